This design comes from an exercise in tuning for small area and a short achievable clock period on the open sky130 flow, not from production work. RTL that was checked went through simulation tests only; none was proved equivalent to the original. The runs stand in the order in which they began. Some may have run side by side, so a run need not build on the results above it, and the first need not be the original design. Some runs may be left out. An edit can pass the tests and still lose a function that they never use. For run 3, only the layout was checked, not whether the RTL still works. In runs 4 to 8 the design's own scripts or RTL, not TritonCTS, make the clock network. The flow treats the clock pin as an ideal source. Dropping or thinning the clock tree relies on that and would not hold on a real chip. No activity file was given, so power comes from the tool's default toggle rates.

--- design/flow/config.mk ---
export PLATFORM = sky130hd
export DESIGN_NAME = axis_dwidth_downsizer
export DESIGN_NICKNAME = axis_dwidth_downsizer
export VERILOG_FILES = /design/flow/design.v
export SDC_FILE = /design/flow/constraint.sdc
export NUM_CORES = 4
export LEC_CHECK = 0
export CAP_MARGIN = 20
export CORE_MARGIN = 2
export CORE_UTILIZATION = 40
export SLEW_MARGIN = 20
--- design/flow/run.sh ---
#!/bin/bash
# synth_recipe.tcl (not shown) runs the flow's synth.tcl, then flattens the netlist and writes it again
# the make line also repeats each setting of config.mk as NAME=value (left out here)
make -C /OpenROAD-flow-scripts/flow DESIGN_CONFIG=/design/flow/config.mk WORK_HOME=/design/flow/orfs CLKGATE_MAP_FILE= SYNTH_SCRIPT=/design/flow/synth_recipe.tcl finish
--- design/flow/design.v ---
module axis_dwidth_downsizer #(
  parameter WIDTH      = 32,  
  parameter NUM_REG    =  4  
)(
    input  logic aclk,                     
    input  logic aresetn,               
    input  logic s_axis_tvalid,   
    output logic s_axis_tready,   
    input  logic [WIDTH*NUM_REG-1:0] s_axis_tdata,     
    input  logic s_axis_tlast,   
    output logic m_axis_tvalid,   
    input  logic m_axis_tready,   
    output [WIDTH-1:0] m_axis_tdata,     
    output m_axis_tlast
);
    localparam READY = 0;
    localparam SHIFT = 1;
    localparam LAST = 2;
  logic [NUM_REG*WIDTH - 1:0] s_reg;
  logic [32:0] cnt;
  logic [1:0] state_reg;
  logic m_axis_tlast_local;
  assign m_axis_tdata = s_reg[NUM_REG*WIDTH - 1:(NUM_REG-1)*WIDTH];
  assign m_axis_tlast = (cnt == NUM_REG - 1) & m_axis_tlast_local;
  always @(posedge aclk) begin
    if (aresetn == 0) begin
      state_reg       <= READY;
      cnt             <=  0;
      s_axis_tready   <=  1;
      m_axis_tvalid   <=  0;
      m_axis_tlast_local <= 0;
      s_reg           <= '0;
    end else begin
      if (s_axis_tlast == 1) m_axis_tlast_local <= 1;
      case (state_reg)
        READY:
          begin
            cnt <=  0;
            if (s_axis_tvalid == 1) begin
              s_reg       <= s_axis_tdata;
              state_reg   <= SHIFT;
              s_axis_tready <= 0;
              m_axis_tvalid <= 1;
            end
          end
        SHIFT:
          begin
            if (cnt < NUM_REG - 1  & m_axis_tready == 1) begin
                cnt   <= cnt + 1;
                s_reg <= s_reg << WIDTH;
            end else if (cnt < NUM_REG - 1 & m_axis_tready == 0) 
                state_reg <= SHIFT;
            else begin
                state_reg <= LAST;
	              m_axis_tvalid <= 0;
                m_axis_tlast_local <= 0;
	          end
          end
        LAST:
          begin
            if (m_axis_tready == 1) begin
                state_reg     <= READY;
                s_axis_tready <= 1;	
	        end
          end
      endcase
    end
  end
endmodule
--- design/flow/constraint.sdc ---
create_clock -name core_clock -period 4.0 [get_ports {aclk}]
set_input_delay 0.8000 -clock core_clock [delete_from_list [all_inputs] [get_ports {aclk}]]
set_output_delay 0.8000 -clock core_clock [all_outputs]
set_load 0.01 [all_outputs]
==> results.txt, run 1 <==
top-count cell post-synth=dfxtp_1; Critical R2R Launch=cnt[10]; largest net degree at the start of global routing=97; Avg Vias per Cell=5.425; # IOs=168; Syn Inst Count=698; All-Layer GR Usage=18.78%; DIE WIDTH=138.7 microns; Arr. time, crit path=2.67 ns; post-CTS setup buffers=0; RePlAce Congestion=0.7836; hold_buf cts=0; detailed-route via count=5615; minimum clock period=3.472 ns; drt drc=0; Routed WL=18720 microns; clock sink count=166; vias in the first global route=5384; dpl ws=0.9505 ns; number of max-cap violations=0; largest family of logic cells by synthesized area=compound AO/OA/AOI/OAI gates; critical path fanouts, max=4; number of synthesized flops with an enable pin=0; Die Height=138.7 microns; Worst setup EP type=primary output; WL/cell=18.08 microns; Max Slew Vio Count=0; Synth Area in Simple Gates=10.85%; final setup violation count=0; DP Wirelength=12900 microns; Setup Skew=0.008214 ns; nets=930; Hold Crit Depth=2; post-synth top area cell=dfxtp_1; YS warnings=1; worst min path class=register to register; # resized after CTS=0; Seq/Total Area, Yosys=45.80%; initial antenna violation count=1; maximum vdd drop=0.2960 mV; clk root buf=clkbuf_16; port buffer count=167; Post-synth top flop=dfxtp_1; FF-to-FF End=s_reg[33]; Clk pin slew, worst setup/hold paths=0.06 ns; setup ws final=0.5277 ns; Synth Register Bits=166; DRT Pass-1 Iters=6; Die ar.=0.01923 sq mm; Leakage Power=0.003834 uW; CTS buffer count=17; max FFs per register=128; total core area=0.01790 sq mm; R2R depth=6; Synth Net Count=836; Compound-Gate Fraction of Synth Area=21.42%; worst skew pair latency=0.42 ns; share of layout cells above drive strength 1=12.80%; crit path kind=register to primary output; RSZ-0062 raised after global routing=false; status=finished clean; Post-Syn Area=0.007256 sq mm; H-tree depth=4; power density over cell area=492.6 mW/mm^2; Fmax=0.2880 GHz; required time worst endpoint=3.20 ns; FFs w/ async S/R, synth=0%; crit share post-route=86.81%; top cells by count, synth=dfxtp_1, nand2_1, mux2i_1; Avg Inst Size Synth=10.39 sq um; drt initial violations=486; Hold Vio Cnt, Final=0; Worst slew margin=31.38%; R2R Setup Slk=1.12 ns; CTS tree=yes; area share of the largest cell type after synthesis=45.80%; nature of the critical path startpoint=register; grt ovf=0; Layout area overhead=29.33%; HP Start=cnt[18]; deepest clock path buffer count=2; Core Rows=49; mux share of post-synthesis cell area=13.24%; Starting Density=40.53%; first-pass GRT wire length=29060 microns; TNS Setup=0 ns; Synth area leaders=dfxtp_1, mux2i_1, o221a_2; XOR/XNOR Fraction of Synth Area=0%; Worst-Margin Slew=1.029 ns; Worst Hold End=cnt[18]; antenna-violating nets left=0; synth unique cells=37; adder-cell share of the synthesized area=0.8622%
kinds of logic after synthesis:
| logic type | Yosys count |
|---|---|
| fa+ha+maj | 5 |
| buf+inv | 110 |
| flops | 166 |
| compound gates | 151 |
| mux | 96 |
| simple gates | 170 |
worst max path at each step:
stage / startpoint / end / slack (ns) / cells after the start
5_1_grt: cnt[10] / m_axis_tlast / 0.37 / 5
2_1_floorplan: cnt[10] / s_reg[35] / 1.63 / 8
6_report: cnt[10] / m_axis_tlast / 0.53 / 5
3_5_place_dp: m_axis_tready / s_reg[121] / 0.95 / 7
3_3_place_gp: cnt[10] / m_axis_tlast / 0.96 / 5
4_1_cts: cnt[10] / m_axis_tlast / 0.52 / 5
metrics by stage:
stage / power [uW] / utilization, % / std cells / area [sq um] / hold slack, ns
3_3_place_gp: 3049 / 49.17 / 1002 / 8802 / 0.4399
2_1_floorplan: 2733 / - / 698 / 7256 / 0.4254
5_1_grt: 4846 / 52.42 / 1035 / 9384 / 0.4905
3_5_place_dp: 3072 / 49.17 / 1002 / 8802 / 0.4566
6_report: 4622 / 52.42 / 1035 / 9384 / 0.4651
4_1_cts: 4667 / 52.40 / 1034 / 9382 / 0.4660
layout make-up:
cell class                      count  area, sq um
Fill cell                        1575         8518
Multi-Input combinational cell    422         3406
Sequential cell                   166         3323
Timing Repair Buffer              177         1757
Clock buffer                       24        481.7
Tap cell                          229        286.5
Clock inverter                      8        97.59
Inverter                            8        30.03
Antenna cell                        1        2.502
worst max-delay path, cell delays in order (launching register included):
cell and delay (ns):
dfxtp_1 0.32, or4_1 0.53, nor4_1 0.56, nand2_1 0.16, nor2_1 0.13, clkdlybuf4s50_1 0.54
where the power goes:
part / total (uW) / switching [uW] / internal (uW)
sequential: 1970 / 121 / 1850
combinational: 1060 / 517 / 544
clock: 1590 / 622 / 966
total: 4620 / 1260 / 3360
cell usage in the layout, fill, tap and decap left out, drive strengths merged, types with 3 or more instances in the layout:
| cell | synthesis | routed |
|---|---|---|
| dfxtp | 166 | 166 |
| clkbuf | 47 | 24 |
| ha | 5 | 5 |
| clkinvlp | 0 | 3 |
| or4 | 5 | 5 |
| nor3 | 3 | 3 |
| nor2b | 3 | 3 |
| and3 | 29 | 29 |
| nand3 | 5 | 5 |
| a32o | 32 | 32 |
| nand4 | 3 | 3 |
| nor4 | 4 | 4 |
| a21oi | 10 | 10 |
| o221a | 96 | 96 |
| mux2i | 96 | 96 |
| o21ai | 3 | 3 |
| inv | 8 | 8 |
| clkinv | 0 | 3 |
| buf | 55 | 11 |
| clkdlybuf4s50 | 0 | 166 |
| nand2 | 106 | 106 |
| nor2 | 7 | 7 |
layer usage:
metal  track usage, %  up-vias  part of all wire [%]
met3            4.178       18                   5.0
met5                0        -                     0
li1                 -     2812                     -
met1            26.71     2632                    49
met2            28.30      153                    44
met4            6.380        0                   1.7
==> run 2: changes to the inputs <==
==> design/flow/design.v (replaced) <==
module axis_dwidth_downsizer #(
  parameter WIDTH      = 32,  
  parameter NUM_REG    =  4  
)(
    input  logic aclk,
    input  logic aresetn,
    input  logic s_axis_tvalid,
    output logic s_axis_tready,
    input  logic [WIDTH*NUM_REG-1:0] s_axis_tdata,
    input  logic s_axis_tlast,
    output logic m_axis_tvalid,
    input  logic m_axis_tready,
    output [WIDTH-1:0] m_axis_tdata,
    output m_axis_tlast
);
  logic [WIDTH-1:0] out_reg;
  logic [(NUM_REG-1)*WIDTH-1:0] hold_reg;
  logic [NUM_REG-1:0] sel;
  logic last_seen;    
  logic last_reg;     
  assign m_axis_tdata = out_reg;
  assign m_axis_tlast = last_reg;
  logic [WIDTH-1:0] next_word;
  logic [WIDTH-1:0] pick [NUM_REG];
  assign pick[0] = {WIDTH{s_axis_tready}} & s_axis_tdata[NUM_REG*WIDTH-1 -: WIDTH];
  for (genvar k = 0; k < NUM_REG-1; k++) begin : g_pick
    assign pick[k+1] = pick[k] |
      ({WIDTH{sel[k]}} & hold_reg[(NUM_REG-1-k)*WIDTH-1 -: WIDTH]);
  end
  assign next_word = pick[NUM_REG-1];
  always @(posedge aclk) begin
    if (s_axis_tready) hold_reg <= s_axis_tdata[(NUM_REG-1)*WIDTH-1:0];
    if (s_axis_tready | m_axis_tready) out_reg <= next_word;
    last_reg <= sel[NUM_REG-2] & m_axis_tready & (last_seen | s_axis_tlast);
  end
  always @(posedge aclk) begin
    if (aresetn == 0) begin
      s_axis_tready <= 1;
      m_axis_tvalid <= 0;
      sel           <= '0;
      last_seen     <= 0;
    end else begin
      last_seen <= ~sel[NUM_REG-1] & (last_seen | s_axis_tlast);
      if (s_axis_tready) begin
        sel <= {{(NUM_REG-1){1'b0}}, s_axis_tvalid};
        if (s_axis_tvalid) begin
          s_axis_tready <= 0;
          m_axis_tvalid <= 1;
        end
      end else begin
        sel <= m_axis_tready ? sel << 1 : {1'b0, sel[NUM_REG-2:0]};
        if (sel[NUM_REG-1]) m_axis_tvalid <= 0;
        if (!m_axis_tvalid & m_axis_tready) s_axis_tready <= 1;
      end
    end
  end
endmodule
==> results.txt, run 2 <==
status=finished clean (unchanged); Worst-Margin Slew=0.9807 ns (was 1.029 ns); DP Wirelength=7275 microns (was 12900 microns); R2R depth=3 (was 6); Core Rows=40 (was 49); slowest CP cell=clkdlybuf4s50_1 (was nor4_1); share of layout cells above drive strength 1=12.53% (was 12.80%); Syn Inst Count=268 (was 698); All-Layer GR Usage=16.97% (was 18.78%); Leakage Power=0.002567 uW (was 0.003834 uW); Worst slew margin=34.53% (was 31.38%); Layout area overhead=44.39% (was 29.33%); hold_buf cts=0 (unchanged); hold_ws=0.4061 ns (was 0.4651 ns); Non-Filler Instances=623 (was 1035); # resized after CTS=0 (unchanged); crit path cell chain=clkdlybuf4s50_1 (was or4_1, nor4_1, nand2_1, nor2_1, clkdlybuf4s50_1); Starting Density=41.39% (was 40.53%); post-CTS setup buffers=0 (unchanged); top cells by count, synth=edfxtp_1, a22oi_1, nand2_1 (was dfxtp_1, nand2_1, mux2i_1); final setup violation count=0 (unchanged); deepest clock path buffer count=2 (unchanged); antenna-violating nets left=0 (unchanged); max FFs per register=96 (was 128); clk root buf=clkbuf_16 (unchanged); required time worst endpoint=3.20 ns (about the same); YS warnings=2 (was 1); drt drc=0 (unchanged); port buffer count=167 (unchanged); RSZ-0062 raised after global routing=false (unchanged); minimum clock period=2.466 ns (was 3.472 ns); most frequent cells in the layout=clkdlybuf4s50_1, edfxtp_1, a22oi_1, nand2_1, a22oi_2 (was dfxtp_1, clkdlybuf4s50_1, nand2_1); Clk pin slew, worst setup/hold paths=0.05 ns (was 0.06 ns); critical path fanouts, max=33 (was 4); Avg Vias per Cell=4.750 (was 5.425); commonest non-fill, non-tap cell in the layout=clkdlybuf4s50_1; Fmax=0.4054 GHz (was 0.2880 GHz); Synth area leaders=edfxtp_1, a22oi_2, a22oi_1 (was dfxtp_1, mux2i_1, o221a_2); crit share post-route=61.66% (was 86.81%); Hold Crit Depth=1 (was 2); synth unique cells=17 (was 37); first-pass GRT wire length=16370 microns (was 29060 microns); worst skew pair latency=0.41 ns (was 0.42 ns); crit path kind=register to primary output (unchanged); Hold Vio Cnt, Final=0 (unchanged); setup ws final=1.534 ns (was 0.5277 ns); Avg Inst Size Synth=18.78 sq um (was 10.39 sq um); fin util=59.76% (was 52.42%); Max Slew Vio Count=0 (unchanged); drt initial violations=153 (was 486); Synth Net Count=401 (was 836); n_diodes=0 (was 1); max incr delay on CP=0.63 ns (was 0.56 ns); CTS buffer count=17 (unchanged); RePlAce Congestion=0.7264 (was 0.7836); FFs w/ async S/R, synth=0% (unchanged); Post-synth top flop=edfxtp_1 (was dfxtp_1); largest net degree at the start of global routing=72 (was 97); dpl ws=1.412 ns (was 0.9505 ns); DIE WIDTH=116.2 microns (was 138.7 microns); # IOs=168 (unchanged); Setup Skew=0.007937 ns (was 0.008214 ns); H-tree depth=4 (unchanged); total core area=0.01216 sq mm (was 0.01790 sq mm); DRT Pass-1 Iters=4 (was 6); WL/cell=17.31 microns (was 18.08 microns); clock sink count=136 (was 166); Synth Register Bits=136 (was 166); top-count cell post-synth=edfxtp_1 (was dfxtp_1); power density over cell area=466.2 mW/mm^2 (was 492.6 mW/mm^2); TNS Setup=0 ns (unchanged); Top delay family on crit path=buffers and inverters (was simple AND/OR/NAND/NOR gates); worst min path class=register to register (unchanged); Arr. time, crit path=1.67 ns (was 2.67 ns); maximum vdd drop=0.2582 mV (was 0.2960 mV); nets=575 (was 930); grt ovf=0 (unchanged); Post-Syn Area=0.005034 sq mm (was 0.007256 sq mm); post-synth top area cell=edfxtp_1 (was dfxtp_1); Seq/Total Area, Yosys=79.54% (was 45.80%); dpl cells=591 (was 1002); Levels on crit path=1 (was 5); Routed WL=10780 microns (was 18720 microns); initial antenna violation count=0 (was 1); Die Height=116.2 microns (was 138.7 microns); area share of the largest cell type after synthesis=76.36% (was 45.80%); Worst Path Buf+Inv=1 (unchanged); CTS tree=yes (unchanged); detailed-route via count=2959 (was 5615); vias in the first global route=3153 (was 5384); number of max-cap violations=0 (unchanged); Die ar.=0.01350 sq mm (was 0.01923 sq mm); number of synthesized flops with an enable pin=128 (was 0); nature of the critical path startpoint=register (unchanged); Worst setup EP type=primary output (unchanged)
run 2: changes by cell type in the layout (fill, tap and decap cells not counted), moves of 32 or more:
cell,change
a22oi_1,+35
a32o_1,-32
dfxtp_1,-160
edfxtp_1,+128
mux2i_1,-94
nand2_1,-71
o221a_1,-40
o221a_2,-56
run 2: power breakdown:
group          leakage [uW]  total [uW]  switching, uW  internal, uW
combinational      0.000954         342            123           219
clock              0.000235        1280            504           777
sequential          0.00138        1770           57.2          1710
total               0.00257        3390            685          2700
run 2: worst paths after layout:
path	start	to	slack (ns)
hold / removal	sel[3]	last_seen	0.41
setup / recovery	s_axis_tready	s_axis_tready	1.53
hold reg to reg	sel[3]	last_seen	0.41
setup reg to reg	s_axis_tready	out_reg[9]	2.12
run 2: cell type report:
class	count	area (sq um)
Fill cell	992	4893
Sequential cell	136	4011
Timing Repair Buffer	171	1702
Multi-Input combinational cell	115	857.1
Clock buffer	25	455.4
Tap cell	168	210.2
Clock inverter	7	28.78
Inverter	1	3.754
run 2: metrics by stage:
| stage | area [sq um] | total power, uW |
|---|---|---|
| after floorplan | 5034 | 1905 |
| after global routing | 7268 | 3528 |
| final | 7268 | 3388 |
| after global placement | 6782 | 2132 |
| after CTS | 7266 | 3436 |
| after detailed placement | 6782 | 2143 |
run 2: kinds of logic (layout without fill, tap and decap cells):
group,after synthesis,after routing,synth area share (%)
buffers and inverters,17,204,3.430
muxes,2,2,0.3977
DFF,136,136,79.54
and+or+nand+nor,46,46,3.828
AOI/OAI and AO/OA,67,67,12.80
run 2: routing by layer:
metal / up-vias / global-route usage, % / wire [microns]
li1: 1420 / - / -
met1: 1396 / 20.18 / 4403
met2: 126 / 26.43 / 5105
met3: 17 / 8.147 / 1066
met4: 0 / 7.460 / 208
met5: - / 0 / 0
==> run 3: changes to the inputs <==
--- a/design/flow/design.v
+++ b/design/flow/design.v
@@ -18,39 +18,45 @@
   logic [NUM_REG-1:0] sel;
   logic last_seen;    
   logic last_reg;     
+  logic idle;         
   assign m_axis_tdata = out_reg;
   assign m_axis_tlast = last_reg;
   logic [WIDTH-1:0] next_word;
   logic [WIDTH-1:0] pick [NUM_REG];
-  assign pick[0] = {WIDTH{s_axis_tready}} & s_axis_tdata[NUM_REG*WIDTH-1 -: WIDTH];
+  assign pick[0] = {WIDTH{idle}} & s_axis_tdata[NUM_REG*WIDTH-1 -: WIDTH];
   for (genvar k = 0; k < NUM_REG-1; k++) begin : g_pick
     assign pick[k+1] = pick[k] |
       ({WIDTH{sel[k]}} & hold_reg[(NUM_REG-1-k)*WIDTH-1 -: WIDTH]);
   end
   assign next_word = pick[NUM_REG-1];
   always @(posedge aclk) begin
-    if (s_axis_tready) hold_reg <= s_axis_tdata[(NUM_REG-1)*WIDTH-1:0];
-    if (s_axis_tready | m_axis_tready) out_reg <= next_word;
+    if (idle) hold_reg <= s_axis_tdata[(NUM_REG-1)*WIDTH-1:0];
+    if (idle | m_axis_tready) out_reg <= next_word;
     last_reg <= sel[NUM_REG-2] & m_axis_tready & (last_seen | s_axis_tlast);
   end
   always @(posedge aclk) begin
     if (aresetn == 0) begin
       s_axis_tready <= 1;
+      idle          <= 1;
       m_axis_tvalid <= 0;
       sel           <= '0;
       last_seen     <= 0;
     end else begin
       last_seen <= ~sel[NUM_REG-1] & (last_seen | s_axis_tlast);
-      if (s_axis_tready) begin
+      if (idle) begin
         sel <= {{(NUM_REG-1){1'b0}}, s_axis_tvalid};
         if (s_axis_tvalid) begin
           s_axis_tready <= 0;
+          idle          <= 0;
           m_axis_tvalid <= 1;
         end
       end else begin
         sel <= m_axis_tready ? sel << 1 : {1'b0, sel[NUM_REG-2:0]};
         if (sel[NUM_REG-1]) m_axis_tvalid <= 0;
-        if (!m_axis_tvalid & m_axis_tready) s_axis_tready <= 1;
+        if (!m_axis_tvalid & m_axis_tready) begin
+          s_axis_tready <= 1;
+          idle          <= 1;
+        end
       end
     end
   end
==> design/flow/flow/run.sh (new file) <==
#!/bin/bash
# Standard ORFS layout, with the port buffers made from the smallest plain buffer
# instead of the cell buffer_ports would pick on its own.
set -euo pipefail
export BUFFER_PORTS_ARGS="-buffer_cell sky130_fd_sc_hd__buf_1"
bash standard.sh finish > standard.log 2>&1
==> design/flow/standard.sh (new file) <==
#!/bin/bash
# synth_recipe.tcl (not shown) runs the flow's synth.tcl, then flattens the netlist and writes it again
# the make line also repeats each setting of config.mk as NAME=value (left out here)
make -C /OpenROAD-flow-scripts/flow DESIGN_CONFIG=/design/flow/config.mk WORK_HOME=/design/flow/orfs CLKGATE_MAP_FILE= SYNTH_SCRIPT=/design/flow/synth_recipe.tcl "${@:-finish}"
--- a/design/flow/config.mk
+++ b/design/flow/config.mk
@@ -7,5 +7,5 @@
 export LEC_CHECK = 0
 export CAP_MARGIN = 20
 export CORE_MARGIN = 2
-export CORE_UTILIZATION = 40
+export CORE_UTILIZATION = 60
 export SLEW_MARGIN = 20
removed: design/flow/run.sh
==> results.txt, run 3 <==
status=finished clean (unchanged); DRT Pass-1 Iters=4 (unchanged); post-synth top area cell=edfxtp_1 (unchanged); Post-synth top flop=edfxtp_1 (unchanged); initial antenna violation count=0 (unchanged); vias in the first global route=2989 (was 3153); H-tree depth=4 (unchanged); nature of the critical path startpoint=register (unchanged); Avg Vias per Cell=5.300 (was 4.750); fin util=76.53% (was 59.76%); YS warnings=2 (unchanged); WL/cell=17.52 microns (was 17.31 microns); Worst slew margin=32.01% (was 34.53%); crit path kind=register to register (was register to primary output); Avg Inst Size Synth=18.70 sq um (was 18.78 sq um); antenna-violating nets left=0 (unchanged); drt drc=0 (unchanged); commonest non-fill, non-tap cell in the layout=buf_1 (was clkdlybuf4s50_1); nets=578 (was 575); clock sink count=137 (was 136); Fmax=0.4492 GHz (was 0.4054 GHz); Layout area overhead=23.61% (was 44.39%); top-count cell post-synth=edfxtp_1 (unchanged); # resized after CTS=0 (unchanged); synth unique cells=19 (was 17); n_diodes=0 (unchanged); detailed-route via count=2984 (was 2959); Synth Net Count=405 (was 401); Post-Syn Area=0.005087 sq mm (was 0.005034 sq mm); Post-Place Cell Area=0.005697 sq mm (was 0.006782 sq mm); DIE WIDTH=96.08 microns (was 116.2 microns); Synth Register Bits=137 (was 136); Synth area leaders=edfxtp_1, a22oi_2, a22oi_1 (unchanged); CTS buffer count=17 (unchanged); Setup Skew=0.009432 ns (was 0.007937 ns); Starting Density=61.92% (was 41.39%); port buffer count=167 (unchanged); CTS tree=yes (unchanged); Max Slew Vio Count=0 (unchanged); max FFs per register=96 (unchanged); clk root buf=clkbuf_8 (was clkbuf_16); area share of the largest cell type after synthesis=75.55% (was 76.36%); DP Wirelength=6376 microns (was 7275 microns); power density over cell area=559.2 mW/mm^2 (was 466.2 mW/mm^2); drt initial violations=106 (was 153); Routed WL=9862 microns (was 10780 microns); critical path fanouts, max=76 (was 33); most frequent cells in the layout=buf_1, edfxtp_1, a22oi_1 (was clkdlybuf4s50_1, edfxtp_1, a22oi_1, nand2_1, a22oi_2); first-pass GRT wire length=14650 microns (was 16370 microns); crit share post-route=55.66% (was 61.66%); Seq/Total Area, Yosys=79.09% (was 79.54%); deepest clock path buffer count=2 (unchanged); R2R Setup Slk=1.77 ns (was 2.12 ns); grt ovf=0 (unchanged); final setup violation count=0 (unchanged); Non-Filler Instances=563 (was 623); share of layout cells above drive strength 1=15.07% (was 12.53%); Arr. time, crit path=2.67 ns (was 1.67 ns); hold_buf cts=0 (unchanged); number of max-cap violations=0 (unchanged); Die ar.=0.009231 sq mm (was 0.01350 sq mm); maximum vdd drop=0.4038 mV (was 0.2582 mV); minimum clock period=2.226 ns (was 2.466 ns); Syn Inst Count=272 (was 268); Leakage Power=0.002180 uW (was 0.002567 uW); FFs w/ async S/R, synth=0% (unchanged); RePlAce Congestion=0.7643 (was 0.7264); worst min path class=register to register (unchanged); largest net degree at the start of global routing=77 (was 72); TNS Setup=0 ns (unchanged); All-Layer GR Usage=22.53% (was 16.97%); Worst-Margin Slew=1.020 ns (was 0.9807 ns); Die Height=96.08 microns (was 116.2 microns); design area=0.006289 sq mm (was 0.007268 sq mm); dpl cells=531 (was 591); number of synthesized flops with an enable pin=128 (unchanged); Hold Vio Cnt, Final=0 (unchanged); Worst setup EP type=register (was primary output); total core area=0.008217 sq mm (was 0.01216 sq mm); RSZ-0062 raised after global routing=false (unchanged); # IOs=168 (unchanged); Core Rows=33 (was 40); hold_ws=0.4178 ns (was 0.4061 ns); worst skew pair latency=0.52 ns (was 0.41 ns); Clk pin slew, worst setup/hold paths=0.06 ns (was 0.05 ns); top cells by count, synth=edfxtp_1, a22oi_1, nand2_1 (unchanged); post-CTS setup buffers=0 (unchanged); required time worst endpoint=4.45 ns (was 3.20 ns)
-- run 3: metal layers --
| metal | track usage [%] | up-vias | routed length (microns) |
|---|---|---|---|
| li1 | - | 1437 | - |
| met1 | 25.79 | 1411 | 3727 |
| met2 | 36.86 | 127 | 5024 |
| met3 | 11.90 | 9 | 1020 |
| met4 | 6.667 | 0 | 91 |
| met5 | 0 | - | 0 |
-- run 3: cell type report --
cell class	count	area [sq um]
well taps	105	131.4
multi-input cells	119	887.1
repair buffers	170	649.4
clock inverters	15	177.7
flip-flops and latches	137	4029
fillers	527	1928
clock buffers	17	414.1
-- run 3: power breakdown --
group	leakage, uW	internal, uW	switching (uW)
Clock	0.000282	910	621
Combinational	0.000510	85.9	115
Sequential	0.00139	1720	66.7
-- run 3: cell families (layout without fill, tap and decap cells) --
| kind of cell | count (synthesis) | after routing | share of synthesized area (%) |
|---|---|---|---|
| DFF | 137 | 137 | 79.09 |
| AOI/OAI and AO/OA | 68 | 68 | 12.86 |
| and+or+nand+nor | 49 | 49 | 4.181 |
| buffers and inverters | 16 | 202 | 3.468 |
| muxes | 2 | 2 | 0.3935 |
-- run 3: path summary, 6_finish.rpt --
check	endpoint	start	cells past startpoint
min	last_seen	sel[3]	1
max	m_axis_tvalid	idle	3
min reg2reg	last_seen	sel[3]	1
max reg2reg	m_axis_tvalid	idle	3
-- run 3: worst max-delay path, cell delays in order (launching register included) --
cell     delay, ns
dfxtp_4       0.85
buf_4         0.85
and2b_1       0.28
o21ai_2       0.12
-- run 3: metrics by stage --
stage	worst slack [ns]	power [uW]
final	1.774	3517
after global routing	1.609	3652
after CTS	1.765	3547
after detailed placement	1.772	2018
after global placement	1.823	2006
after floorplan	0.2069	1921
==> run 4: changes to the inputs <==
--- a/design/flow/design.v
+++ b/design/flow/design.v
@@ -21,17 +21,20 @@
   logic idle;         
   assign m_axis_tdata = out_reg;
   assign m_axis_tlast = last_reg;
-  logic [WIDTH-1:0] next_word;
+  logic hold;
+  assign hold = ~idle & ~m_axis_tready;
+  logic [WIDTH-1:0] out_next;
   logic [WIDTH-1:0] pick [NUM_REG];
-  assign pick[0] = {WIDTH{idle}} & s_axis_tdata[NUM_REG*WIDTH-1 -: WIDTH];
+  assign pick[0] = ({WIDTH{idle}} & s_axis_tdata[NUM_REG*WIDTH-1 -: WIDTH]) |
+                   ({WIDTH{hold}} & out_reg);
   for (genvar k = 0; k < NUM_REG-1; k++) begin : g_pick
     assign pick[k+1] = pick[k] |
-      ({WIDTH{sel[k]}} & hold_reg[(NUM_REG-1-k)*WIDTH-1 -: WIDTH]);
+      ({WIDTH{sel[k] & m_axis_tready}} & hold_reg[(NUM_REG-1-k)*WIDTH-1 -: WIDTH]);
   end
-  assign next_word = pick[NUM_REG-1];
+  assign out_next = pick[NUM_REG-1];
   always @(posedge aclk) begin
     if (idle) hold_reg <= s_axis_tdata[(NUM_REG-1)*WIDTH-1:0];
-    if (idle | m_axis_tready) out_reg <= next_word;
+    out_reg <= out_next;
     last_reg <= sel[NUM_REG-2] & m_axis_tready & (last_seen | s_axis_tlast);
   end
   always @(posedge aclk) begin
==> design/flow/flow/run.sh (replaced) <==
#!/bin/bash
# The standard ORFS layout (standard.sh) with two changes:
#  - the port buffers are the smallest plain buffer, not the cell buffer_ports picks itself;
#  - the clock tree is one level of CTS_LEAVES buffers driven by the clock port, built by
#    flow/cts_tree.tcl in place of TritonCTS (the rest of ORFS's CTS step runs as usual).
set -euo pipefail
here=$(cd "$(dirname "$0")" && pwd)
export BUFFER_PORTS_ARGS="-buffer_cell sky130_fd_sc_hd__buf_1"
export PRE_CTS_TCL="$here/cts_tree.tcl"
export CTS_LEAVES=4
export CTS_LEAF_BUF=sky130_fd_sc_hd__clkbuf_16
bash standard.sh finish > standard.log 2>&1
==> design/flow/flow/cts_tree.tcl (new file) <==
# Sourced by ORFS's cts.tcl through PRE_CTS_TCL. Replaces TritonCTS with a one-level clock
# tree: the clock port drives CTS_LEAVES buffers of type CTS_LEAF_BUF, each placed at the centre
# of an equal share of the flip-flops (found by splitting them in halves along x and y in turn).
rename clock_tree_synthesis _tritoncts_unused
proc clock_tree_synthesis {args} {
  set nleaf $::env(CTS_LEAVES)
  set block [ord::get_db_block]
  set master [[ord::get_db] findMaster $::env(CTS_LEAF_BUF)]
  set clk [get_clocks *]
  set port_name [get_full_name [lindex [get_property $clk sources] 0]]
  set bterm [$block findBTerm $port_name]
  set net [$bterm getNet]
  set sinks {}
  foreach it [$net getITerms] {
    set bb [[$it getInst] getBBox]
    lappend sinks [list [expr {([$bb xMin] + [$bb xMax]) / 2}] [expr {([$bb yMin] + [$bb yMax]) / 2}] $it]
  }
  set groups [split_sinks $sinks $nleaf 0]
  set k 0
  foreach g $groups {
    set sx 0; set sy 0
    foreach s $g { set sx [expr {$sx + [lindex $s 0]}]; set sy [expr {$sy + [lindex $s 1]}] }
    set n [llength $g]
    set inst [odb::dbInst_create $block $master "clkbuf_leaf_$k"]
    set lnet [odb::dbNet_create $block "clknet_leaf_$k"]
    $lnet setSigType CLOCK
    $inst setLocation [expr {$sx / $n}] [expr {$sy / $n}]
    $inst setPlacementStatus PLACED
    foreach s $g {
      set it [lindex $s 2]
      $it disconnect
      $it connect $lnet
    }
    foreach it [$inst getITerms] {
      set m [$it getMTerm]
      if {[$m getSigType] ne "SIGNAL"} continue
      if {[$m getIoType] eq "INPUT"} { $it connect $net } else { $it connect $lnet }
    }
    puts "clock leaf $k: [$master getName] drives $n sinks"
    incr k
  }
  set_propagated_clock [all_clocks]
}
# Split sinks (lists x y iterm) into n groups of near-equal size, cutting across the longer side.
proc split_sinks {sinks n depth} {
  if {$n <= 1} { return [list $sinks] }
  set xs [lmap s $sinks {lindex $s 0}]
  set ys [lmap s $sinks {lindex $s 1}]
  set dx [expr {[tcl::mathfunc::max {*}$xs] - [tcl::mathfunc::min {*}$xs]}]
  set dy [expr {[tcl::mathfunc::max {*}$ys] - [tcl::mathfunc::min {*}$ys]}]
  set axis [expr {$dx >= $dy ? 0 : 1}]
  set sorted [lsort -integer -index $axis $sinks]
  set n1 [expr {$n / 2}]
  set cut [expr {round(double([llength $sorted]) * $n1 / $n)}]
  return [concat [split_sinks [lrange $sorted 0 [expr {$cut - 1}]] $n1 [expr {$depth + 1}]] \
                 [split_sinks [lrange $sorted $cut end] [expr {$n - $n1}] [expr {$depth + 1}]]]
}
--- a/design/flow/config.mk
+++ b/design/flow/config.mk
@@ -8,4 +8,5 @@
 export CAP_MARGIN = 20
 export CORE_MARGIN = 2
 export CORE_UTILIZATION = 60
+export SETUP_SLACK_MARGIN = 2.4
 export SLEW_MARGIN = 20
==> results.txt, run 4 <==
vias in the first global route=2967 (was 2989); All-Layer GR Usage=23.29% (was 22.53%); status=finished clean (unchanged); Layout area overhead=20.86% (was 23.61%); crit share post-route=39.47% (was 55.66%); initial antenna violation count=0 (unchanged); Fmax=0.6334 GHz (was 0.4492 GHz); R2R Setup Slk=2.45 ns (was 1.77 ns); TNS Setup=0 ns (unchanged); power density over cell area=433.1 mW/mm^2 (was 559.2 mW/mm^2); Hold Vio Cnt, Final=0 (unchanged); slowest CP cell=a222oi_1 (was dfxtp_4); Critical R2R Launch=idle (unchanged); commonest non-fill, non-tap cell in the layout=buf_1 (unchanged); Worst slew margin=65.33% (was 32.01%); Clk pin slew, worst setup/hold paths=0.12 ns (was 0.06 ns); detailed-route via count=3207 (was 2984); critical path fanouts, max=7 (was 76); Worst-Margin Slew=0.5188 ns (was 1.020 ns); most frequent cells in the layout=buf_1, edfxtp_1, dfxtp_1 (was buf_1, edfxtp_1, a22oi_1); top-count cell post-synth=edfxtp_1 (unchanged); Setup Skew=0.01143 ns (was 0.009432 ns); area share of the largest cell type after synthesis=61.39% (was 75.55%); most frequent CP cell=buf_12; n_diodes=0 (unchanged); worst min path class=register to register (unchanged); required time worst endpoint=4.05 ns (was 4.45 ns); number of synthesized flops with an enable pin=96 (was 128); max incr delay on CP=0.35 ns (was 0.85 ns); max FFs per register=96 (unchanged); grt ovf=0 (unchanged); top cells by count, synth=edfxtp_1, dfxtp_1, a22oi_1 (was edfxtp_1, a22oi_1, nand2_1); register area=0.003707 sq mm (was 0.004029 sq mm); Core Rows=32 (was 33); post-synth top area cell=edfxtp_1 (unchanged); crit path kind=input port to register (was register to register); Synth area leaders=edfxtp_1, dfxtp_1, a222oi_1 (was edfxtp_1, a22oi_2, a22oi_1); Seq/Total Area, Yosys=78.87% (was 79.09%); Worst Hold End=last_seen (unchanged); DIE WIDTH=92.47 microns (was 96.08 microns); multi-input logic area=893.4 sq um (was 887.1 sq um); XOR/XNOR Fraction of Synth Area=0% (unchanged); Post-synth top flop=edfxtp_1 (unchanged); first-pass GRT wire length=15390 microns (was 14650 microns); Synth Net Count=416 (was 405); Post-Syn Area=0.004696 sq mm (was 0.005087 sq mm); crit path cell chain=buf_12, nor2_4, buf_12, a222oi_1, o21ai_1 (was buf_4, and2b_1, o21ai_2); hold_buf cts=0 (unchanged); drt drc=0 (unchanged); nets=585 (was 578); Top delay family on crit path=compound AO/OA/AOI/OAI gates (was flip-flops); Arr. time, crit path=1.63 ns (was 2.67 ns); Die Height=92.47 microns (was 96.08 microns); # IOs=168 (unchanged); Compound-Gate Fraction of Synth Area=16.07% (was 12.86%); RePlAce Congestion=0.7367 (was 0.7643); Starting Density=61.40% (was 61.92%); total core area=0.007647 sq mm (was 0.008217 sq mm); FFs w/ async S/R, synth=0% (unchanged); RSZ-0062 raised after global routing=false (unchanged); antenna-violating nets left=0 (unchanged); final setup violation count=0 (unchanged); Worst Path Buf+Inv=2 (was 1); DRT Pass-1 Iters=6 (was 4); Worst setup EP type=register (unchanged); Synth Register Bits=137 (unchanged); synth unique cells=23 (was 19); FF-to-FF End=out_reg[0] (was m_axis_tvalid); Leakage Power=0.001868 uW (was 0.002180 uW); YS warnings=2 (unchanged); Syn Inst Count=283 (was 272); Tot Pwr=2458 uW (was 3517 uW); maximum vdd drop=0.3263 mV (was 0.4038 mV); HP Start=sel[3] (unchanged); adder-cell share of the synthesized area=0% (unchanged); share of layout cells above drive strength 1=5.778% (was 15.07%); Avg Inst Size Synth=16.59 sq um (was 18.70 sq um); Routed WL=10620 microns (was 9862 microns); Fillers=520 (was 527); DP Wirelength=6306 microns (was 6376 microns); WL/cell=19.24 microns (was 17.52 microns); worst skew pair latency=0.18 ns (was 0.52 ns); largest net degree at the start of global routing=50 (was 77); mux share of post-synthesis cell area=0.2132% (was 0.3935%); largest family of logic cells by synthesized area=compound AO/OA/AOI/OAI gates (unchanged); drt initial violations=238 (was 106); port buffer count=167 (unchanged); number of max-cap violations=0 (unchanged); nature of the critical path startpoint=input port (was register); Die ar.=0.008550 sq mm (was 0.009231 sq mm); Synth Area in Simple Gates=2.212% (was 4.181%); R2R depth=4 (was 3); Hold Crit Depth=1 (unchanged); minimum clock period=1.579 ns (was 2.226 ns); Max Slew Vio Count=0 (unchanged); Avg Vias per Cell=5.810 (was 5.300)
-- run 4: kinds of logic (layout without fill, tap and decap cells) --
logic type / after synthesis / after routing
AO/OA/AOI/OAI: 102 / 102
buffers and inverters: 23 / 188
flip-flops: 137 / 137
multiplexers: 1 / 1
AND/OR/NAND/NOR: 20 / 22
-- run 4: metrics by stage --
stage / setup slack (ns) / cell area [sq um] / util, % / hold slack [ns] / instances
after floorplan: 2.270 / 4732 / - / 0.3979 / 283
after global placement: 1.729 / 5373 / 70.26 / 0.4205 / 535
after detailed placement: 1.741 / 5373 / 70.26 / 0.4288 / 535
after CTS: 2.450 / 5605 / 73.30 / 0.4457 / 549
after global routing: 2.403 / 5675 / 74.21 / 0.4546 / 552
final: 2.421 / 5675 / 74.21 / 0.4465 / 552
-- run 4: power by group --
part / total, uW / leakage (uW) / internal [uW] / switching (uW)
Clock: 512 / 0.0000493 / 187 / 325
Combinational: 241 / 0.000495 / 108 / 133
Sequential: 1700 / 0.00132 / 1650 / 53.2
Total: 2460 / 0.00187 / 1950 / 511
-- run 4: worst reg2reg max path, cell delays in order, from the launching register on --
cell,delay [ns]
dfxtp_4,0.63
nor2_4,0.14
buf_12,0.16
a222oi_1,0.35
o21ai_1,0.15
-- run 4: final cells by class --
type | count | share of cell area, %
tap | 102 | 2.249
inverter | 2 | 0.1984
buffer | 4 | 1.764
timing repair buffer | 181 | 14.59
sequential | 137 | 65.32
timing repair inverter | 1 | 0.1323
multi-input combinational | 125 | 15.74
-- run 4: how the worst max path moves through the flow --
| stage | from | endpoint | slack (ns) | cells past startpoint |
|---|---|---|---|---|
| 5_1_grt | idle | out_reg[0] | 2.40 | 4 |
| 3_5_place_dp | m_axis_tready | out_reg[30] | 1.74 | 3 |
| 4_1_cts | m_axis_tready | out_reg[2] | 2.45 | 5 |
| 2_1_floorplan | idle | out_reg[25] | 2.27 | 4 |
| 6_report | m_axis_tready | out_reg[0] | 2.42 | 5 |
| 3_3_place_gp | m_axis_tready | out_reg[30] | 1.73 | 3 |
-- run 4: repair_timing --
action,CTS,global route
cloned,3,2
buffers inserted,7,1
pin swaps,1,2
setup endpoints to repair,102,10
resized for setup,8,4
-- run 4: layer usage --
layer	wire length, microns	GRT usage (%)	vias to the layer above
li1	-	-	1497
met1	4128	31.02	1549
met2	5377	41.42	150
met3	928	3.906	11
met4	185	3.607	0
met5	0	0	-
==> run 5: changes to the inputs <==
==> design/flow/design.v (replaced) <==
module axis_dwidth_downsizer #(
  parameter WIDTH      = 32,  
  parameter NUM_REG    =  4  
)(
    input  logic aclk,
    input  logic aresetn,
    input  logic s_axis_tvalid,
    output logic s_axis_tready,
    input  logic [WIDTH*NUM_REG-1:0] s_axis_tdata,
    input  logic s_axis_tlast,
    output logic m_axis_tvalid,
    input  logic m_axis_tready,
    output [WIDTH-1:0] m_axis_tdata,
    output m_axis_tlast
);
  localparam NH = NUM_REG - 1;
  logic [WIDTH-1:0] out_reg;
  logic [NH*WIDTH-1:0] hold_reg;
  logic [NUM_REG-1:0] sel;
  logic last_seen;    
  logic last_reg;     
  logic busy;         
  logic [NH-1:0] free;
  assign m_axis_tdata = out_reg;
  assign m_axis_tlast = last_reg;
  logic hold;
  assign hold = busy & ~m_axis_tready;
  logic [WIDTH-1:0] pick [NUM_REG];
  assign pick[0] = ({WIDTH{~busy}} & s_axis_tdata[NUM_REG*WIDTH-1 -: WIDTH]) |
                   ({WIDTH{hold}} & out_reg);
  for (genvar k = 0; k < NH; k++) begin : g_pick
    assign pick[k+1] = pick[k] |
      ({WIDTH{sel[k] & m_axis_tready}} & hold_reg[(NH-k)*WIDTH-1 -: WIDTH]);
  end
  always @(posedge aclk) begin
    for (int k = 0; k < NH; k++)
      if (free[k]) hold_reg[(NH-k)*WIDTH-1 -: WIDTH] <= s_axis_tdata[(NH-k)*WIDTH-1 -: WIDTH];
    out_reg <= pick[NH];
    last_reg <= sel[NUM_REG-2] & m_axis_tready & (last_seen | s_axis_tlast);
  end
  always @(posedge aclk) begin
    if (aresetn == 0) begin
      s_axis_tready <= 1;
      busy          <= 0;
      free          <= '1;
      m_axis_tvalid <= 0;
      sel           <= '0;
      last_seen     <= 0;
    end else begin
      last_seen <= ~sel[NUM_REG-1] & (last_seen | s_axis_tlast);
      if (s_axis_tready) begin
        sel <= {{(NUM_REG-1){1'b0}}, s_axis_tvalid};
        if (s_axis_tvalid) begin
          s_axis_tready <= 0;
          busy          <= 1;
          free          <= '0;
          m_axis_tvalid <= 1;
        end
      end else begin
        sel <= m_axis_tready ? sel << 1 : {1'b0, sel[NUM_REG-2:0]};
        if (m_axis_tready) free <= free | sel[NH-1:0];
        if (sel[NUM_REG-1]) m_axis_tvalid <= 0;
        if (!m_axis_tvalid & m_axis_tready) begin
          s_axis_tready <= 1;
          busy          <= 0;
        end
      end
    end
  end
endmodule
==> results.txt, run 5 <==
Max Slew Vio Count=0 (unchanged); initial antenna violation count=0 (unchanged); hold_buf cts=0 (unchanged); number of max-cap violations=0 (unchanged); most frequent cells in the layout=buf_1, edfxtp_1, dfxtp_1 (unchanged); slowest CP cell=dfxtp_1 (was a222oi_1); status=finished clean (unchanged); Setup Skew=0.008266 ns (was 0.01143 ns); critical path fanouts, max=4 (was 7); Synth area leaders=edfxtp_1, dfxtp_1, a222oi_1 (unchanged); nature of the critical path startpoint=register (was input port); drt drc=0 (unchanged); Leakage Power=0.001858 uW (was 0.001868 uW); vias in the first global route=3209 (was 2967); nets=590 (was 585); Worst Path Buf+Inv=1 (was 2); crit path cell chain=buf_1 (was buf_12, nor2_4, buf_12, a222oi_1, o21ai_1); drt initial violations=362 (was 238); detailed-route via count=3281 (was 3207); hold_ws=0.4352 ns (was 0.4465 ns); Avg Vias per Cell=5.890 (was 5.810); synth unique cells=26 (was 23); Die ar.=0.008739 sq mm (was 0.008550 sq mm); port buffer count=167 (unchanged); final setup violation count=0 (unchanged); Die Height=93.49 microns (was 92.47 microns); Post-synth top flop=edfxtp_1 (unchanged); maximum vdd drop=0.2816 mV (was 0.3263 mV); Starting Density=62.18% (was 61.40%); FFs w/ async S/R, synth=0% (unchanged); minimum clock period=1.543 ns (was 1.579 ns); # IOs=168 (unchanged); total core area=0.007727 sq mm (was 0.007647 sq mm); All-Layer GR Usage=24.42% (was 23.29%); antenna-violating nets left=0 (unchanged); top-count cell post-synth=edfxtp_1 (unchanged); Worst-Margin Slew=0.8875 ns (was 0.5188 ns); share of layout cells above drive strength 1=5.495% (was 5.778%); WL/cell=20.31 microns (was 19.24 microns); Routed WL=11310 microns (was 10620 microns); Synth Register Bits=140 (was 137); Avg Inst Size Synth=16.34 sq um (was 16.59 sq um); multi-input logic area=922.1 sq um (was 893.4 sq um); Seq/Total Area, Yosys=78.33% (was 78.87%); Top delay family on crit path=flip-flops (was compound AO/OA/AOI/OAI gates); DP Wirelength=6680 microns (was 6306 microns); RSZ-0062 raised after global routing=true (was false); worst min path class=register to register (unchanged); Tot Pwr=2507 uW (was 2458 uW); crit share post-route=38.57% (was 39.47%); n_diodes=0 (unchanged); Layout area overhead=18.07% (was 20.86%); Hold Vio Cnt, Final=0 (unchanged); TNS Setup=0 ns (unchanged); top cells by count, synth=edfxtp_1, dfxtp_1, a22oi_1 (unchanged); crit path kind=register to primary output (was input port to register); Syn Inst Count=294 (was 283); power density over cell area=441.9 mW/mm^2 (was 433.1 mW/mm^2); post-synth top area cell=edfxtp_1 (unchanged); commonest non-fill, non-tap cell in the layout=buf_1 (unchanged); worst skew pair latency=0.18 ns (about the same); Post-Syn Area=0.004805 sq mm (was 0.004696 sq mm); max FFs per register=96 (unchanged); DIE WIDTH=93.49 microns (was 92.47 microns); Clk pin slew, worst setup/hold paths=0.12 ns (about the same); DRT Pass-1 Iters=7 (was 6); register area=0.003767 sq mm (was 0.003707 sq mm); max incr delay on CP=0.40 ns (was 0.35 ns); grt ovf=0 (unchanged); Fillers=528 (was 520); largest net degree at the start of global routing=36 (was 50); Synth Net Count=427 (was 416); Arr. time, crit path=0.74 ns (was 1.63 ns); Worst setup EP type=primary output (was register); area share of the largest cell type after synthesis=60.00% (was 61.39%); first-pass GRT wire length=16360 microns (was 15390 microns); required time worst endpoint=3.20 ns (was 4.05 ns); Fmax=0.6482 GHz (was 0.6334 GHz); RePlAce Congestion=0.7812 (was 0.7367); number of synthesized flops with an enable pin=96 (unchanged); Worst slew margin=40.83% (was 65.33%); YS warnings=2 (unchanged); Core Rows=32 (unchanged)
## run 5: changes by cell type after synthesis, moves of 2 or more
cell      change
o21ai_0       -7
a222oi_1      +2
nand2_1       -3
a21oi_1       +4
clkbuf_1      +3
a221oi_1      -2
o21ai_1       +9
buf_2         -2
dfxtp_1       +3
inv_1         +2
## run 5: cells by family after synthesis
group | share of synthesized area, %
AO/OA/AOI/OAI | 16.48
flip-flops | 78.33
multiplexers | 0.2083
buffers and inverters | 2.995
AND/OR/NAND/NOR | 1.980
## run 5: layout make-up
| cell class | count | area share [%] |
|---|---|---|
| Timing Repair Buffer | 176 | 12.66 |
| Buffer | 4 | 1.764 |
| Inverter | 4 | 0.3970 |
| Tap cell | 102 | 2.250 |
| Sequential cell | 140 | 66.41 |
| Multi-Input combinational cell | 129 | 16.25 |
| Timing Repair inverter | 2 | 0.2647 |
## run 5: timing repair
action | in CTS | in global routing
resized for setup | 8 | 3
setup endpoints to repair | 36 | 32
buffers inserted | 3 | 3
cloned | 3 | 1
pin swaps | 1 | 1
## run 5: metal layers
layer | vias to the layer above | GRT usage [%] | share of wire (%)
met2 | 164 | 42.87 | 51
met5 | - | 0 | 0
met1 | 1581 | 32.35 | 38
li1 | 1525 | - | -
met4 | 0 | 4.534 | 1.6
met3 | 11 | 4.512 | 9.2
## run 5: path summary, 6_finish.rpt
path	startpoint	to	slack, ns	depth (start not counted)
max	m_axis_tvalid	m_axis_tvalid	2.46	1
min	sel[3]	last_seen	0.44	1
max reg2reg	busy	out_reg[20]	2.54	4
min reg2reg	sel[3]	last_seen	0.44	1
## run 5: power breakdown
group	internal, uW	total, uW	switching [uW]	leakage, uW
Sequential	1690	1770	82.9	0.00134
Clock	187	514	326	0.0000493
Combinational	101	220	119	0.000467
Total	1980	2510	528	0.00186
## run 5: per-stage QoR
stage,worst slack [ns],area (sq um),instances,utilization (%)
2_1_floorplan,2.265,4815,294,-
3_3_place_gp,1.602,5459,543,70.64
3_5_place_dp,1.556,5459,543,70.64
4_1_cts,2.374,5623,553,72.77
5_1_grt,2.390,5673,557,73.41
6_report,2.457,5673,557,73.41
==> run 6: changes to the inputs <==
--- a/design/flow/config.mk
+++ b/design/flow/config.mk
@@ -8,5 +8,5 @@
 export CAP_MARGIN = 20
 export CORE_MARGIN = 2
 export CORE_UTILIZATION = 60
-export SETUP_SLACK_MARGIN = 2.4
+export SETUP_SLACK_MARGIN = 2.45
 export SLEW_MARGIN = 20
==> results.txt, run 6 <==
required time worst endpoint=3.20 ns (about the same); crit share post-route=37.80% (was 38.57%); Starting Density=62.18% (unchanged); maximum vdd drop=0.3305 mV (was 0.2816 mV); drt drc=0 (unchanged); Worst slew margin=40.94% (was 40.83%); largest net degree at the start of global routing=36 (unchanged); grt met1 use=32.54% (was 32.35%); dpl ws=1.572 ns (was 1.556 ns); vias in the first global route=3276 (was 3209); status=finished clean (unchanged); Seq/Total Area, Yosys=78.33% (unchanged); Avg Inst Size Synth=16.34 sq um (unchanged); port buffer count=167 (unchanged); share of layout cells above drive strength 1=7.843% (was 5.495%); grt ovf=0 (unchanged); Hold Vio Cnt, Final=0 (unchanged); final setup violation count=0 (unchanged); Synth Net Count=427 (unchanged); fin util=74.09% (was 73.41%); initial antenna violation count=0 (unchanged); Synth area leaders=edfxtp_1, dfxtp_1, a222oi_1 (unchanged); hold_buf cts=0 (unchanged); Die Height=93.49 microns (unchanged); Post-Syn Area=0.004805 sq mm (unchanged); TNS Setup=0 ns (unchanged); first-pass GRT wire length=16630 microns (was 16360 microns); Fillers=524 (was 528); Syn Inst Count=294 (unchanged); Levels on crit path=1 (unchanged); Synth Register Bits=140 (unchanged); R2R depth=3 (was 4); Post-synth top flop=edfxtp_1 (unchanged); Worst Path Buf+Inv=1 (unchanged); RSZ-0062 raised after global routing=false (was true); number of synthesized flops with an enable pin=96 (unchanged); Avg Vias per Cell=6.000 (was 5.890); Core Rows=32 (unchanged); Arr. time, crit path=0.71 ns (was 0.74 ns); Layout area overhead=19.17% (was 18.07%); worst skew pair latency=0.18 ns (about the same); crit path kind=register to primary output (unchanged); FFs w/ async S/R, synth=0% (unchanged); Max Slew Vio Count=0 (unchanged); commonest non-fill, non-tap cell in the layout=buf_1 (unchanged); detailed-route via count=3366 (was 3281); power density over cell area=438.8 mW/mm^2 (was 441.9 mW/mm^2); nature of the critical path startpoint=register (unchanged); slowest CP cell=dfxtp_1 (unchanged); antenna-violating nets left=0 (unchanged); GR met2 Demand/Resource=44.42% (was 42.87%); crit path cell chain=buf_1 (unchanged); Top delay family on crit path=flip-flops (unchanged); worst min path class=register to register (unchanged); n_diodes=0 (unchanged); Setup Skew=0.006759 ns (was 0.008266 ns); total core area=0.007727 sq mm (unchanged); post-synth top area cell=edfxtp_1 (unchanged); GR peak layer=met2 (unchanged); nets=594 (was 590); Worst setup EP type=primary output (unchanged); WL/cell=20.41 microns (was 20.31 microns); max FFs per register=96 (unchanged); minimum clock period=1.512 ns (was 1.543 ns); DIE WIDTH=93.49 microns (unchanged); top-count cell post-synth=edfxtp_1 (unchanged); drt initial violations=306 (was 362); # IOs=168 (unchanged); Worst-Margin Slew=0.8859 ns (was 0.8875 ns); setup ws final=2.488 ns (was 2.457 ns); RePlAce Congestion=0.7733 (was 0.7812); synth unique cells=26 (unchanged); met3 usage=3.384% (was 4.512%); critical path fanouts, max=2 (was 4); Leakage Power=0.001895 uW (was 0.001858 uW); All-Layer GR Usage=24.67% (was 24.42%); Die ar.=0.008739 sq mm (unchanged); top cells by count, synth=edfxtp_1, dfxtp_1, a22oi_1 (unchanged); Hold Crit Depth=1 (unchanged); Routed WL=11450 microns (was 11310 microns); Clk pin slew, worst setup/hold paths=0.12 ns (about the same); DP Wirelength=6862 microns (was 6680 microns); max incr delay on CP=0.38 ns (was 0.40 ns); Fmax=0.6613 GHz (was 0.6482 GHz); DRT Pass-1 Iters=7 (unchanged); YS warnings=2 (unchanged); number of max-cap violations=0 (unchanged); area share of the largest cell type after synthesis=60.00% (unchanged); most frequent cells in the layout=buf_1, edfxtp_1, dfxtp_1 (unchanged)
[run 6: cell counts after synthesis]
Identical to the previous run, type by type.
[run 6: where the power goes]
group          internal, uW  switching [uW]  total [uW]
clock                   187             326         513
sequential             1690            83.9        1770
combinational           106             119         224
total                  1980             528        2510
[run 6: final timing paths]
path | startpoint | to | slack, ns
setup / recovery | out_reg[22] | m_axis_tdata[22] | 2.49
hold / removal | sel[3] | last_seen | 0.42
setup reg to reg | sel[2] | free[2] | 2.62
hold reg to reg | sel[3] | last_seen | 0.42
[run 6: final cells by class]
type / instances / area [sq um] / share of cell area [%]
inverter: 4 / 22.52 / 0.3934
sequential: 140 / 3771 / 65.87
timing repair inverter: 2 / 15.01 / 0.2622
timing repair buffer: 180 / 767.0 / 13.40
multi-input combinational: 129 / 922.1 / 16.11
buffer: 4 / 100.1 / 1.748
tap: 102 / 127.6 / 2.229
[run 6: through the flow]
step	area [sq um]	hold WS [ns]	cells	power (uW)
2_1_floorplan	4815	0.3885	294	1888
3_3_place_gp	5459	0.3937	543	1997
3_5_place_dp	5459	0.4059	543	2010
4_1_cts	5667	0.4237	558	2513
5_1_grt	5725	0.4509	561	2603
6_report	5725	0.4220	561	2512
[run 6: kinds of logic after synthesis]
family | synth area share [%]
flip-flops | 78.33
buffers and inverters | 2.995
AND/OR/NAND/NOR | 1.980
multiplexers | 0.2083
AO/OA/AOI/OAI | 16.48
[run 6: routing by layer]
layer | part of all wire [%] | vias up | wire length (microns)
li1 | - | 1531 | -
met1 | 37 | 1643 | 4268
met2 | 51 | 178 | 5872
met3 | 9.6 | 14 | 1096
met4 | 1.9 | 0 | 214
met5 | 0 | - | 0
[run 6: timing repair]
item | in CTS | in global routing
pin swaps | 0 | 2
buffers inserted | 8 | 1
cloned | 3 | 2
gates resized for setup | 10 | 10
setup endpoints to repair | 36 | 19
==> run 7: changes to the inputs <==
--- a/design/flow/design.v
+++ b/design/flow/design.v
@@ -20,28 +20,33 @@
   logic last_seen;    
   logic last_reg;     
   logic busy;         
+  logic idle;         
   logic [NH-1:0] free;
   assign m_axis_tdata = out_reg;
   assign m_axis_tlast = last_reg;
-  logic hold;
-  assign hold = busy & ~m_axis_tready;
+  logic [WIDTH-1:0] taken, kept, out_next;
   logic [WIDTH-1:0] pick [NUM_REG];
-  assign pick[0] = ({WIDTH{~busy}} & s_axis_tdata[NUM_REG*WIDTH-1 -: WIDTH]) |
-                   ({WIDTH{hold}} & out_reg);
+  assign pick[0] = '0;
   for (genvar k = 0; k < NH; k++) begin : g_pick
     assign pick[k+1] = pick[k] |
-      ({WIDTH{sel[k] & m_axis_tready}} & hold_reg[(NH-k)*WIDTH-1 -: WIDTH]);
+      ({WIDTH{sel[k]}} & hold_reg[(NH-k)*WIDTH-1 -: WIDTH]);
   end
+  assign taken = pick[NH];
+  assign kept = ({WIDTH{idle}} & s_axis_tdata[NUM_REG*WIDTH-1 -: WIDTH]) |
+                ({WIDTH{busy}} & out_reg);
+  axis_dwidth_downsizer_pick2 #(.WIDTH(WIDTH)) u_next (
+    .sel(busy & m_axis_tready), .one_n(~taken), .zero_n(~kept), .y(out_next));
   always @(posedge aclk) begin
     for (int k = 0; k < NH; k++)
       if (free[k]) hold_reg[(NH-k)*WIDTH-1 -: WIDTH] <= s_axis_tdata[(NH-k)*WIDTH-1 -: WIDTH];
-    out_reg <= pick[NH];
+    out_reg <= out_next;
     last_reg <= sel[NUM_REG-2] & m_axis_tready & (last_seen | s_axis_tlast);
   end
   always @(posedge aclk) begin
     if (aresetn == 0) begin
       s_axis_tready <= 1;
       busy          <= 0;
+      idle          <= 1;
       free          <= '1;
       m_axis_tvalid <= 0;
       sel           <= '0;
@@ -53,6 +58,7 @@
         if (s_axis_tvalid) begin
           s_axis_tready <= 0;
           busy          <= 1;
+          idle          <= 0;
           free          <= '0;
           m_axis_tvalid <= 1;
         end
@@ -63,8 +69,19 @@
         if (!m_axis_tvalid & m_axis_tready) begin
           s_axis_tready <= 1;
           busy          <= 0;
+          idle          <= 1;
         end
       end
     end
   end
 endmodule
+module axis_dwidth_downsizer_pick2 #(
+  parameter WIDTH = 32
+)(
+    input  logic sel,
+    input  logic [WIDTH-1:0] one_n,
+    input  logic [WIDTH-1:0] zero_n,
+    output logic [WIDTH-1:0] y
+);
+  assign y = sel ? ~one_n : ~zero_n;
+endmodule
==> design/flow/flow/run.sh (replaced) <==
#!/bin/bash
# The standard ORFS layout (standard.sh, including its synthesis) with these changes:
#  - the port buffers are the smallest plain buffer, not the cell buffer_ports picks itself;
#  - the clock tree is one level of CTS_LEAVES buffers driven by the clock port, built by
#    flow/cts_tree.tcl in place of TritonCTS (the rest of ORFS's CTS step runs as usual);
#  - at the start of CTS the output port buffers become OUT_BUF_CELL and the registers that
#    drive m_axis_tdata become OUT_FLOP_CELL (a stronger drive of the same flip-flop).
set -euo pipefail
here=$(cd "$(dirname "$0")" && pwd)
export BUFFER_PORTS_ARGS="-buffer_cell sky130_fd_sc_hd__buf_1"
export PRE_CTS_TCL="$here/cts_tree.tcl"
export CTS_LEAVES=4
export CTS_LEAF_BUF=sky130_fd_sc_hd__clkbuf_16
export OUT_BUF_CELL=sky130_fd_sc_hd__buf_2
export OUT_FLOP_CELL=sky130_fd_sc_hd__dfxtp_2
export OUT_FLOP_PATTERN='out_reg*'
bash standard.sh finish > standard.log 2>&1
--- a/design/flow/flow/cts_tree.tcl
+++ b/design/flow/flow/cts_tree.tcl
@@ -40,6 +40,25 @@
     incr k
   }
   set_propagated_clock [all_clocks]
+  presize_outputs
+}
+# Upsize the output port buffers and the registers that drive them (drive strength only).
+proc presize_outputs {} {
+  if {[info exists ::env(OUT_BUF_CELL)] && $::env(OUT_BUF_CELL) ne ""} {
+    foreach bterm [[ord::get_db_block] getBTerms] {
+      if {[$bterm getIoType] ne "OUTPUT"} continue
+      foreach it [[$bterm getNet] getITerms] {
+        if {![$it isOutputSignal]} continue
+        set inst [$it getInst]
+        if {[string match "*buf*" [[$inst getMaster] getName]]} {
+          replace_cell [get_cells [$inst getName]] $::env(OUT_BUF_CELL)
+        }
+      }
+    }
+  }
+  if {[info exists ::env(OUT_FLOP_CELL)] && $::env(OUT_FLOP_CELL) ne ""} {
+    foreach c [get_cells $::env(OUT_FLOP_PATTERN)] { replace_cell $c $::env(OUT_FLOP_CELL) }
+  }
 }
 # Split sinks (lists x y iterm) into n groups of near-equal size, cutting across the longer side.
 proc split_sinks {sinks n depth} {
--- a/design/flow/config.mk
+++ b/design/flow/config.mk
@@ -8,5 +8,7 @@
 export CAP_MARGIN = 20
 export CORE_MARGIN = 2
 export CORE_UTILIZATION = 60
-export SETUP_SLACK_MARGIN = 2.45
+export SETUP_SLACK_MARGIN = 2.5
 export SLEW_MARGIN = 20
+export SYNTH_HIERARCHICAL = 1
+export SYNTH_MINIMUM_KEEP_SIZE = 0
==> results.txt, run 7 <==
post-synth top area cell=edfxtp_1 (unchanged); CP startpoint=m_axis_tvalid (was out_reg[22]); Max Slew Vio Count=0 (unchanged); number of synthesized flops with an enable pin=96 (unchanged); dpl ws=1.914 ns (was 1.572 ns); maximum vdd drop=0.2870 mV (was 0.3305 mV); Synth Register Bits=141 (was 140); synth unique cells=26 (unchanged); Die ar.=0.009084 sq mm (was 0.008739 sq mm); hold_buf cts=0 (unchanged); port buffer count=167 (unchanged); area share of the largest cell type after synthesis=57.63% (was 60.00%); required time worst endpoint=3.20 ns (about the same); FF-to-FF End=sel[0] (was free[2]); # IOs=168 (unchanged); FFs w/ async S/R, synth=0% (unchanged); max incr delay on CP=0.37 ns (was 0.38 ns); worst min path class=register to register (unchanged); crit path cell chain=buf_2 (was buf_1); DRT Pass-1 Iters=6 (was 7); top-count cell post-synth=edfxtp_1 (unchanged); largest net degree at the start of global routing=37 (was 36); Levels on crit path=1 (unchanged); max FFs per register=96 (unchanged); Critical R2R Launch=sel[0] (was sel[2]); WL/cell=20.33 microns (was 20.41 microns); power density over cell area=443.2 mW/mm^2 (was 438.8 mW/mm^2); Post-Place Cell Area=0.005655 sq mm (was 0.005459 sq mm); crit path kind=register to primary output (unchanged); design area=0.005923 sq mm (was 0.005725 sq mm); Hold Vio Cnt, Final=0 (unchanged); vias in the first global route=3216 (was 3276); nature of the critical path startpoint=register (unchanged); Setup Skew=0.009172 ns (was 0.006759 ns); Arr. time, crit path=0.67 ns (was 0.71 ns); antenna-violating nets left=0 (unchanged); Worst-Margin Slew=0.9019 ns (was 0.8859 ns); Clock power frac=19.6% (was 20.4%); Avg Inst Size Synth=17.07 sq um (was 16.34 sq um); Power Internal=2055 uW (was 1984 uW); Seq/Total Area, Yosys=75.64% (was 78.33%); Synth Net Count=426 (was 427); commonest non-fill, non-tap cell in the layout=buf_1 (unchanged); total core area=0.008134 sq mm (was 0.007727 sq mm); crit path to=m_axis_tvalid (was m_axis_tdata[22]); Worst Path Buf+Inv=1 (unchanged); All-Layer GR Usage=23.94% (was 24.67%); Routed WL=11260 microns (was 11450 microns); n_diodes=0 (unchanged); Sw Share=21.71% (was 21.03%); R2R depth=3 (unchanged); drt initial violations=277 (was 306); nets=584 (was 594); initial antenna violation count=0 (unchanged); setup ws final=2.528 ns (was 2.488 ns); top cells by count, synth=edfxtp_1, dfxtp_1, mux2i_1 (was edfxtp_1, dfxtp_1, a22oi_1); share of layout cells above drive strength 1=20.04% (was 7.843%); RSZ-0062 raised after global routing=false (unchanged); R2R Setup Slk=2.65 ns (was 2.62 ns); Top delay family on crit path=flip-flops (unchanged); hold_ws=0.4231 ns (was 0.4220 ns); status=finished clean (unchanged); drt drc=0 (unchanged); slowest CP cell=dfxtp_2 (was dfxtp_1); Flop pwr share=69.3% (was 70.6%); Layout area overhead=18.41% (was 19.17%); Avg Vias per Cell=5.884 (was 6.000); crit share post-route=36.79% (was 37.80%); Tot Pwr=2625 uW (was 2512 uW); grt ovf=0 (unchanged); Post-synth top flop=edfxtp_1 (unchanged); Synth area leaders=edfxtp_1, dfxtp_1, mux2i_1 (was edfxtp_1, dfxtp_1, a222oi_1); critical path fanouts, max=3 (was 2); NetSw=569.8 uW (was 528.4 uW); TNS Setup=0 ns (unchanged); Post-Syn Area=0.005002 sq mm (was 0.004805 sq mm); Leakage Power=0.002070 uW (was 0.001895 uW); YS warnings=8 (was 2); detailed-route via count=3260 (was 3366); Fmax=0.6795 GHz (was 0.6613 GHz); minimum clock period=1.472 ns (was 1.512 ns); Core Rows=33 (was 32); number of max-cap violations=0 (unchanged); combinational power share=11.0% (was 8.9%); Worst slew margin=39.87% (was 40.94%); Starting Density=61.50% (was 62.18%); DIE WIDTH=95.31 microns (was 93.49 microns); RePlAce Congestion=0.7729 (was 0.7733); first-pass GRT wire length=16500 microns (was 16630 microns); worst skew pair latency=0.18 ns (about the same); final setup violation count=0 (unchanged); DP Wirelength=7065 microns (was 6862 microns); Worst setup EP type=primary output (unchanged); Die Height=95.31 microns (was 93.49 microns); Syn Inst Count=293 (was 294); Clk pin slew, worst setup/hold paths=0.12 ns (about the same); most frequent cells in the layout=buf_1, edfxtp_1, dfxtp_2 (was buf_1, edfxtp_1, dfxtp_1)
run 7: worst min-delay path by stage:
| stage | startpoint | end | slack (ns) | depth (start not counted) |
|---|---|---|---|---|
| after global routing | sel[3] | last_seen | 0.45 | 1 |
| after floorplan | sel[3] | last_seen | 0.39 | 1 |
| after global placement | sel[3] | last_seen | 0.39 | 1 |
| after CTS | sel[3] | last_seen | 0.43 | 1 |
| after detailed placement | sel[3] | last_seen | 0.41 | 1 |
| final | sel[3] | last_seen | 0.42 | 1 |
run 7: final cells by class:
cell class	instances	area, sq um
sequential	141	3834
fill	572	2211
multi-input combinational	125	1070
timing repair buffer	176	777.0
tap	105	131.4
buffer	4	100.1
inverter	3	11.26
run 7: per-layer routing:
layer	up-vias	part of all wire, %	track usage (%)
li1	1511	-	-
met1	1580	38	29.53
met2	158	51	44.89
met3	11	9.0	4.032
met4	0	1.7	3.623
met5	-	0	0
run 7: cells by family (layout without fill, tap and decap cells):
logic type,Yosys count,in the layout,synth area share (%)
flops,141,141,75.64
buf+inv,28,183,3.227
simple gates,18,19,2.001
mux,34,34,6.803
compound gates,72,72,12.33
run 7: per-stage QoR:
stage	cells	util [%]
floorplan	293	-
global placement	545	69.53
detailed placement	545	69.53
CTS	553	72.59
global route	554	72.82
finish	554	72.82
run 7: power groups by stage:
stage	clock network (uW)	logic, uW	registers [uW]
3_3_place_gp	0	253	1840
5_1_grt	568	316	1840
3_5_place_dp	0	262	1850
4_1_cts	523	287	1820
6_report	516	289	1820
2_1_floorplan	0	131	1840
run 7: timing repair:
item	4_1_cts	5_1_grt
gates resized for setup	6	3
setup endpoints to repair	36	26
pin swaps	1	0
gates cloned	1	0
buffers inserted	3	1
==> run 8: changes to the inputs <==
==> design/flow/design.v (replaced) <==
module axis_dwidth_downsizer #(
  parameter WIDTH      = 32,  
  parameter NUM_REG    =  4  
)(
    input  logic aclk,
    input  logic aresetn,
    input  logic s_axis_tvalid,
    output logic s_axis_tready,
    input  logic [WIDTH*NUM_REG-1:0] s_axis_tdata,
    input  logic s_axis_tlast,
    output logic m_axis_tvalid,
    input  logic m_axis_tready,
    output [WIDTH-1:0] m_axis_tdata,
    output m_axis_tlast
);
  localparam NH = NUM_REG - 1;
  logic [WIDTH-1:0] out_reg;
  logic [NH*WIDTH-1:0] hold_reg;
  logic [NUM_REG-1:0] sel;
  logic last_seen;    
  logic last_reg;     
  logic busy;         
  logic [NH-1:0] free;
  assign m_axis_tdata = out_reg;
  assign m_axis_tlast = last_reg;
  logic hold;
  assign hold = busy & ~m_axis_tready;
  logic [WIDTH-1:0] pick [NUM_REG];
  assign pick[0] = ({WIDTH{~busy}} & s_axis_tdata[NUM_REG*WIDTH-1 -: WIDTH]) |
                   ({WIDTH{hold}} & out_reg);
  for (genvar k = 0; k < NH; k++) begin : g_pick
    assign pick[k+1] = pick[k] |
      ({WIDTH{sel[k] & m_axis_tready}} & hold_reg[(NH-k)*WIDTH-1 -: WIDTH]);
  end
  always @(posedge aclk) begin
    for (int k = 0; k < NH; k++)
      if (free[k]) hold_reg[(NH-k)*WIDTH-1 -: WIDTH] <= s_axis_tdata[(NH-k)*WIDTH-1 -: WIDTH];
    out_reg <= pick[NH];
    last_reg <= sel[NUM_REG-2] & m_axis_tready & (last_seen | s_axis_tlast);
  end
  always @(posedge aclk) begin
    if (aresetn == 0) begin
      s_axis_tready <= 1;
      busy          <= 0;
      free          <= '1;
      m_axis_tvalid <= 0;
      sel           <= '0;
      last_seen     <= 0;
    end else begin
      last_seen <= ~sel[NUM_REG-1] & (last_seen | s_axis_tlast);
      if (s_axis_tready) begin
        sel <= {{(NUM_REG-1){1'b0}}, s_axis_tvalid};
        if (s_axis_tvalid) begin
          s_axis_tready <= 0;
          busy          <= 1;
          free          <= '0;
          m_axis_tvalid <= 1;
        end
      end else begin
        sel <= m_axis_tready ? sel << 1 : {1'b0, sel[NUM_REG-2:0]};
        if (m_axis_tready) free <= free | sel[NH-1:0];
        if (sel[NUM_REG-1]) m_axis_tvalid <= 0;
        if (!m_axis_tvalid & m_axis_tready) begin
          s_axis_tready <= 1;
          busy          <= 0;
        end
      end
    end
  end
endmodule
==> design/flow/flow/run.sh (replaced) <==
#!/bin/bash
# The standard ORFS layout (standard.sh, including its synthesis) with these changes:
#  - the input port buffers are the smallest plain buffer, not the cell buffer_ports picks itself;
#  - the clock tree is one level of CTS_LEAVES buffers driven by the clock port, built by
#    flow/cts_tree.tcl in place of TritonCTS (the rest of ORFS's CTS step runs as usual);
#  - at the start of CTS the output port buffers become OUT_BUF_CELL.
set -euo pipefail
here=$(cd "$(dirname "$0")" && pwd)
export BUFFER_PORTS_ARGS="-buffer_cell sky130_fd_sc_hd__buf_1"
export PRE_CTS_TCL="$here/cts_tree.tcl"
export CTS_LEAVES=4
export CTS_LEAF_BUF=sky130_fd_sc_hd__clkbuf_16
export OUT_BUF_CELL=sky130_fd_sc_hd__buf_2
bash standard.sh finish > standard.log 2>&1
--- a/design/flow/config.mk
+++ b/design/flow/config.mk
@@ -8,7 +8,5 @@
 export CAP_MARGIN = 20
 export CORE_MARGIN = 2
 export CORE_UTILIZATION = 60
-export SETUP_SLACK_MARGIN = 2.5
+export SETUP_SLACK_MARGIN = 2.45
 export SLEW_MARGIN = 20
-export SYNTH_HIERARCHICAL = 1
-export SYNTH_MINIMUM_KEEP_SIZE = 0
==> results.txt, run 8 <==
Starting Density=62.18% (was 61.50%); grt ovf=0 (unchanged); fin util=74.60% (was 72.82%); crit path kind=register to primary output (unchanged); vias in the first global route=3278 (was 3216); Fillers=512 (was 572); initial antenna violation count=0 (unchanged); Die ar.=0.008739 sq mm (was 0.009084 sq mm); DIE WIDTH=93.49 microns (was 95.31 microns); # IOs=168 (unchanged); worst skew pair latency=0.18 ns (about the same); Worst Hold End=last_seen (unchanged); TNS Setup=0 ns (unchanged); critical path fanouts, max=2 (was 3); combinational power share=9.2% (was 11.0%); post-synth top area cell=edfxtp_1 (unchanged); Clk pin slew, worst setup/hold paths=0.12 ns (about the same); drt drc=0 (unchanged); Synth Register Bits=140 (was 141); Synth area leaders=edfxtp_1, dfxtp_1, a222oi_1 (was edfxtp_1, dfxtp_1, mux2i_1); Flop pwr share=70.3% (was 69.3%); largest net degree at the start of global routing=36 (was 37); minimum clock period=1.494 ns (was 1.472 ns); Core Rows=32 (was 33); area share of the largest cell type after synthesis=60.00% (was 57.63%); Avg Vias per Cell=5.927 (was 5.884); total core area=0.007727 sq mm (was 0.008134 sq mm); RePlAce Congestion=0.7733 (was 0.7729); Fmax=0.6694 GHz (was 0.6795 GHz); worst min path class=register to register (unchanged); Sw Share=20.94% (was 21.71%); top cells by count, synth=edfxtp_1, dfxtp_1, a22oi_1 (was edfxtp_1, dfxtp_1, mux2i_1); Synth Net Count=427 (was 426); Routed WL=11460 microns (was 11260 microns); Post-synth top flop=edfxtp_1 (unchanged); share of layout cells above drive strength 1=14.60% (was 20.04%); YS warnings=2 (was 8); status=finished clean (unchanged); commonest non-fill, non-tap cell in the layout=buf_1 (unchanged); max incr delay on CP=0.38 ns (was 0.37 ns); Leakage Power=0.001987 uW (was 0.002070 uW); Critical R2R Launch=sel[2] (was sel[0]); hold_buf cts=0 (unchanged); WL/cell=20.42 microns (was 20.33 microns); FF-to-FF End=out_reg[24] (was sel[0]); Worst slew margin=41.74% (was 39.87%); RSZ-0062 raised after global routing=false (unchanged); max FFs per register=96 (unchanged); nature of the critical path startpoint=register (unchanged); Max Slew Vio Count=0 (unchanged); maximum vdd drop=0.3313 mV (was 0.2870 mV); port buffer count=167 (unchanged); number of max-cap violations=0 (unchanged); first-pass GRT wire length=16660 microns (was 16500 microns); final setup violation count=0 (unchanged); Setup Skew=0.01248 ns (was 0.009172 ns); All-Layer GR Usage=24.70% (was 23.94%); Seq/Total Area, Yosys=78.33% (was 75.64%); Syn Inst Count=294 (was 293); FFs w/ async S/R, synth=0% (unchanged); synth unique cells=26 (unchanged); Clock power frac=20.4% (was 19.6%); NetSw=528.0 uW (was 569.8 uW); Worst setup EP type=primary output (unchanged); DRT Pass-1 Iters=5 (was 6); top-count cell post-synth=edfxtp_1 (unchanged); crit path cell chain=buf_2 (unchanged); nets=594 (was 584); detailed-route via count=3325 (was 3260); Hold Crit Depth=1 (unchanged); Die Height=93.49 microns (was 95.31 microns); antenna-violating nets left=0 (unchanged); power density over cell area=437.4 mW/mm^2 (was 443.2 mW/mm^2); HP Start=sel[3] (unchanged); Hold Vio Cnt, Final=0 (unchanged); most frequent cells in the layout=buf_1, edfxtp_1, dfxtp_1 (was buf_1, edfxtp_1, dfxtp_2); number of synthesized flops with an enable pin=96 (unchanged); required time worst endpoint=3.20 ns (about the same); Top delay family on crit path=flip-flops (unchanged); Layout area overhead=19.97% (was 18.41%); Worst Path Buf+Inv=1 (unchanged); Post-Syn Area=0.004805 sq mm (was 0.005002 sq mm); R2R Setup Slk=2.64 ns (was 2.65 ns); DP Wirelength=6862 microns (was 7065 microns); slowest CP cell=dfxtp_1 (was dfxtp_2); Power Internal=1993 uW (was 2055 uW); Arr. time, crit path=0.69 ns (was 0.67 ns); drt initial violations=297 (was 277); crit share post-route=37.35% (was 36.79%); n_diodes=0 (unchanged); Worst-Margin Slew=0.8739 ns (was 0.9019 ns); Avg Inst Size Synth=16.34 sq um (was 17.07 sq um); R2R depth=3 (unchanged)
## run 8: area by class of cell
class / instances / area [sq um] / area share (%)
Timing Repair Buffer: 180 / 805.8 / 13.98
Multi-Input combinational cell: 129 / 922.1 / 16.00
Buffer: 4 / 100.1 / 1.736
Sequential cell: 140 / 3771 / 65.42
Tap cell: 102 / 127.6 / 2.214
Inverter: 4 / 22.52 / 0.3907
Timing Repair inverter: 2 / 15.01 / 0.2605
## run 8: stage by stage
stage | worst slack [ns] | cells | total power, uW | hold slack [ns] | area (sq um)
after floorplan | 2.265 | 294 | 1888 | 0.3885 | 4815
after global placement | 1.599 | 543 | 1997 | 0.3937 | 5459
after detailed placement | 1.572 | 543 | 2010 | 0.4059 | 5459
after CTS | 2.462 | 558 | 2522 | 0.4237 | 5710
after global routing | 2.456 | 561 | 2611 | 0.4509 | 5764
final | 2.506 | 561 | 2521 | 0.4239 | 5764
## run 8: worst max path at each step
stage                     cells after the start     startpoint  slack [ns]          endpoint
after floorplan                               6  m_axis_tready        2.26       out_reg[23]
after global routing                          1    out_reg[16]        2.46  m_axis_tdata[16]
after global placement                        4  m_axis_tready        1.60            sel[0]
final                                         1    out_reg[16]        2.51  m_axis_tdata[16]
after CTS                                     5  m_axis_tready        2.46       out_reg[12]
after detailed placement                      4  m_axis_tready        1.57            sel[0]
## run 8: kinds of logic after synthesis
| family | count (synthesis) | share of synthesized area, % |
|---|---|---|
| mux | 1 | 0.2083 |
| compound gates | 109 | 16.48 |
| simple gates | 17 | 1.980 |
| buf+inv | 27 | 2.995 |
| flops | 140 | 78.33 |
## run 8: power groups by stage
stage          Clock, uW  Sequential, uW  Combinational (uW)
2_1_floorplan          0            1800                88.3
3_3_place_gp           0            1800                 196
3_5_place_dp           0            1810                 203
4_1_cts              519            1770                 228
5_1_grt              567            1790                 255
6_report             515            1770                 233
## run 8: layer usage
| metal | GRT usage [%] | routed length (microns) |
|---|---|---|
| met5 | 0 | 0 |
| met4 | 4.289 | 214 |
| met3 | 3.384 | 942 |
| met2 | 44.48 | 5902 |
| met1 | 32.60 | 4397 |
## run 8: what timing repair did
action                                  4_1_cts  5_1_grt
buffers inserted                              8        1
resized for setup                            10        6
gates cloned                                  3        2
pin swaps                                     0        1
endpoints found under the setup margin       36       15

[separate check: timing with driven ports]
No port has a modelled driver above. Below, the same layouts with a new extraction and two added sets of constraints.
Step 1, drivers: a clkbuf_16 drives aclk and a buf_2 each remaining input, both assumed.
Step 2 also shifts input and output timing later by t, the mid clock arrival at the registers, as if the neighbouring blocks saw the same clock.
Three values: ideal, step 1, step 2; two values: the first two.
run | t (ns) | slack for setup (ns) | worst setup path at the end | worst register clock-pin slew, ns | worst slew at a driven data input, ns
run 1 | 0.458 | 0.528 / 0.484 / 0.816 | input to register | 0.06 / 0.06 | 0.08
run 2 | 0.438 | 1.534 / 1.497 / 1.463 | input to register | 0.05 / 0.05 | 0.07
run 3 | 0.543 | 1.774 / 1.774 / 1.774 | register to register | 0.06 / 0.06 | 0.06
run 4 | 0.257 | 2.421 / 2.374 / 2.117 | input to register | 0.12 / 0.12 | 0.13
run 5 | 0.253 | 2.457 / 2.379 / 2.245 | input to register | 0.12 / 0.12 | 0.06
run 6 | 0.254 | 2.488 / 2.408 / 2.267 | input to register | 0.12 / 0.12 | 0.11
run 7 | 0.253 | 2.528 / 2.449 / 2.333 | input to register | 0.12 / 0.12 | 0.06
run 8 | 0.256 | 2.506 / 2.426 / 2.270 | input to register | 0.12 / 0.12 | 0.11
After both steps setup and hold are still met in every run listed. The setup slack of run 4, which loses most, moves by -0.047 ns with the drivers and by -0.304 ns with both steps.
